What follows belongs to an exercise in optimizing a design on an open flow for small area and few clock cycles; a production flow would make more cautious choices.
RTL that was checked went through simulation tests only; none was proved equivalent to the original.
The runs stand in the order in which they began. Some may have run side by side, so a run need not build on the results above it, and the first need not be the original design.
Some runs may be left out. An edit can pass the tests and still lose a function that they never use.
No functional check of the RTL was part of runs 2, 3 and 14.
The clock cells of runs 8 to 17 come from the design's own scripts or RTL, not from TritonCTS.
No driver is modelled on the clock port, so clock power and skew are understated where the tree is cut down; a real chip needs a root buffer or a tree.
No activity file was given, so power comes from the tool's default toggle rates.

$ cat flow/run.sh
#!/bin/bash
# synth_recipe.tcl (not shown) runs the flow's synth.tcl, then flattens the netlist and writes it again
# the make line also repeats each setting of config.mk as NAME=value (left out here)
make -C /OpenROAD-flow-scripts/flow DESIGN_CONFIG=/design/flow/config.mk WORK_HOME=/design/flow/orfs CLKGATE_MAP_FILE= SYNTH_SCRIPT=/design/flow/synth_recipe.tcl finish
$ cat flow/config.mk
export PLATFORM = sky130hd
export DESIGN_NAME = diff2d
export DESIGN_NICKNAME = diff2d
export VERILOG_FILES = /design/flow/design.v
export SDC_FILE = /design/flow/constraint.sdc
export NUM_CORES = 4
export LEC_CHECK = 0
export CAP_MARGIN = 20
export CORE_MARGIN = 2
export CORE_UTILIZATION = 40
export SLEW_MARGIN = 20
$ cat flow/constraint.sdc
create_clock -name core_clock -period 10.0 [get_ports {i_clk}]
set_input_delay 2.0000 -clock core_clock [delete_from_list [all_inputs] [get_ports {i_clk}]]
set_output_delay 2.0000 -clock core_clock [all_outputs]
set_load 0.01 [all_outputs]
$ cat flow/design.v
module diff2d(i_clk, i_reset, i_data, i_start, o_datax, o_datay, o_address, o_Dx_addr, o_DyValid, o_DxValid, o_bussy);
  parameter WIDTH = 32, ADD_W = 12;
  input  wire                      i_clk;
  input  wire                      i_reset;
  input  wire signed [(WIDTH-1):0] i_data;
  input  wire                      i_start;
  output wire signed [(WIDTH-1):0] o_datax;
  output wire signed [(WIDTH-1):0] o_datay;
  output wire        [(ADD_W-1):0] o_address;
  output wire        [(ADD_W-1):0] o_Dx_addr;
  output wire                      o_DyValid;
  output wire                      o_DxValid;
  output wire                      o_bussy;
  reg  [5:0]  r_x;
  reg  [5:0]  r_y;
  reg         r_phase;   
  reg         r_run;     
  reg         r_dv;      
  reg         r_ov;      
  reg  [(WIDTH-1):0] r_prev;
  reg  [(WIDTH-1):0] r_diff;
  wire        x_zero = (r_x == 6'd0);
  wire [5:0]  n_x = r_x + 6'd1;                        
  wire [5:0]  n_y = r_y + {5'd0, x_zero};
  wire [5:0]  a_y = r_y + {4'd0, x_zero & r_phase, x_zero ^ r_phase};
  wire        last = r_phase & r_dv & (&r_x) & (&r_y);
  always @(posedge i_clk) begin
    r_phase <= i_start | ~r_phase;
    if (i_start) begin
      r_x <= 6'd63;
      r_y <= 6'd63;
    end else if (r_phase) begin
      r_x <= n_x;
      r_y <= n_y;
    end
    if (r_phase | x_zero)
      r_prev <= i_data;
    r_diff <= i_data - r_prev;
  end
  always @(posedge i_clk) begin
    if (i_reset) begin
      r_run <= 1'b0;
      r_dv  <= 1'b0;
      r_ov  <= 1'b0;
    end else begin
      r_run <= i_start | (r_run & ~last);
      r_dv  <= r_run & (r_dv | ~r_phase);
      r_ov  <= r_dv;
    end
  end
  assign o_address = {a_y, n_x};
  assign o_Dx_addr = {r_y, r_x};
  assign o_datay   = r_diff;
  assign o_datax   = r_diff;
  assign o_DyValid = r_ov & ~r_phase;
  assign o_DxValid = r_ov & r_phase;
  assign o_bussy   = r_run | r_dv;
endmodule
==> results of run 1 <==
[cells in the mapped netlist, types with 8 or more instances]
master | instances | area share
nor2_1 | 9 | 0.0074
nand3_1 | 12 | 0.013
dfxtp_1 | 48 | 0.21
ha_1 | 39 | 0.11
inv_1 | 42 | 0.035
nor2b_1 | 8 | 0.011
o21ai_0 | 21 | 0.023
buf_4 | 33 | 0.054
a21oi_1 | 36 | 0.040
edfxtp_1 | 32 | 0.21
o21a_1 | 10 | 0.016
nand4_1 | 10 | 0.014
nand2_1 | 36 | 0.030
xnor2_1 | 22 | 0.042
xor2_1 | 22 | 0.042
[worst reg2reg max path, stage by stage (launching register included)]
cell and delay [ns]:
dfxtp_1 0.35, inv_1 0.10, ha_1 0.14, nand2b_1 0.05, nor4_1 0.37, inv_1 0.09
ha_1 0.22, inv_1 0.39, buf_4 0.39
[metrics by stage]
step                std cells    util
CTS                       696  0.5443
detailed placement        680  0.5150
global placement          680  0.5150
global route              696  0.5443
finish                    696  0.5443
floorplan                 463       -
[power groups by stage]
stage               clock [uW]  sequential, uW  combinational [uW]
finish                     353             419                 394
detailed placement           0             427                 395
global placement             0             424                 394
CTS                        363             421                 398
global route               377             427                 424
floorplan                    0             438                 217
[logic make-up (layout without fill, tap and decap cells)]
logic type	after synthesis	after routing	share of synthesized area
buf+inv	91	184	0.1077
flops	80	80	0.4219
mux	2	2	0.004395
simple gates	101	101	0.1123
xor+xnor	44	44	0.08459
fa+ha+maj	41	41	0.1159
compound gates	104	104	0.1533
[layout by cell type, fill, tap and decap left out, drive strengths merged, types with 3 or more instances in the layout]
cell	instances
nand2	36
nand3	12
nand4	10
a21o	4
a31oi	4
xnor2	22
o211a	3
and2	4
clkdlybuf4s50	125
clkbuf	9
nor2	10
a21oi	36
o21a	10
o211ai	4
nor2b	8
edfxtp	32
xor2	22
dfxtp	48
o21ai	24
and3	8
clkinv	5
ha	39
inv	42
[area by class of cell]
| type | count | share of cell area |
|---|---|---|
| Clock buffer | 9 | 0.03767 |
| Multi-Input combinational cell | 292 | 0.3585 |
| Clock inverter | 7 | 0.01612 |
| Timing Repair Buffer | 126 | 0.2105 |
| Sequential cell | 80 | 0.3215 |
| Tap cell | 140 | 0.02930 |
| Inverter | 42 | 0.02637 |
[metal layers]
layer / global-route usage / vias up
li1: - / 1753
met3: 0.04429 / 11
met4: 0.04500 / 0
met2: 0.2589 / 87
met5: 0 / -
met1: 0.2235 / 1646
[how the worst min path moves through the flow]
stage	slack (ns)	depth (start not counted)	to
final	0.50	1	r_dv
after global routing	0.51	1	r_dv
after CTS	0.49	1	r_dv
after detailed placement	0.47	1	r_dv
after global placement	0.47	1	r_dv
after floorplan	0.44	2	r_run
[registers in the layout, indices dropped and copies added, names as in the netlist]
signal / cells
r_ov: 1
r_phase: 1
r_prev: 32
r_run: 1
r_diff: 32
r_dv: 1
r_y: 6
r_x: 6
==> run_results.csv, run 1 <==
group,metric,value,unit
run_status,outcome,"timing/DRC/antenna clean",
pwr,p_sw,338.8,uW
clock_tree,htreeDepth,3,
setup_path,crit_slowest_cell,"clkdlybuf4s50_1",
yosys,yosysWarnings,1,
routing,top_layer_used,"met4",
setup_path,critPathLaunch,"r_x[0]",
routing,ant_nets,0,
yosys,postSynthNetCount,539,
clock_tree,cts_buffers,9,
layout,fillCellCount,1016,
setup_path,required,8.00,ns
routing,wl_met3,537,um
setup_path,start_kind,"register",
layout,regArea,1922,sq um
layout,area_growth,31.23,%
clock_tree,postCtsHoldBufs,0,
timing,max-slew-margin-rel,0.5366,
timing,fmax,194.0,MHz
routing,drc_errors,0,
timing,drv_slew,0,
clock_tree,clockRootBuffer,"clkbuf_16",
clock_tree,cts_resized,0,
timing,finalHoldViolations,0,
clock_tree,clk_path_buf_depth,2,
setup_path,crit_end,"o_address[10]",
setup_path,cp_common_cell,"ha_1",
global_routing,grt_pass1_wl,16.70,mm
timing,setup_slack,4.846,ns
die,coreArea,10980,sq um
timing,rsz0062_at_grt,"no",
timing,tns,0,ns
pwr,ir_worst_vdd,99.58,uV
clock_tree,cts_setup_buffers,0,
yosys,avgSynthCellArea,9.839,sq um
pwr,power_density,195.1,nW/um^2
die,ios,126,
yosys,synth_seq_cells,80,
yosys,synth_edf_count,32,
clock_tree,numClockSinks,80,
pwr,design_power_total,1166,uW
setup_path,crit_chain,"inv_1 > ha_1 > nand2b_1 > nor4_1 > inv_1 > ha_1 > ha_1 > fa_1 > nand3_1 > xnor2_1 > clkdlybuf4s50_1",
timing,hold_slack,0.5002,ns
setup_path,rr_endpoint,"r_prev[10]",
placement,place_ws,5.210,ns
timing,layout_min_cycle_time,5.154,ns
die,initial_core_util,0.4148,
timing,tightest_slew,0.6941,ns
routing,first_iter_violations,155,
clock_tree,cts_tree,"yes",
placement,port_buffers,125,
routing,firstDrtPassIters,4,
min_path,hold_path_class,"reg2reg",
layout,nNetsFinal,627,
setup_path,path_depth,11,
routing,wl_met1,4.857,mm
clock_tree,path_clk_slew,0.06,ns
yosys,ys.flop_type,"dfxtp_1",
setup_path,worst_r2r_startpoint,"r_x[0]",
layout,drive_gt1_frac,0.05576,
layout,diodes,0,
yosys,synth_cell_type_count,57,
routing,totalWireLength,10.22,mm
routing,dr_wl_met2,4.703,mm
layout,multi_input_area,2143,sq um
timing,setup_viol_count_final,0,
setup_path,slowest_delay,0.55,ns
min_path,hp-start,"r_run",
setup_path,rrSetupSlack,7.56,ns
yosys,synth_cells,463,
pwr,pwr-share-comb,0.338,
placement,place_hpwl,7.929,mm
routing,wl_per_cell,14.69,um
yosys,seq_area_frac_synth,0.4219,
routing,vias_per_cell,5.024,
pwr,p_leak,0.002517,uW
global_routing,antenna_found_initial,0,
placement,gp_congestion,0.8132,
setup_path,path_max_fanout,5,
setup_path,path_buf_inv,3,
layout,final_cell_area,5978,sq um
pwr,power.share.clock,0.303,
clock_tree,clkLatencyLatePin,0.33,ns
die,die_area,12260,sq um
setup_path,rr_worst_depth,8,
die,die_h,110.7,um
run,cap_violations,0,
setup_path,cp_data_arrival_time,3.15,ns
setup_path,critPathCaptureType,"primary output",
yosys,synthArstFlopShare,0,
pwr,sequentialPowerShare,0.359,
yosys,netlist_area,4556,sq um
global_routing,grt_overflow_total,0,
global_routing,track_usage,0.1644,
timing,period_share,0.5154,
timing,skew,0.01134,ns
setup_path,path_delay_family,"adder cells",
die,num_rows,38,
die,die_x,110.7,um
placement,dpl-instance-area,5657,sq um
routing,vias,3497,
setup_path,critPathKind,"reg2out",
global_routing,grt_pass1_vias,3346,
pwr,swShare,0.2905,
global_routing,grt_max_degree,21,
pwr,cellInternalPower,827.6,uW
Testbench counts, summed over its fixed seeds: cycles 196,680.
==> run 2: changes to the inputs <==
--- a/flow/design.v
+++ b/flow/design.v
@@ -2,2 +2,3 @@
   parameter WIDTH = 32, ADD_W = 12;
+  localparam H = WIDTH/2;
   input  wire                      i_clk;
@@ -19,4 +20,8 @@
   reg         r_ov;      
-  reg  [(WIDTH-1):0] r_prev;
-  reg  [(WIDTH-1):0] r_diff;
+  reg         r_ld;      
+  reg  [(H-1):0]     r_nprev_lo;   
+  reg  [(WIDTH-1):H] r_nprev_hi;   
+  reg  [(WIDTH-1):H] r_data_hi;
+  reg  [(H-1):0]     r_diff_lo;
+  reg                r_carry;
   wire        x_zero = (r_x == 6'd0);
@@ -26,2 +31,20 @@
   wire        last = r_phase & r_dv & (&r_x) & (&r_y);
+  wire        ld = r_phase | x_zero;
+  function [H:0] add_rc;
+    input [(H-1):0] a;
+    input [(H-1):0] b;
+    input           cin;
+    integer i;
+    reg c;
+    begin
+      c = cin;
+      for (i = 0; i < H; i = i + 1) begin
+        add_rc[i] = a[i] ^ b[i] ^ c;
+        c = (a[i] & b[i]) | (c & (a[i] ^ b[i]));
+      end
+      add_rc[H] = c;
+    end
+  endfunction
+  wire [H:0]         w_lo = add_rc(i_data[(H-1):0], r_nprev_lo, 1'b1);
+  wire [H:0]         w_hi = add_rc(r_data_hi, r_nprev_hi, r_carry);
   always @(posedge i_clk) begin
@@ -35,5 +58,10 @@
     end
-    if (r_phase | x_zero)
-      r_prev <= i_data;
-    r_diff <= i_data - r_prev;
+    r_ld <= ld;
+    if (ld)
+      r_nprev_lo <= ~i_data[(H-1):0];
+    if (r_ld)
+      r_nprev_hi <= ~r_data_hi;
+    r_data_hi <= i_data[(WIDTH-1):H];
+    r_diff_lo <= w_lo[(H-1):0];
+    r_carry   <= w_lo[H];
   end
@@ -50,6 +78,7 @@
   end
+  wire [(WIDTH-1):0] w_diff = {w_hi[(H-1):0], r_diff_lo};
   assign o_address = {a_y, n_x};
   assign o_Dx_addr = {r_y, r_x};
-  assign o_datay   = r_diff;
-  assign o_datax   = r_diff;
+  assign o_datay   = w_diff;
+  assign o_datax   = w_diff;
   assign o_DyValid = r_ov & ~r_phase;
==> flow/flow/run.sh (new file) <==
#!/bin/bash
# The standard layout, with the smallest buffer on each port and a clock tree
# without dummy balancing loads. make's full output goes to flow.log.
set -euo pipefail
export BUFFER_PORTS_ARGS="-buffer_cell sky130_fd_sc_hd__buf_1"
export CTS_ARGS="-sink_clustering_enable -repair_clock_nets -dont_use_dummy_load -buf_list sky130_fd_sc_hd__clkbuf_4 -sink_clustering_size 40 -sink_clustering_max_diameter 100"
bash standard.sh > flow.log 2>&1
==> flow/standard.sh (new file) <==
#!/bin/bash
# synth_recipe.tcl (not shown) runs the flow's synth.tcl, then flattens the netlist and writes it again
# the make line also repeats each setting of config.mk as NAME=value (left out here)
make -C /OpenROAD-flow-scripts/flow DESIGN_CONFIG=/design/flow/config.mk WORK_HOME=/design/flow/orfs CLKGATE_MAP_FILE= SYNTH_SCRIPT=/design/flow/synth_recipe.tcl "${@:-finish}"
--- a/flow/config.mk
+++ b/flow/config.mk
@@ -9,3 +9,6 @@
 export CORE_MARGIN = 2
-export CORE_UTILIZATION = 40
+export CORE_UTILIZATION = 70
+export CTS_BUF_LIST = sky130_fd_sc_hd__clkbuf_4
+export CTS_CLUSTER_DIAMETER = 100
+export CTS_CLUSTER_SIZE = 40
 export SLEW_MARGIN = 20
removed: flow/run.sh
==> run 2 against run 1 <==
Still clean. Global-route usage rose by 4.2 points. Die area fell by 53%. Non-clock buffer count is 1 lower. Largest cell class is now flip-flops and latches.
==> run_results.csv, run 2 <==
group,metric,value,unit
run_status,outcome,"timing/DRC/antenna clean",
yosys,seq_area_frac_synth,0.5385,
yosys,synth.most_common_cell,"inv_1",
timing,period_share,0.8993,
layout,final_cell_mix,"125 x buf_1, 58 x inv_1, 50 x dfxtp_1, 32 x edfxtp_1, 31 x fa_1",
pwr,power_density,181.4,nW/um^2
die,num_rows,26,
setup_path,path_buf_inv,3,
routing,firstDrtPassIters,4,
die,initial_core_util,0.7179,
yosys,synth_top_cells_by_count,"58 x inv_1, 50 x dfxtp_1, 33 x buf_4, 32 x edfxtp_1, 31 x fa_1",
yosys,synthArstFlopShare,0,
clock_tree,clockRootBuffer,"clkbuf_4",
layout,regArea,1962,sq um
yosys,yosysWarnings,1,
global_routing,grt_max_degree,21,
die,coreArea,5075,sq um
global_routing,antenna_found_initial,0,
pwr,p_leak,0.001708,uW
placement,port_buffers,125,
setup_path,critPathCaptureType,"primary output",
clock_tree,numClockSinks,82,
timing,layout_min_cycle_time,8.993,ns
clock_tree,postCtsHoldBufs,0,
yosys,postSynthNetCount,361,
timing,rsz0062_at_grt,"no",
setup_path,path_max_fanout,2,
timing,hold_slack,0.4740,ns
placement,gp_congestion,0.7127,
timing,max-slew-margin-rel,0.4581,
placement,place_hpwl,4.412,mm
yosys,netlist_area,3643,sq um
setup_path,start_kind,"register",
setup_path,cp_common_cell,"fa_1",
layout,fillCellCount,355,
setup_path,crit_slowest_cell,"fa_1",
min_path,hold_path_class,"reg2reg",
global_routing,grt_pass1_vias,2010,
routing,wl_met1,2.431,mm
setup_path,worst_r2r_startpoint,"r_nprev_lo[0]",
clock_tree,cts_resized,0,
die,die_area,5798,sq um
clock_tree,cts_tree,"yes",
yosys,synth_edf_count,32,
layout,nNetsFinal,458,
clock_tree,clk_path_buf_depth,2,
yosys,synth_seq_cells,82,
run,cap_violations,0,
global_routing,track_usage,0.2062,
die,ios,126,
yosys,synth_cell_type_count,31,
pwr,power.share.clock,0.185,
pwr,cellInternalPower,493.3,uW
timing,tightest_slew,0.8118,ns
timing,drv_slew,0,
die,die_x,76.15,um
yosys,ys.flop_type,"dfxtp_1",
pwr,pwr-share-comb,0.244,
clock_tree,htreeDepth,3,
yosys,synth_cells,286,
min_path,hp-start,"r_data_hi[27]",
pwr,sequentialPowerShare,0.571,
routing,wl_per_cell,12.57,um
layout,diodes,0,
routing,ant_nets,0,
routing,vias,2152,
timing,setup_viol_count_final,0,
timing,fmax,111.2,MHz
clock_tree,path_clk_slew,0.10,ns
global_routing,grt_overflow_total,0,
clock_tree,cts_setup_buffers,0,
yosys,synth_area_leader_cell,"dfxtp_1",
layout,multi_input_area,1175,sq um
routing,dr_wl_met2,2.823,mm
routing,wl_met3,346,um
routing,top_layer_used,"met4",
placement,dp.cells,442,
setup_path,critPathKind,"reg2out",
timing,finalHoldViolations,0,
die,die_h,76.15,um
global_routing,grt_pass1_wl,9.177,mm
layout,drive_gt1_frac,0.03412,
pwr,ir_worst_vdd,111.8,uV
routing,drc_errors,0,
routing,totalWireLength,5.669,mm
clock_tree,clkLatencyLatePin,0.40,ns
clock_tree,cts_buffers,9,
timing,skew,0.02820,ns
setup_path,slowest_delay,0.40,ns
setup_path,crit_chain,"inv_1 > fa_1 > inv_1 > fa_1 > fa_1 > fa_1 > fa_1 > fa_1 > fa_1 > fa_1 > fa_1 > fa_1 > fa_1 > fa_1 > fa_1 > fa_1 > fa_1 > xnor2_1 > xnor2_1 > buf_1",
yosys,ys_top_cells_by_area,"dfxtp_1 27%, edfxtp_1 26%, fa_1 17%",
yosys,yosysTopAreaCellShare,0.2747,
timing,tns,0,ns
setup_path,critPathLaunch,"r_nprev_hi[16]",
routing,first_iter_violations,52,
yosys,avgSynthCellArea,12.74,sq um
routing,vias_per_cell,4.772,
pwr,p_sw,228.6,uW
layout,area_growth,9.203,%
setup_path,cp_data_arrival_time,6.99,ns
layout,layout.cells.non_filler,451,
layout,final_common_cell,"buf_1",
pwr,swShare,0.3167,
setup_path,path_delay_family,"adder cells",
setup_path,required,8.00,ns
## run 2: changes by cell type in the layout (fill, tap and decap cells not counted), moves of 10 or more
cell,previous run,this run
o21a_1,10,0
fa_1,2,31
nand2_1,36,13
xor2_1,22,9
clkdlybuf4s50_1,125,0
xnor2_1,22,6
o21ai_0,21,4
inv_1,42,58
a21oi_1,36,3
buf_1,0,125
ha_1,39,9
## run 2: metrics by stage
step                utilization  power, uW  instance area, sq um  worst slack [ns]
CTS                      0.7840      730.8                  3979            0.9580
floorplan                     -      567.4                  3643             1.482
finish                   0.7840      722.0                  3979             1.007
detailed placement       0.7707      598.7                  3911             1.404
global placement         0.7707      591.4                  3911             1.472
global route             0.7840      764.2                  3979            0.6532
## run 2: path summary, 6_finish.rpt
kind / endpoint / slack (ns) / cells past startpoint
worst min-delay path: r_nprev_hi[27] / 0.47 / 1
worst max-delay path: o_datay[31] / 1.01 / 20
worst max register to register: r_diff_lo[15] / 3.42 / 22
worst min register to register: r_nprev_hi[27] / 0.47 / 1
## run 2: power by group through the flow
| stage | sequential (uW) | clock, uW | combinational, uW |
|---|---|---|---|
| 6_report | 412 | 134 | 176 |
| 5_1_grt | 418 | 149 | 198 |
| 4_1_cts | 412 | 139 | 180 |
| 3_5_place_dp | 420 | 0 | 178 |
| 3_3_place_gp | 419 | 0 | 173 |
| 2_1_floorplan | 421 | 0 | 146 |
## run 2: cell families after synthesis
| logic type | count (synthesis) | share of synthesized area |
|---|---|---|
| buf+inv | 97 | 0.1391 |
| fa+ha+maj | 40 | 0.2012 |
| simple gates | 41 | 0.06594 |
| compound gates | 10 | 0.01648 |
| flops | 82 | 0.5385 |
| xor+xnor | 15 | 0.03606 |
| mux | 1 | 0.002747 |
## run 2: area by class of cell
class	instances	area share
Clock buffer	9	0.01698
Inverter	58	0.05472
Multi-Input combinational cell	107	0.2953
Sequential cell	82	0.4931
Tap cell	70	0.02201
Timing Repair Buffer	125	0.1179
## run 2: layer usage
metal | track usage | vias up
met2 | 0.3384 | 79
met1 | 0.2615 | 1024
met3 | 0.04621 | 4
met4 | 0.1036 | 0
met5 | 0 | -
li1 | - | 1045
==> run 3: changes to the inputs <==
==> flow/run.sh (new file) <==
#!/bin/bash
# synth_recipe.tcl (not shown) runs the flow's synth.tcl, then flattens the netlist and writes it again
# the make line also repeats each setting of config.mk as NAME=value (left out here)
make -C /OpenROAD-flow-scripts/flow DESIGN_CONFIG=/design/flow/config.mk WORK_HOME=/design/flow/orfs CLKGATE_MAP_FILE= SYNTH_SCRIPT=/design/flow/synth_recipe.tcl finish
removed: flow/flow/run.sh
removed: flow/standard.sh
==> run 3 against run 2 <==
The flow now stops in global routing (5_1_grt). Synthesized cell count is the same. Area after synthesis is the same.
==> run_results.csv, run 3 <==
group,metric,value,unit
run_status,outcome,"aborted with a tool error",
run_status,stop_stage,"global routing (5_1_grt)",
run_status,error_line,"[ERROR GRT-0232] Routing congestion too high. Check the congestion heatmap in the GUI.",
yosys,yosysTopAreaCellShare,0.2747,
die,die_h,76.15,um
die,ios,126,
clock_tree,cts_buffers,9,
yosys,synth-adder-area-share,0.2012,
yosys,postSynthNetCount,361,
die,die_x,76.15,um
global_routing,grt_overflow_total,7,
yosys,netlist_area,3643,sq um
yosys,synthArstFlopShare,0,
yosys,ys.flop_type,"dfxtp_1",
placement,place_hpwl,7.342,mm
yosys,synth_top_family_by_area,"adder cells",
yosys,synth_seq_cells,82,
yosys,avgSynthCellArea,12.74,sq um
die,initial_core_util,0.7179,
clock_tree,numClockSinks,82,
global_routing,grt_max_degree,21,
global_routing,track_usage,0.6346,
clock_tree,clk_path_buf_depth,2,
yosys,yosysWarnings,1,
yosys,synth_cell_type_count,31,
yosys,seq_area_frac_synth,0.5385,
placement,dpl-instance-area,4693,sq um
yosys,synth_edf_count,32,
yosys,ys_top_cells_by_area,"dfxtp_1 27%, edfxtp_1 26%, fa_1 17%",
yosys,synth_cells,286,
yosys,synth_area_leader_cell,"dfxtp_1",
die,num_rows,26,
timing,worstEpCategory,"top-level output",
clock_tree,htreeDepth,3,
clock_tree,cts_setup_buffers,0,
placement,gp_congestion,0.7262,
yosys,synthXorXnorAreaFrac,0.03606,
yosys,synth-simple-area-share,0.06593,
timing,grt_repair_worst_endpoint,"o_datax[31]",
yosys,synth_top_cells_by_count,"58 x inv_1, 50 x dfxtp_1, 33 x buf_4, 32 x edfxtp_1, 31 x fa_1",
yosys,synthMuxAreaShare,0.002747,
yosys,synth.most_common_cell,"inv_1",
placement,port_buffers,125,
yosys,synth_compound_area_frac,0.01648,
clock_tree,clockRootBuffer,"clkbuf_4",
## run 3: layer usage
| layer | overflow | track usage |
|---|---|---|
| met5 | 0 | 0 |
| met4 | 3 | 0.6964 |
| met3 | 0 | 0.3910 |
| met2 | 4 | 0.8795 |
| met1 | 0 | 0.6069 |
## run 3: power groups by stage
stage | registers (uW) | clock network, uW | logic (uW)
CTS | 420 | 246 | 320
global placement | 419 | 0 | 277
floorplan | 421 | 0 | 146
detailed placement | 424 | 0 | 298
## run 3: worst min-delay path by stage
stage                        startpoint             end  slack, ns
after floorplan                   r_run            r_dv       0.44
after global placement    r_data_hi[31]  r_nprev_hi[31]       0.45
after detailed placement  r_data_hi[21]  r_nprev_hi[21]       0.47
after CTS                         r_run            r_dv       0.50
## run 3: logic make-up after synthesis
logic type,after synthesis
xor+xnor,15
fa+ha+maj,40
simple gates,41
flops,82
buf+inv,97
mux,1
compound gates,10
## run 3: timing repair
item / 4_1_cts
hold buffers: 0
setup endpoints to repair: 1
gates resized for setup: 1
## run 3: through the flow
stage	setup slack (ns)	std cells	total power (uW)
4_1_cts	0.02992	458	986.5
3_5_place_dp	0.6419	442	721.9
3_3_place_gp	1.078	442	695.4
2_1_floorplan	1.482	286	567.4
==> run 4: changes to the inputs <==
--- a/flow/design.v
+++ b/flow/design.v
@@ -20,3 +20,2 @@
   reg         r_ov;      
-  reg         r_ld;      
   reg  [(H-1):0]     r_nprev_lo;   
@@ -32,2 +31,3 @@
   wire        ld = r_phase | x_zero;
+  wire        ld_d = ~r_phase | x_zero;
   function [H:0] add_rc;
@@ -42,3 +42,3 @@
         add_rc[i] = a[i] ^ b[i] ^ c;
-        c = (a[i] & b[i]) | (c & (a[i] ^ b[i]));
+        c = (a[i] & b[i]) | (a[i] & c) | (b[i] & c);
       end
@@ -58,6 +58,5 @@
     end
-    r_ld <= ld;
     if (ld)
       r_nprev_lo <= ~i_data[(H-1):0];
-    if (r_ld)
+    if (ld_d)
       r_nprev_hi <= ~r_data_hi;
==> flow/flow/run.sh (new file) <==
#!/bin/bash
# The standard layout, with the smallest buffer on each port and a clock tree
# without dummy balancing loads. make's full output goes to flow.log.
set -euo pipefail
export BUFFER_PORTS_ARGS="-buffer_cell sky130_fd_sc_hd__buf_1"
export CTS_ARGS="-sink_clustering_enable -repair_clock_nets -dont_use_dummy_load -buf_list sky130_fd_sc_hd__clkbuf_8 -sink_clustering_size 100 -sink_clustering_max_diameter 500"
bash standard.sh > flow.log 2>&1
==> flow/standard.sh (new file) <==
#!/bin/bash
# synth_recipe.tcl (not shown) runs the flow's synth.tcl, then flattens the netlist and writes it again
# the make line also repeats each setting of config.mk as NAME=value (left out here)
make -C /OpenROAD-flow-scripts/flow DESIGN_CONFIG=/design/flow/config.mk WORK_HOME=/design/flow/orfs CLKGATE_MAP_FILE= SYNTH_SCRIPT=/design/flow/synth_recipe.tcl "${@:-finish}"
--- a/flow/config.mk
+++ b/flow/config.mk
@@ -10,5 +10,2 @@
 export CORE_UTILIZATION = 70
-export CTS_BUF_LIST = sky130_fd_sc_hd__clkbuf_4
-export CTS_CLUSTER_DIAMETER = 100
-export CTS_CLUSTER_SIZE = 40
 export SLEW_MARGIN = 20
removed: flow/run.sh
==> run 4 against run 3 <==
The run now finishes clean. Area after synthesis down 1.4%. Synthesized cell count is 1.4% lower.
==> run_results.csv, run 4 <==
group,metric,value,unit
run_status,outcome,"timing/DRC/antenna clean",
clock_tree,cts_setup_buffers,0,
timing,hold_slack,0.4719,ns
layout,regArea,1942,sq um
layout,nNetsFinal,456,
layout,final_common_cell,"buf_1",
placement,dpl-instance-area,3872,sq um
global_routing,antenna_found_initial,0,
setup_path,critPathCaptureType,"primary output",
setup_path,start_kind,"register",
yosys,synth.most_common_cell,"inv_1",
die,initial_core_util,0.7124,
timing,drv_slew,0,
setup_path,required,8.00,ns
clock_tree,postCtsHoldBufs,0,
timing,period_share,0.8988,
yosys,postSynthNetCount,358,
min_path,holdPathStages,1,
yosys,synth_top_cells_by_count,"55 x inv_1, 49 x dfxtp_1, 35 x buf_4, 32 x edfxtp_1, 31 x fa_1",
yosys,synth_cell_type_count,29,
yosys,ys.flop_type,"dfxtp_1",
clock_tree,numClockSinks,81,
global_routing,grt_pass1_wl,8.211,mm
layout,final_cell_area,3996,sq um
layout,multi_input_area,1167,sq um
placement,place_hpwl,4.231,mm
die,die_x,75.64,um
timing,fmax,111.3,MHz
yosys,synth_area_leader_cell,"dfxtp_1",
yosys,synth_edf_count,32,
die,coreArea,5042,sq um
clock_tree,cts_resized,0,
layout,final_cell_mix,"125 x buf_1, 55 x inv_1, 49 x dfxtp_1, 32 x edfxtp_1, 31 x fa_1",
timing,setup_viol_count_final,0,
pwr,power_density,186.3,nW/um^2
clock_tree,clockRootBuffer,"clkbuf_8",
run,cap_violations,0,
routing,vias_per_cell,4.757,
yosys,netlist_area,3592,sq um
setup_path,worst_r2r_startpoint,"r_nprev_lo[0]",
pwr,design_power_total,744.6,uW
layout,drive_gt1_frac,0.03175,
clock_tree,clk_path_buf_depth,2,
routing,first_iter_violations,58,
placement,port_buffers,125,
clock_tree,htreeDepth,3,
setup_path,critPathKind,"reg2out",
routing,ant_nets,0,
pwr,p_leak,0.001708,uW
routing,wl_per_cell,11.93,um
clock_tree,clkLatencyLatePin,0.35,ns
clock_tree,path_clk_slew,0.06,ns
die,ios,126,
global_routing,grt_max_degree,23,
layout,diodes,0,
yosys,seq_area_frac_synth,0.5406,
layout,area_growth,11.25,%
die,die_area,5721,sq um
setup_path,rr_endpoint,"r_diff_lo[15]",
yosys,ys_top_cells_by_area,"dfxtp_1 27%, edfxtp_1 27%, fa_1 17%",
routing,drc_errors,0,
setup_path,path_max_fanout,2,
setup_path,rr_worst_depth,20,
routing,firstDrtPassIters,4,
clock_tree,cts_tree,"yes",
yosys,synth_seq_cells,81,
pwr,ir_worst_vdd,147.3,uV
yosys,synth_cells,282,
setup_path,rrSetupSlack,3.37,ns
timing,tightest_slew,0.7185,ns
setup_path,cp_data_arrival_time,6.99,ns
min_path,hp-start,"r_data_hi[31]",
timing,rsz0062_at_grt,"no",
timing,max-slew-margin-rel,0.5204,
timing,skew,0.02181,ns
min_path,hold_path_class,"reg2reg",
routing,totalWireLength,5.343,mm
min_path,whs_endpoint,"r_nprev_hi[31]",
timing,layout_min_cycle_time,8.988,ns
yosys,synthArstFlopShare,0,
timing,tns,0,ns
yosys,yosysTopAreaCellShare,0.2731,
timing,finalHoldViolations,0,
global_routing,grt_overflow_total,0,
layout,fin_util,0.7926,
global_routing,track_usage,0.2000,
die,die_h,75.64,um
clock_tree,cts_buffers,9,
routing,vias,2131,
yosys,avgSynthCellArea,12.74,sq um
yosys,yosysWarnings,1,
global_routing,grt_pass1_vias,1957,
layout,fillCellCount,359,
die,num_rows,26,
placement,gp_congestion,0.7319,
-- run 4: power by group --
part | internal, uW | leakage (uW) | switching, uW
combinational | 64.4 | 0.000919 | 103
sequential | 378 | 0.000723 | 25.0
clock | 80.3 | 0.0000647 | 94.3
total | 523 | 0.00171 | 222
-- run 4: stage by stage --
stage,cells,setup WS [ns]
after floorplan,282,1.482
after global placement,439,1.452
after detailed placement,439,1.374
after CTS,448,0.9767
after global routing,448,0.6747
final,448,1.012
-- run 4: cells by family after synthesis --
family / synth area share
buf+inv: 0.1344
simple gates: 0.06131
xor+xnor: 0.03657
mux: 0.002787
compound gates: 0.01672
flops: 0.5406
fa+ha+maj: 0.2076
-- run 4: worst max path at each step --
stage	from	to	slack, ns	cells after the start
6_report	r_nprev_hi[16]	o_datay[31]	1.01	20
5_1_grt	r_nprev_hi[16]	o_datax[31]	0.67	20
4_1_cts	r_nprev_hi[16]	o_datay[31]	0.98	20
3_5_place_dp	r_nprev_hi[16]	o_datay[31]	1.37	20
3_3_place_gp	r_nprev_hi[16]	o_datay[31]	1.45	20
2_1_floorplan	r_nprev_hi[16]	o_datay[31]	1.48	20
-- run 4: worst max-delay path, cell delays in order, from the launching register on --
cell and delay, ns:
edfxtp_1 0.35, inv_1 0.09, fa_1 0.18, inv_1 0.06, fa_1 0.37, fa_1 0.40
fa_1 0.40, fa_1 0.39, fa_1 0.41, fa_1 0.39, fa_1 0.40, fa_1 0.39
fa_1 0.39, fa_1 0.38, fa_1 0.38, fa_1 0.38, fa_1 0.38, fa_1 0.39
xnor2_1 0.20, xnor2_1 0.15, buf_1 0.17
-- run 4: final cells by class --
type,instances,share of cell area
clock buffers,9,0.03100
inverters,55,0.05166
multi-input cells,108,0.2921
flip-flops and latches,81,0.4859
well taps,70,0.02192
repair buffers,125,0.1174
-- run 4: routing by layer --
layer	global-route usage	part of all wire	routed length [um]	vias up
li1	-	-	-	1033
met3	0.08069	0.065	347	7
met1	0.2319	0.40	2154	1020
met4	0.07018	0.012	64	0
met5	0	0	0	-
met2	0.3382	0.52	2776	71
Testbench counts for the RTL of run 4, summed over its fixed seeds: cycles 196,680.
==> run 5: changes to the inputs <==
==> flow/flow/run.sh (replaced) <==
#!/bin/bash
# The standard layout, with the smallest buffer on each port and a clock tree
# without dummy balancing loads. make's full output goes to flow.log.
set -euo pipefail
export BUFFER_PORTS_ARGS="-buffer_cell sky130_fd_sc_hd__buf_1"
export CTS_ARGS="-sink_clustering_enable -repair_clock_nets -dont_use_dummy_load -buf_list sky130_fd_sc_hd__clkbuf_16 -sink_clustering_size 100 -sink_clustering_max_diameter 500"
bash standard.sh > flow.log 2>&1
==> run 5 against run 4 <==
First-iteration DRC count grew 33%. Sequential cell count is the same. Final area is 2.5% higher. Count of clock-buffer cells in the layout unchanged. Sequential power hardly changed. Critical path depth unchanged. Worst hold slack got worse by 0.0065 ns. Largest power group unchanged. Area after synthesis unchanged.
==> run_results.csv, run 5 <==
group,metric,value,unit
run_status,outcome,"timing/DRC/antenna clean",
pwr,pwr-share-comb,0.202,
layout,area_growth,14.07,%
min_path,hold_path_class,"reg2reg",
pwr,power_density,203.9,nW/um^2
yosys,yosysTopAreaCellShare,0.2731,
pwr,sequentialPowerShare,0.484,
timing,layout_min_cycle_time,9.067,ns
setup_path,rr_worst_depth,20,
yosys,ys.flop_type,"dfxtp_1",
clock_tree,clkLatencyLatePin,0.33,ns
timing,skew,0.01517,ns
pwr,ir_worst_vdd,150.5,uV
timing,tightest_slew,0.7214,ns
yosys,synth_edf_count,32,
yosys,avgSynthCellArea,12.74,sq um
placement,place_hpwl,4.231,mm
setup_path,critPathCaptureType,"primary output",
yosys,synth.most_common_cell,"inv_1",
routing,vias_per_cell,4.817,
pwr,p_sw,234.3,uW
routing,vias,2158,
yosys,netlist_area,3592,sq um
die,die_x,75.64,um
timing,drv_slew,0,
global_routing,antenna_found_initial,0,
setup_path,cp_common_cell,"fa_1",
clock_tree,clockRootBuffer,"clkbuf_16",
routing,firstDrtPassIters,4,
yosys,synth_seq_cells,81,
clock_tree,postCtsHoldBufs,0,
global_routing,grt_overflow_total,0,
setup_path,path_depth,20,
routing,first_iter_violations,77,
setup_path,cp_data_arrival_time,7.07,ns
layout,final_cell_mix,"125 x buf_1, 55 x inv_1, 49 x dfxtp_1, 32 x edfxtp_1, 31 x fa_1",
clock_tree,cts_resized,0,
setup_path,path_buf_inv,3,
global_routing,grt_max_degree,23,
layout,diodes,0,
global_routing,grt_pass1_wl,8.811,mm
clock_tree,cts_setup_buffers,0,
yosys,synth_top_cells_by_count,"55 x inv_1, 49 x dfxtp_1, 35 x buf_4, 32 x edfxtp_1, 31 x fa_1",
setup_path,start_kind,"register",
clock_tree,cts_buffers,9,
routing,wl_per_cell,12.60,um
routing,drc_errors,0,
die,die_area,5721,sq um
routing,ant_nets,0,
die,num_rows,26,
timing,finalHoldViolations,0,
placement,gp_congestion,0.7319,
setup_path,crit_end,"o_datay[31]",
yosys,postSynthNetCount,358,
clock_tree,clk_path_buf_depth,2,
yosys,synth_cell_type_count,29,
setup_path,rrSetupSlack,3.30,ns
die,ios,126,
timing,fmax,110.3,MHz
global_routing,grt_pass1_vias,1967,
die,die_h,75.64,um
timing,tns,0,ns
layout,final_common_cell,"buf_1",
timing,setup_viol_count_final,0,
pwr,design_power_total,835.5,uW
clock_tree,htreeDepth,3,
run,cap_violations,0,
layout,nNetsFinal,456,
clock_tree,cts_tree,"yes",
setup_path,rr_endpoint,"r_diff_lo[15]",
pwr,swShare,0.2804,
pwr,power.share.clock,0.315,
setup_path,critPathKind,"reg2out",
setup_path,critPathLaunch,"r_nprev_hi[16]",
pwr,p_leak,0.001754,uW
setup_path,crit_chain,"inv_1 > fa_1 > inv_1 > fa_1 > fa_1 > fa_1 > fa_1 > fa_1 > fa_1 > fa_1 > fa_1 > fa_1 > fa_1 > fa_1 > fa_1 > fa_1 > fa_1 > xnor2_1 > xnor2_1 > buf_1",
die,initial_core_util,0.7124,
clock_tree,numClockSinks,81,
setup_path,crit_slowest_cell,"fa_1",
yosys,synth_area_leader_cell,"dfxtp_1",
global_routing,track_usage,0.2129,
timing,rsz0062_at_grt,"no",
setup_path,path_delay_family,"adder cells",
layout,drive_gt1_frac,0.03175,
yosys,yosysWarnings,1,
routing,totalWireLength,5.644,mm
setup_path,slowest_delay,0.42,ns
die,coreArea,5042,sq um
setup_path,worst_r2r_startpoint,"r_nprev_lo[0]",
timing,period_share,0.9067,
yosys,synth_cells,282,
clock_tree,path_clk_slew,0.05,ns
setup_path,required,8.00,ns
pwr,cellInternalPower,601.2,uW
timing,max-slew-margin-rel,0.5184,
yosys,synthArstFlopShare,0,
yosys,ys_top_cells_by_area,"dfxtp_1 27%, edfxtp_1 27%, fa_1 17%",
yosys,seq_area_frac_synth,0.5406,
setup_path,path_max_fanout,2,
placement,port_buffers,125,
-- run 5: power groups by stage --
stage | clock network [uW] | registers [uW] | logic, uW
floorplan | 0 | 414 | 137
global placement | 0 | 410 | 164
detailed placement | 0 | 411 | 169
CTS | 268 | 405 | 172
global route | 278 | 410 | 195
finish | 263 | 404 | 168
-- run 5: layer usage --
metal  share of wire  up-vias  wire, um  global-route usage
li1                -     1036         -                   -
met1            0.41     1040      2311              0.2667
met2            0.53       77      2977              0.3507
met3           0.057        5       321             0.08466
met4          0.0060        0        34             0.05263
met5               0        -         0                   0
-- run 5: worst min path at each step --
stage / start / endpoint / slack (ns) / cells after the start
after floorplan: r_data_hi[31] / r_nprev_hi[31] / 0.44 / 1
after CTS: r_data_hi[31] / r_nprev_hi[31] / 0.47 / 1
after detailed placement: r_data_hi[30] / r_nprev_hi[30] / 0.46 / 1
after global routing: r_data_hi[31] / r_nprev_hi[31] / 0.48 / 1
final: r_data_hi[31] / r_nprev_hi[31] / 0.47 / 1
after global placement: r_data_hi[31] / r_nprev_hi[31] / 0.46 / 1
-- run 5: kinds of logic after synthesis --
logic type / count (synthesis) / share of synthesized area
adders and majority gates: 41 / 0.2076
muxes: 1 / 0.002787
AOI/OAI and AO/OA: 10 / 0.01672
xor gates and xnor gates: 15 / 0.03657
and+or+nand+nor: 41 / 0.06131
buffers and inverters: 93 / 0.1344
DFF: 81 / 0.5406
-- run 5: cell type report --
| type | count | area [sq um] |
|---|---|---|
| Clock buffer | 9 | 225.2 |
| Sequential cell | 81 | 1942 |
| Inverter | 55 | 206.4 |
| Timing Repair Buffer | 125 | 469.2 |
| Fill cell | 322 | 944.7 |
| Multi-Input combinational cell | 108 | 1167 |
| Tap cell | 70 | 87.58 |
-- run 5: through the flow --
| stage | cell area (sq um) | utilization | std cells | hold WS (ns) | setup WS, ns |
|---|---|---|---|---|---|
| final | 4098 | 0.8127 | 448 | 0.4654 | 0.9329 |
| after global routing | 4098 | 0.8127 | 448 | 0.4844 | 0.6351 |
| after CTS | 4098 | 0.8127 | 448 | 0.4669 | 0.8839 |
| after detailed placement | 3872 | 0.7680 | 439 | 0.4624 | 1.374 |
| after global placement | 3872 | 0.7680 | 439 | 0.4561 | 1.452 |
| after floorplan | 3592 | - | 282 | 0.4403 | 1.482 |
==> run 6: changes to the inputs <==
==> flow/flow/run.sh (replaced) <==
#!/bin/bash
# The standard layout, with the smallest buffer on each port and a clock tree
# of one buffer (flow/pre_cts.tcl). make's full output goes to flow.log.
set -euo pipefail
export BUFFER_PORTS_ARGS="-buffer_cell sky130_fd_sc_hd__buf_1"
export PRE_CTS_TCL="$PWD/flow/pre_cts.tcl"
export CLOCK_ROOT_BUF=sky130_fd_sc_hd__clkbuf_16
bash standard.sh > flow.log 2>&1
==> flow/flow/pre_cts.tcl (new file) <==
# Clock tree: a single clock buffer, placed at the centre of the registers,
# drives every register's clock pin; the clock port drives only that buffer.
set xs 0
set ys 0
set n 0
foreach inst [[ord::get_db_block] getInsts] {
  if { [[$inst getMaster] isSequential] } {
    set bb [$inst getBBox]
    set xs [expr { $xs + ([$bb xMin] + [$bb xMax]) / 2.0 }]
    set ys [expr { $ys + ([$bb yMin] + [$bb yMax]) / 2.0 }]
    incr n
  }
}
set dbu [[ord::get_db_tech] getDbUnitsPerMicron]
set cx [expr { $xs / $n / $dbu }]
set cy [expr { $ys / $n / $dbu }]
puts "clock root buffer for $n registers at ($cx, $cy)"
insert_buffer -buffer_cell $::env(CLOCK_ROOT_BUF) -net i_clk \
  -location [list $cx $cy] -buffer_name clkbuf_root -net_name clknet_root
[[ord::get_db_block] findNet clknet_root] setSigType CLOCK
# the tree is built: clock_tree_synthesis has nothing left to do
proc clock_tree_synthesis { args } {
  puts "clock_tree_synthesis skipped: the clock tree is the single buffer clkbuf_root"
}
==> run 6 against run 5 <==
The run now fails in clock tree synthesis (4_1_cts). Area after synthesis is the same. Synthesized cell count is the same.
==> run_results.csv, run 6 <==
group,metric,value,unit
placement,gp_congestion,0.7319,
placement,place_hpwl,4.231,mm
run_status,stop_stage,"clock tree synthesis (4_1_cts)",
die,num_rows,26,
yosys,synth.most_common_cell,"inv_1",
yosys,ys_top_cells_by_area,"dfxtp_1 27%, edfxtp_1 27%, fa_1 17%",
placement,dpl-instance-area,3872,sq um
yosys,seq_area_frac_synth,0.5406,
yosys,ys.flop_type,"dfxtp_1",
die,die_h,75.64,um
yosys,synthArstFlopShare,0,
placement,port_buffers,125,
run_status,error_line,"Error: cts.tcl, 6 invalid command name \"NULL\"",
die,die_x,75.64,um
yosys,synth_cells,282,
yosys,synth_edf_count,32,
placement,dp.cells,439,
yosys,postSynthNetCount,358,
yosys,yosysWarnings,1,
yosys,synth_top_cells_by_count,"55 x inv_1, 49 x dfxtp_1, 35 x buf_4, 32 x edfxtp_1, 31 x fa_1",
run_status,outcome,"aborted with a tool error",
die,initial_core_util,0.7124,
yosys,avgSynthCellArea,12.74,sq um
yosys,synth_area_leader_cell,"dfxtp_1",
die,ios,126,
yosys,yosysTopAreaCellShare,0.2731,
yosys,synth_seq_cells,81,
yosys,netlist_area,3592,sq um
yosys,synth_cell_type_count,29,
-- run 6: worst min path at each step --
stage	from	endpoint	slack (ns)	cells after the start
after detailed placement	r_data_hi[30]	r_nprev_hi[30]	0.46	1
after floorplan	r_data_hi[31]	r_nprev_hi[31]	0.44	1
after global placement	r_data_hi[31]	r_nprev_hi[31]	0.46	1
-- run 6: power groups by stage --
stage | Combinational, uW | Clock (uW) | Sequential (uW)
2_1_floorplan | 137 | 0 | 414
3_5_place_dp | 169 | 0 | 411
3_3_place_gp | 164 | 0 | 410
-- run 6: logic make-up after synthesis --
kind of cell               Yosys count  synth area share
buffers and inverters               93            0.1344
muxes                                1          0.002787
adders and majority gates           41            0.2076
and+or+nand+nor                     41           0.06131
DFF                                 81            0.5406
AOI/OAI and AO/OA                   10           0.01672
xor gates and xnor gates            15           0.03657
-- run 6: through the flow --
step,utilization,worst slack [ns]
3_5_place_dp,0.7680,1.374
3_3_place_gp,0.7680,1.452
2_1_floorplan,-,1.482
==> run 7: changes to the inputs <==
--- a/flow/flow/run.sh
+++ b/flow/flow/run.sh
@@ -6,3 +6,3 @@
 export PRE_CTS_TCL="$PWD/flow/pre_cts.tcl"
-export CLOCK_ROOT_BUF=sky130_fd_sc_hd__clkbuf_16
+export CLOCK_ROOT_BUF=sky130_fd_sc_hd__clkbuf_8
 bash standard.sh > flow.log 2>&1
==> run 7 against run 6 <==
The flow again stops in clock tree synthesis (4_1_cts). Synthesized cell count did not move. Area after synthesis unchanged.
==> run_results.csv, run 7 <==
group,metric,value,unit
run_status,outcome,"aborted with a tool error",
run_status,stop_stage,"clock tree synthesis (4_1_cts)",
run_status,error_line,"Error: cts.tcl, 6 invalid command name \"NULL\"",
yosys,synth_cells,282,
die,die_h,75.64,um
yosys,synth_area_leader_cell,"dfxtp_1",
yosys,synth_cell_type_count,29,
placement,place_hpwl,4.231,mm
yosys,ys.flop_type,"dfxtp_1",
placement,port_buffers,125,
yosys,netlist_area,3592,sq um
die,ios,126,
die,initial_core_util,0.7124,
yosys,ys_top_cells_by_area,"dfxtp_1 27%, edfxtp_1 27%, fa_1 17%",
yosys,yosysWarnings,1,
yosys,synth.most_common_cell,"inv_1",
yosys,synth_edf_count,32,
die,die_x,75.64,um
die,num_rows,26,
yosys,postSynthNetCount,358,
yosys,seq_area_frac_synth,0.5406,
placement,gp_congestion,0.7319,
yosys,synth_top_cells_by_count,"55 x inv_1, 49 x dfxtp_1, 35 x buf_4, 32 x edfxtp_1, 31 x fa_1",
placement,place_ws,1.374,ns
yosys,synthArstFlopShare,0,
yosys,synth_seq_cells,81,
yosys,yosysTopAreaCellShare,0.2731,
yosys,avgSynthCellArea,12.74,sq um
## run 7: cell counts after synthesis
Identical to the previous run, type by type.
## run 7: logic make-up after synthesis
group | share of synthesized area
AOI/OAI and AO/OA | 0.01672
xor gates and xnor gates | 0.03657
adders and majority gates | 0.2076
buffers and inverters | 0.1344
DFF | 0.5406
muxes | 0.002787
and+or+nand+nor | 0.06131
## run 7: worst min-delay path by stage
stage | slack [ns] | end | startpoint | cells past startpoint
floorplan | 0.44 | r_nprev_hi[31] | r_data_hi[31] | 1
global placement | 0.46 | r_nprev_hi[31] | r_data_hi[31] | 1
detailed placement | 0.46 | r_nprev_hi[30] | r_data_hi[30] | 1
## run 7: power groups by stage
| stage | logic, uW | clock network (uW) | registers [uW] |
|---|---|---|---|
| 3_5_place_dp | 169 | 0 | 411 |
| 3_3_place_gp | 164 | 0 | 410 |
| 2_1_floorplan | 137 | 0 | 414 |
## run 7: per-stage QoR
step	cells	cell area (sq um)
floorplan	282	3592
detailed placement	439	3872
global placement	439	3872
==> run 8: changes to the inputs <==
==> flow/flow/run.sh (replaced) <==
#!/bin/bash
# The standard layout, with the smallest buffer on each port and a two-level
# clock tree built by flow/pre_cts.tcl. make's full output goes to flow.log.
set -euo pipefail
export BUFFER_PORTS_ARGS="-buffer_cell sky130_fd_sc_hd__buf_1"
export PRE_CTS_TCL="$PWD/flow/pre_cts.tcl"
export CLOCK_LEAVES=8
export CLOCK_LEAF_BUF=sky130_fd_sc_hd__clkbuf_4
export CLOCK_ROOT_BUF=sky130_fd_sc_hd__clkbuf_4
bash standard.sh > flow.log 2>&1
==> flow/flow/pre_cts.tcl (replaced) <==
# Clock tree built by hand: the registers are split into CLOCK_LEAVES groups by
# position (halving alternately along x and y); a leaf buffer at each group's
# centre drives that group's clock pins, and a root buffer at the centre of the
# leaves drives the leaves. The clock port drives only the root buffer.
set blk [ord::get_db_block]
set clk [$blk findNet i_clk]

proc centre { iterms } {
  set xs 0.0
  set ys 0.0
  foreach it $iterms {
    set bb [[$it getInst] getBBox]
    set xs [expr { $xs + ([$bb xMin] + [$bb xMax]) / 2.0 }]
    set ys [expr { $ys + ([$bb yMin] + [$bb yMax]) / 2.0 }]
  }
  set n [llength $iterms]
  return [list [expr { int($xs / $n) }] [expr { int($ys / $n) }]]
}

proc split_groups { iterms levels axis } {
  if { $levels == 0 } { return [list $iterms] }
  set keyed {}
  foreach it $iterms {
    set bb [[$it getInst] getBBox]
    if { $axis == 0 } { set k [expr { [$bb xMin] + [$bb xMax] }] } else { set k [expr { [$bb yMin] + [$bb yMax] }] }
    lappend keyed [list $k $it]
  }
  set sorted {}
  foreach p [lsort -integer -index 0 $keyed] { lappend sorted [lindex $p 1] }
  set h [expr { [llength $sorted] / 2 }]
  set a [lrange $sorted 0 [expr { $h - 1 }]]
  set b [lrange $sorted $h end]
  return [concat [split_groups $a [expr { $levels - 1 }] [expr { 1 - $axis }]] \
                 [split_groups $b [expr { $levels - 1 }] [expr { 1 - $axis }]]]
}

proc add_buffer { blk master name netname driver_net loads } {
  set inst [odb::dbInst_create $blk $master $name]
  set net [odb::dbNet_create $blk $netname]
  $net setSigType CLOCK
  foreach it $loads {
    $it disconnect
    $it connect $net
  }
  [$inst findITerm X] connect $net
  [$inst findITerm A] connect $driver_net
  set c [centre $loads]
  set w [[$inst getMaster] getWidth]
  $inst setLocation [expr { [lindex $c 0] - $w / 2 }] [lindex $c 1]
  $inst setPlacementStatus PLACED
  return $inst
}

set sinks {}
foreach it [$clk getITerms] { lappend sinks $it }
set levels [expr { int(log($::env(CLOCK_LEAVES)) / log(2) + 0.5) }]
set groups [split_groups $sinks $levels 0]
set leaf_master [[ord::get_db] findMaster $::env(CLOCK_LEAF_BUF)]
set root_master [[ord::get_db] findMaster $::env(CLOCK_ROOT_BUF)]
set leaves {}
set k 0
foreach g $groups {
  set inst [add_buffer $blk $leaf_master clkbuf_leaf_$k clknet_leaf_$k $clk $g]
  puts "clock leaf $k: [llength $g] registers"
  lappend leaves [$inst findITerm A]
  incr k
}
add_buffer $blk $root_master clkbuf_root clknet_root $clk $leaves
puts "clock root drives $k leaves"

# the tree is built: clock_tree_synthesis has nothing left to do
proc clock_tree_synthesis { args } {
  puts "clock_tree_synthesis skipped: the clock tree was built by pre_cts.tcl"
}
==> run 8 against run 7 <==
Now clean on timing, DRC and antenna. Area after synthesis unchanged. Synthesized cell count is the same.
==> run_results.csv, run 8 <==
group,metric,value,unit
clock_tree,cts_resized,0,
yosys,yosysWarnings,1,
yosys,ys_top_cells_by_area,"dfxtp_1 27%, edfxtp_1 27%, fa_1 17%",
routing,firstDrtPassIters,4,
clock_tree,path_clk_slew,0.10,ns
layout,area_growth,9.683,%
routing,totalWireLength,5.344,mm
setup_path,slowest_delay,0.41,ns
yosys,synth_seq_cells,81,
placement,place_ws,1.374,ns
routing,wl_per_cell,11.93,um
pwr,power_density,177.6,nW/um^2
die,coreArea,5042,sq um
yosys,synth_cells,282,
setup_path,crit_chain,"inv_1 > fa_1 > inv_1 > fa_1 > fa_1 > fa_1 > fa_1 > fa_1 > fa_1 > fa_1 > fa_1 > fa_1 > fa_1 > fa_1 > fa_1 > fa_1 > fa_1 > xnor2_1 > xnor2_1 > buf_1",
placement,place_hpwl,4.231,mm
pwr,ir_worst_vdd,131.3,uV
clock_tree,postCtsHoldBufs,0,
yosys,avgSynthCellArea,12.74,sq um
yosys,synth_top_cells_by_count,"55 x inv_1, 49 x dfxtp_1, 35 x buf_4, 32 x edfxtp_1, 31 x fa_1",
yosys,seq_area_frac_synth,0.5406,
die,die_area,5721,sq um
run_status,outcome,"timing/DRC/antenna clean",
routing,vias,2127,
yosys,ys.flop_type,"dfxtp_1",
yosys,netlist_area,3592,sq um
clock_tree,cts_setup_buffers,0,
timing,period_share,0.9062,
timing,max-slew-margin-rel,0.5007,
routing,drc_errors,0,
die,die_x,75.64,um
yosys,synth.most_common_cell,"inv_1",
layout,final_common_cell,"buf_1",
setup_path,critPathCaptureType,"primary output",
layout,drive_gt1_frac,0.03175,
timing,layout_min_cycle_time,9.062,ns
clock_tree,clkLatencyLatePin,0.40,ns
yosys,synthArstFlopShare,0,
timing,drv_slew,0,
setup_path,path_buf_inv,3,
placement,dpl-instance-area,3872,sq um
timing,tns,0,ns
placement,port_buffers,125,
global_routing,grt_pass1_wl,8.286,mm
setup_path,path_max_fanout,2,
timing,setup_slack,0.9384,ns
timing,skew,0.01364,ns
global_routing,antenna_found_initial,0,
global_routing,track_usage,0.1839,
setup_path,required,8.00,ns
global_routing,grt_pass1_vias,1978,
die,initial_core_util,0.7124,
setup_path,critPathKind,"reg2out",
setup_path,start_kind,"register",
layout,diodes,0,
pwr,design_power_total,699.7,uW
timing,fmax,110.4,MHz
global_routing,grt_max_degree,23,
timing,tightest_slew,0.7480,ns
routing,ant_nets,0,
layout,final_cell_mix,"125 x buf_1, 55 x inv_1, 49 x dfxtp_1, 32 x edfxtp_1, 31 x fa_1",
run,cap_violations,0,
pwr,p_leak,0.001684,uW
die,num_rows,26,
placement,gp_congestion,0.7319,
setup_path,crit_slowest_cell,"fa_1",
yosys,synth_edf_count,32,
layout,final_cell_area,3940,sq um
timing,finalHoldViolations,0,
global_routing,grt_overflow_total,0,
yosys,postSynthNetCount,358,
yosys,synth_cell_type_count,29,
yosys,synth_area_leader_cell,"dfxtp_1",
die,die_h,75.64,um
layout,nNetsFinal,456,
die,ios,126,
layout,fin_util,0.7814,
setup_path,cp_common_cell,"fa_1",
timing,setup_viol_count_final,0,
min_path,hold_path_class,"reg2reg",
setup_path,cp_data_arrival_time,7.06,ns
routing,vias_per_cell,4.748,
setup_path,path_delay_family,"adder cells",
timing,rsz0062_at_grt,"no",
routing,first_iter_violations,48,
yosys,yosysTopAreaCellShare,0.2731,
-- run 8: cell counts after synthesis --
No cell type changed its count.
-- run 8: worst register-to-register path, cell delays in order (launching register included) --
cell	delay, ns
edfxtp_1	0.36
inv_1	0.06
ha_1	0.13
inv_1	0.05
fa_1	0.39
fa_1	0.39
fa_1	0.38
fa_1	0.39
fa_1	0.39
fa_1	0.39
fa_1	0.38
fa_1	0.39
fa_1	0.39
fa_1	0.40
fa_1	0.39
fa_1	0.39
fa_1	0.40
fa_1	0.38
inv_1	0.08
fa_1	0.41
inv_1	0.07
-- run 8: metrics by stage --
step | hold WS [ns] | cells
3_5_place_dp | 0.4624 | 439
3_3_place_gp | 0.4561 | 439
4_1_cts | 0.4626 | 448
6_report | 0.4826 | 448
2_1_floorplan | 0.4403 | 282
5_1_grt | 0.5014 | 448
-- run 8: kinds of logic (layout without fill, tap and decap cells) --
logic type | after synthesis | count (layout) | synth area share
fa+ha+maj | 41 | 41 | 0.2076
xor+xnor | 15 | 15 | 0.03657
buf+inv | 93 | 189 | 0.1344
flops | 81 | 81 | 0.5406
simple gates | 41 | 41 | 0.06131
compound gates | 10 | 10 | 0.01672
mux | 1 | 1 | 0.002787
-- run 8: path summary, 6_finish.rpt --
kind	startpoint	end	slack (ns)	depth (start not counted)
max reg2reg	r_nprev_lo[0]	r_diff_lo[15]	3.36	20
max	r_nprev_hi[16]	o_datay[31]	0.94	20
min	r_data_hi[31]	r_nprev_hi[31]	0.48	1
min reg2reg	r_data_hi[31]	r_nprev_hi[31]	0.48	1
-- run 8: metal layers --
layer / vias to the layer above / global-route usage / share of wire / wire length, um
met5: - / 0 / 0 / 0
met4: 0 / 0.02534 / 0.013 / 69
met3: 6 / 0.03042 / 0.065 / 348
met2: 74 / 0.3401 / 0.52 / 2772
met1: 1015 / 0.2340 / 0.40 / 2154
li1: 1032 / - / - / -
-- run 8: cell type report --
type,instances,area [sq um]
Sequential cell,81,1942
Tap cell,70,87.58
Buffer,9,67.56
Multi-Input combinational cell,108,1167
Inverter,55,206.4
Timing Repair Buffer,125,469.2
Fill cell,373,1102
-- run 8: where the power goes --
group	switching, uW	total (uW)	internal [uW]
Sequential	25.2	403	378
Combinational	103	167	64.3
Clock	88.0	130	41.9
==> run 9: changes to the inputs <==
--- a/flow/design.v
+++ b/flow/design.v
@@ -20,3 +20,4 @@
   reg         r_ov;      
-  reg  [(H-1):0]     r_nprev_lo;   
+  reg  [(H-1):1]     r_nprev_lo;   
+  reg                r_prev_0;     
   reg  [(WIDTH-1):H] r_nprev_hi;   
@@ -32,6 +33,7 @@
   wire        ld_d = ~r_phase | x_zero;
-  function [H:0] add_rc;
-    input [(H-1):0] a;
-    input [(H-1):0] b;
-    input           cin;
+  function [WIDTH:0] add_rc;
+    input [(WIDTH-1):0] a;
+    input [(WIDTH-1):0] b;
+    input               cin;
+    input integer       n;
     integer i;
@@ -39,4 +41,5 @@
     begin
+      add_rc = {(WIDTH+1){1'b0}};
       c = cin;
-      for (i = 0; i < H; i = i + 1) begin
+      for (i = 0; i < n; i = i + 1) begin
         add_rc[i] = a[i] ^ b[i] ^ c;
@@ -44,7 +47,9 @@
       end
-      add_rc[H] = c;
+      add_rc[n] = c;
     end
   endfunction
-  wire [H:0]         w_lo = add_rc(i_data[(H-1):0], r_nprev_lo, 1'b1);
-  wire [H:0]         w_hi = add_rc(r_data_hi, r_nprev_hi, r_carry);
+  wire               w_c1 = i_data[0] | ~r_prev_0;
+  wire [WIDTH:0]     w_lo1 = add_rc({{(WIDTH-H+1){1'b0}}, i_data[(H-1):1]}, {{(WIDTH-H+1){1'b0}}, r_nprev_lo}, w_c1, H-1);
+  wire [H:0]         w_lo = {w_lo1[H-1:0], i_data[0] ^ r_prev_0};
+  wire [WIDTH:0]     w_hi = add_rc({{H{1'b0}}, r_data_hi}, {{H{1'b0}}, r_nprev_hi}, r_carry, WIDTH-H);
   always @(posedge i_clk) begin
@@ -58,4 +63,6 @@
     end
-    if (ld)
-      r_nprev_lo <= ~i_data[(H-1):0];
+    if (ld) begin
+      r_nprev_lo <= ~i_data[(H-1):1];
+      r_prev_0   <= i_data[0];
+    end
     if (ld_d)
@@ -77,3 +84,3 @@
   end
-  wire [(WIDTH-1):0] w_diff = {w_hi[(H-1):0], r_diff_lo};
+  wire [(WIDTH-1):0] w_diff = {w_hi[(WIDTH-H-1):0], r_diff_lo};
   assign o_address = {a_y, n_x};
--- a/flow/flow/run.sh
+++ b/flow/flow/run.sh
@@ -8,3 +8,3 @@
 export CLOCK_LEAF_BUF=sky130_fd_sc_hd__clkbuf_4
-export CLOCK_ROOT_BUF=sky130_fd_sc_hd__clkbuf_4
+export CLOCK_ROOT_BUF=sky130_fd_sc_hd__clkbuf_1
 bash standard.sh > flow.log 2>&1
==> run 9 against run 8 <==
Still clean. Core utilization is 0.15 points lower. Cell count decreased by 0.22%. Setup slack lost 0.27 ns. Combinational power barely moved. Sequential power about the same. Die area hardly changed. Critical path depth unchanged. Largest cell class unchanged. Largest power group unchanged. Highest routed layer unchanged.
==> run_results.csv, run 9 <==
group,metric,value,unit
run_status,outcome,"timing/DRC/antenna clean",
layout,reg.largest.list,"r_data_hi: 16 flops, r_diff_lo: 16 flops, r_nprev_hi: 16 flops",
timing,finalHoldViolations,0,
pwr,ir_worst_vdd,144.6,uV
setup_path,rr_worst_depth,19,
timing,rsz0062_at_grt,"no",
timing,max-slew-margin-rel,0.4809,
die,num_rows,26,
setup_path,path_max_fanout,2,
routing,first_iter_violations,64,
clock_tree,cts_setup_buffers,0,
run,cap_violations,0,
global_routing,grt_pass1_wl,8.383,mm
yosys,synth_top_cells_by_count,"54 x inv_1, 49 x dfxtp_1, 35 x buf_4, 32 x edfxtp_1, 31 x fa_1",
layout,diodes,0,
die,die_x,75.60,um
layout,final_cell_mix,"125 x buf_1, 54 x inv_1, 49 x dfxtp_1, 32 x edfxtp_1, 31 x fa_1",
layout,nNetsFinal,455,
timing,layout_min_cycle_time,9.331,ns
clock_tree,postCtsHoldBufs,0,
timing,drv_slew,0,
setup_path,critPathCaptureType,"primary output",
setup_path,critPathLaunch,"r_nprev_hi[16]",
yosys,ys_top_cells_by_area,"dfxtp_1 27%, edfxtp_1 27%, fa_1 17%",
routing,ant_nets,0,
yosys,seq_area_frac_synth,0.5411,
routing,vias_per_cell,4.716,
pwr,p_leak,0.001675,uW
placement,port_buffers,125,
global_routing,grt_pass1_vias,2014,
placement,gp_congestion,0.7183,
timing,skew,0.01060,ns
layout,final_common_cell,"buf_1",
setup_path,cp_data_arrival_time,7.33,ns
placement,place_hpwl,4.187,mm
die,die_area,5715,sq um
setup_path,rr_endpoint,"r_diff_lo[15]",
clock_tree,clkLatencyLatePin,0.68,ns
setup_path,start_kind,"register",
die,die_h,75.60,um
timing,setup_slack,0.6694,ns
yosys,netlist_area,3588,sq um
yosys,synthArstFlopShare,0,
timing,fmax,107.2,MHz
routing,vias,2108,
timing,period_share,0.9331,
die,initial_core_util,0.7117,
timing,tns,0,ns
clock_tree,cts_resized,0,
yosys,synth.most_common_cell,"inv_1",
yosys,yosysWarnings,1,
layout,drive_gt1_frac,0.02918,
placement,dp.cells,438,
clock_tree,path_clk_slew,0.11,ns
yosys,ys.flop_type,"dfxtp_1",
setup_path,required,8.00,ns
routing,wl_per_cell,11.87,um
yosys,synth_cell_type_count,28,
yosys,synth_area_leader_cell,"dfxtp_1",
layout,fillCellCount,352,
yosys,synth_seq_cells,81,
routing,totalWireLength,5.304,mm
yosys,synth_cells,281,
min_path,hold_path_class,"reg2reg",
timing,setup_viol_count_final,0,
yosys,yosysTopAreaCellShare,0.2734,
yosys,synth_edf_count,32,
global_routing,track_usage,0.1873,
global_routing,antenna_found_initial,0,
yosys,postSynthNetCount,357,
global_routing,grt_max_degree,23,
placement,place_ws,1.338,ns
min_path,hp-start,"r_run",
layout,area_growth,9.589,%
pwr,power_density,177.4,nW/um^2
global_routing,grt_overflow_total,0,
routing,drc_errors,0,
setup_path,crit_end,"o_datay[31]",
timing,tightest_slew,0.7776,ns
die,coreArea,5042,sq um
die,ios,126,
setup_path,worst_r2r_startpoint,"r_prev_0",
routing,firstDrtPassIters,4,
setup_path,critPathKind,"reg2out",
yosys,avgSynthCellArea,12.77,sq um
layout,layout.cells.non_filler,447,
setup_path,rrSetupSlack,3.34,ns
## run 9: cell count changes after synthesis, sizes merged
cell    before  now
clkbuf       2    1
inv         55   54
buf         36   37
## run 9: final cells by class
type	count	area [sq um]	share of cell area
Buffer	9	63.81	0.01623
Tap cell	70	87.58	0.02227
Timing Repair Buffer	125	469.2	0.1193
Multi-Input combinational cell	108	1167	0.2969
Sequential cell	81	1942	0.4938
Inverter	54	202.7	0.05154
## run 9: worst min-delay path by stage
| stage | end | slack, ns | cells after the start |
|---|---|---|---|
| 6_report | r_dv | 0.48 | 1 |
| 3_3_place_gp | r_nprev_hi[31] | 0.45 | 1 |
| 5_1_grt | r_nprev_hi[28] | 0.50 | 1 |
| 2_1_floorplan | r_nprev_hi[31] | 0.44 | 1 |
| 3_5_place_dp | r_nprev_hi[30] | 0.47 | 1 |
| 4_1_cts | r_nprev_hi[31] | 0.47 | 1 |
## run 9: critical path: stages (launching register included)
cell,delay [ns]
edfxtp_1,0.38
inv_1,0.08
fa_1,0.17
inv_1,0.05
fa_1,0.37
fa_1,0.39
fa_1,0.40
fa_1,0.39
fa_1,0.39
fa_1,0.39
fa_1,0.39
fa_1,0.38
fa_1,0.38
fa_1,0.38
fa_1,0.39
fa_1,0.39
fa_1,0.39
fa_1,0.38
xnor2_1,0.21
xnor2_1,0.17
buf_1,0.17
## run 9: logic make-up (layout without fill, tap and decap cells)
group           Yosys count  count (layout)  synth area share
buf+inv                  92             188            0.1335
flops                    81              81            0.5411
fa+ha+maj                41              41            0.2078
simple gates             41              41           0.06137
xor+xnor                 15              15           0.03661
compound gates           10              10           0.01673
mux                       1               1          0.002790
## run 9: report_power, final
group / total (uW) / internal, uW / switching (uW)
Combinational: 166 / 64.2 / 102
Sequential: 404 / 378 / 25.9
Clock: 128 / 38.0 / 89.5
Total: 698 / 480 / 218
## run 9: per-stage QoR
step / instance area, sq um / hold WS [ns] / power, uW / util
after floorplan: 3588 / 0.4403 / 550.3 / -
after global placement: 3869 / 0.4481 / 574.2 / 0.7672
after detailed placement: 3869 / 0.4665 / 581.3 / 0.7672
after CTS: 3933 / 0.4661 / 676.6 / 0.7799
after global routing: 3933 / 0.5033 / 750.5 / 0.7799
final: 3933 / 0.4807 / 697.5 / 0.7799
## run 9: routing by layer
layer,vias up,GRT usage,part of all wire
met3,5,0.02646,0.068
met4,0,0.01949,0.010
li1,1034,-,-
met5,-,0,0
met2,76,0.3556,0.52
met1,993,0.2361,0.41
Testbench counts for the RTL of run 9, summed over its fixed seeds: cycles 196,680.
==> run 10: changes to the inputs <==
--- a/flow/flow/run.sh
+++ b/flow/flow/run.sh
@@ -8,3 +8,3 @@
 export CLOCK_LEAF_BUF=sky130_fd_sc_hd__clkbuf_4
-export CLOCK_ROOT_BUF=sky130_fd_sc_hd__clkbuf_1
+export CLOCK_ROOT_BUF=sky130_fd_sc_hd__clkbuf_2
 bash standard.sh > flow.log 2>&1
==> run 10 against run 9 <==
Clock power about the same. Largest power group unchanged. Register-to-register slack about the same. Setup slack better by 0.22 ns. Final area about the same. Largest cell class unchanged.
==> run_results.csv, run 10 <==
group,metric,value,unit
setup_path,rr_worst_depth,19,
yosys,seq_area_frac_synth,0.5411,
timing,setup_viol_count_final,0,
die,num_rows,26,
global_routing,grt_overflow_total,0,
min_path,whs_endpoint,"r_dv",
layout,area_growth,9.623,%
pwr,p_leak,0.001678,uW
routing,totalWireLength,5.312,mm
min_path,hp-start,"r_run",
die,die_area,5715,sq um
clock_tree,path_clk_slew,0.10,ns
global_routing,grt_max_degree,23,
routing,ant_nets,0,
timing,max-slew-margin-rel,0.4798,
layout,nNetsFinal,455,
layout,final_cell_mix,"125 x buf_1, 54 x inv_1, 49 x dfxtp_1, 32 x edfxtp_1, 31 x fa_1",
layout,final_common_cell,"buf_1",
die,coreArea,5042,sq um
timing,fmax,109.7,MHz
run,cap_violations,0,
layout,reg.largest.list,"r_data_hi: 16 flops, r_diff_lo: 16 flops, r_nprev_hi: 16 flops",
routing,first_iter_violations,64,
timing,finalHoldViolations,0,
timing,rsz0062_at_grt,"no",
timing,skew,0.01011,ns
yosys,netlist_area,3588,sq um
yosys,synth_cell_type_count,28,
setup_path,rrSetupSlack,3.34,ns
placement,place_hpwl,4.187,mm
setup_path,critPathLaunch,"r_nprev_hi[16]",
setup_path,rr_endpoint,"r_diff_lo[15]",
yosys,synthArstFlopShare,0,
routing,vias_per_cell,4.720,
pwr,swShare,0.3115,
placement,gp_congestion,0.7183,
setup_path,required,8.00,ns
die,initial_core_util,0.7117,
yosys,synth_seq_cells,81,
yosys,avgSynthCellArea,12.77,sq um
pwr,p_sw,217.7,uW
pwr,sequentialPowerShare,0.577,
die,die_h,75.60,um
global_routing,grt_pass1_wl,8.397,mm
routing,drc_errors,0,
setup_path,worst_r2r_startpoint,"r_prev_0",
yosys,ys_top_cells_by_area,"dfxtp_1 27%, edfxtp_1 27%, fa_1 17%",
setup_path,start_kind,"register",
pwr,pwr-share-comb,0.238,
layout,fillCellCount,351,
timing,layout_min_cycle_time,9.114,ns
global_routing,track_usage,0.1876,
layout,diodes,0,
setup_path,path_max_fanout,2,
pwr,ir_worst_vdd,144.6,uV
yosys,synth.most_common_cell,"inv_1",
pwr,cellInternalPower,481.2,uW
yosys,postSynthNetCount,357,
yosys,synth_cells,281,
routing,wl_per_cell,11.88,um
timing,period_share,0.9114,
timing,hold_slack,0.4799,ns
routing,firstDrtPassIters,4,
yosys,synth_edf_count,32,
yosys,yosysTopAreaCellShare,0.2734,
die,die_x,75.60,um
placement,port_buffers,125,
yosys,yosysWarnings,1,
min_path,holdPathStages,1,
pwr,power_density,177.7,nW/um^2
setup_path,cp_data_arrival_time,7.11,ns
clock_tree,postCtsHoldBufs,0,
global_routing,antenna_found_initial,0,
yosys,synth_top_cells_by_count,"54 x inv_1, 49 x dfxtp_1, 35 x buf_4, 32 x edfxtp_1, 31 x fa_1",
clock_tree,cts_resized,0,
timing,drv_slew,0,
run_status,outcome,"timing/DRC/antenna clean",
clock_tree,cts_setup_buffers,0,
clock_tree,clkLatencyLatePin,0.47,ns
global_routing,grt_pass1_vias,2017,
routing,vias,2110,
layout,drive_gt1_frac,0.03183,
min_path,hold_path_class,"reg2reg",
setup_path,critPathKind,"reg2out",
pwr,power.share.clock,0.184,
die,ios,126,
yosys,ys.flop_type,"dfxtp_1",
yosys,synth_area_leader_cell,"dfxtp_1",
timing,tns,0,ns
timing,tightest_slew,0.7793,ns
setup_path,critPathCaptureType,"primary output",
run 10: cell counts after synthesis:
No cell type changed its count.
run 10: per-layer routing:
layer	vias up	part of all wire	wire length, um	track usage
li1	1032	-	-	-
met1	995	0.41	2163	0.2371
met2	78	0.51	2734	0.3556
met3	5	0.068	359	0.02646
met4	0	0.010	55	0.01949
met5	-	0	0	0
run 10: layout make-up:
type	instances	area, sq um	share of cell area
timing repair buffer	125	469.2	0.1193
sequential	81	1942	0.4936
tap	70	87.58	0.02226
buffer	9	65.06	0.01654
inverter	54	202.7	0.05153
multi-input combinational	108	1167	0.2968
run 10: kinds of logic (layout without fill, tap and decap cells):
logic type / count (synthesis) / after routing / share of synthesized area
adder cells (fa/ha/maj): 41 / 41 / 0.2078
buffers and inverters: 92 / 188 / 0.1335
AO/OA/AOI/OAI: 10 / 10 / 0.01673
flip-flops: 81 / 81 / 0.5411
multiplexers: 1 / 1 / 0.002790
XOR/XNOR: 15 / 15 / 0.03661
AND/OR/NAND/NOR: 41 / 41 / 0.06137
run 10: per-stage QoR:
step / worst slack, ns / std cells / power [uW] / instance area, sq um / utilization
after floorplan: 1.482 / 281 / 550.3 / 3588 / -
after global placement: 1.520 / 438 / 574.2 / 3869 / 0.7672
after detailed placement: 1.338 / 438 / 581.3 / 3869 / 0.7672
after CTS: 1.324 / 447 / 677.7 / 3934 / 0.7801
after global routing: 0.5300 / 447 / 751.7 / 3934 / 0.7801
final: 0.8857 / 447 / 698.9 / 3934 / 0.7801
run 10: power groups by stage:
stage               sequential [uW]  clock [uW]  combinational [uW]
detailed placement              412           0                 170
floorplan                       414           0                 137
finish                          404         129                 166
global placement                410           0                 164
CTS                             412        95.6                 170
global route                    411         146                 195
run 10: how the worst max path moves through the flow:
stage          slack [ns]          end  cells after the start
2_1_floorplan        1.48  o_datay[31]                     20
3_5_place_dp         1.34  o_datay[31]                     20
4_1_cts              1.32  o_datay[31]                     20
5_1_grt              0.53  o_datay[31]                     20
6_report             0.89  o_datay[31]                     20
3_3_place_gp         1.52  o_datax[31]                     20
run 10: worst max-delay path, stage by stage (launching register included):
cell and delay [ns]:
edfxtp_1 0.38, inv_1 0.08, fa_1 0.17, inv_1 0.05
fa_1 0.37, fa_1 0.39, fa_1 0.40, fa_1 0.39
fa_1 0.39, fa_1 0.39, fa_1 0.39, fa_1 0.38
fa_1 0.38, fa_1 0.38, fa_1 0.39, fa_1 0.39
fa_1 0.39, fa_1 0.38, xnor2_1 0.21, xnor2_1 0.17
buf_1 0.17
==> run 11: changes to the inputs <==
--- a/flow/design.v
+++ b/flow/design.v
@@ -25,8 +25,25 @@
   reg  [(H-1):0]     r_diff_lo;
-  reg                r_carry;
+  reg                r_borrow;    
   wire        x_zero = (r_x == 6'd0);
-  wire [5:0]  n_x = r_x + 6'd1;                        
-  wire [5:0]  n_y = r_y + {5'd0, x_zero};
-  wire [5:0]  a_y = r_y + {4'd0, x_zero & r_phase, x_zero ^ r_phase};
-  wire        last = r_phase & r_dv & (&r_x) & (&r_y);
+  function [6:0] inc6;
+    input [5:0] v;
+    input       ci;
+    integer i;
+    reg c;
+    begin
+      c = ci;
+      for (i = 0; i < 6; i = i + 1) begin
+        inc6[i] = v[i] ^ c;
+        c = v[i] & c;
+      end
+      inc6[6] = c;
+    end
+  endfunction
+  wire [6:0]  w_nx = inc6(r_x, 1'b1);
+  wire [6:0]  w_ny = inc6(r_y, x_zero);
+  wire [6:0]  w_ay = inc6(w_ny[5:0], r_phase);
+  wire [5:0]  n_x = w_nx[5:0];                         
+  wire [5:0]  n_y = w_ny[5:0];
+  wire [5:0]  a_y = w_ay[5:0];
+  wire        last = r_dv & w_nx[6] & w_ay[6];
   wire        ld = r_phase | x_zero;
@@ -53,3 +70,3 @@
   wire [H:0]         w_lo = {w_lo1[H-1:0], i_data[0] ^ r_prev_0};
-  wire [WIDTH:0]     w_hi = add_rc({{H{1'b0}}, r_data_hi}, {{H{1'b0}}, r_nprev_hi}, r_carry, WIDTH-H);
+  wire [WIDTH:0]     w_hi = add_rc({{H{1'b0}}, r_data_hi}, {{H{1'b0}}, r_nprev_hi}, ~r_borrow, WIDTH-H);
   always @(posedge i_clk) begin
@@ -71,3 +88,3 @@
     r_diff_lo <= w_lo[(H-1):0];
-    r_carry   <= w_lo[H];
+    r_borrow  <= ~w_lo[H];
   end
==> run 11 against run 10 <==
Still clean on timing, DRC and antenna. Worst hold slack lost 0.0019 ns. Critical path depth shrank 2. Global-route usage is essentially flat. Final area shrank 1.9%. Register-to-register slack gained 0.03 ns. Routed wire length shrank 2.4%. Die area shrank 2.9%. Via count shrank 6.7%.
==> run_results.csv, run 11 <==
group,metric,value,unit
run_status,outcome,"timing/DRC/antenna clean",
min_path,whs_endpoint,"r_nprev_hi[31]",
die,die_x,74.49,um
setup_path,critPathKind,"reg2out",
setup_path,rr_endpoint,"r_diff_lo[15]",
pwr,pwr-share-comb,0.240,
timing,tns,0,ns
timing,setup_viol_count_final,0,
setup_path,critPathCaptureType,"primary output",
setup_path,path_delay_family,"adder cells",
setup_path,worst_r2r_startpoint,"r_prev_0",
setup_path,crit_chain,"fa_1 > fa_1 > fa_1 > fa_1 > fa_1 > fa_1 > fa_1 > fa_1 > fa_1 > fa_1 > fa_1 > fa_1 > fa_1 > fa_1 > fa_1 > xnor2_1 > xnor2_1 > buf_1",
routing,vias,1969,
yosys,ys.flop_type,"dfxtp_1",
routing,ant_nets,0,
layout,diodes,0,
pwr,swShare,0.3084,
placement,dpl-instance-area,3792,sq um
timing,rsz0062_at_grt,"no",
timing,finalHoldViolations,0,
layout,regArea,1942,sq um
routing,drc_errors,0,
setup_path,rr_worst_depth,17,
yosys,avgSynthCellArea,14.20,sq um
global_routing,grt_overflow_total,0,
timing,period_share,0.9373,
pwr,sequentialPowerShare,0.576,
setup_path,rrSetupSlack,3.37,ns
timing,fmax,106.7,MHz
min_path,holdPathStages,1,
run,cap_violations,0,
yosys,yosysWarnings,1,
yosys,yosysTopAreaCellShare,0.2820,
timing,skew,0.007548,ns
layout,final_cell_mix,"125 x buf_1, 49 x dfxtp_1, 41 x inv_1, 32 x edfxtp_1, 30 x fa_1",
yosys,synth_cells,245,
layout,reg.largest.list,"r_data_hi: 16 flops, r_diff_lo: 16 flops, r_nprev_hi: 16 flops",
routing,wl_per_cell,12.53,um
setup_path,required,8.00,ns
yosys,synthArstFlopShare,0,
layout,drive_gt1_frac,0.05187,
placement,place_hpwl,4.223,mm
setup_path,path_buf_inv,1,
global_routing,grt_pass1_wl,8.135,mm
setup_path,start_kind,"register",
global_routing,grt_pass1_vias,1901,
setup_path,cp_data_arrival_time,7.37,ns
routing,first_iter_violations,28,
yosys,synth_area_leader_cell,"dfxtp_1",
die,die_h,74.49,um
routing,firstDrtPassIters,3,
clock_tree,cts_setup_buffers,0,
clock_tree,clkLatencyLatePin,0.47,ns
yosys,synth_edf_count,32,
placement,gp_congestion,0.7356,
setup_path,cp_common_cell,"fa_1",
global_routing,track_usage,0.1871,
layout,nNetsFinal,432,
routing,vias_per_cell,4.756,
pwr,p_sw,214.8,uW
die,initial_core_util,0.7316,
timing,tightest_slew,0.4127,ns
min_path,hp-start,"r_data_hi[31]",
yosys,synth_top_cells_by_count,"49 x dfxtp_1, 41 x inv_1, 32 x buf_4, 32 x edfxtp_1, 30 x fa_1",
layout,multi_input_area,1121,sq um
layout,final_common_cell,"buf_1",
die,coreArea,4755,sq um
pwr,cellInternalPower,481.7,uW
timing,drv_slew,0,
yosys,netlist_area,3478,sq um
yosys,postSynthNetCount,328,
timing,hold_slack,0.4781,ns
min_path,hold_path_class,"reg2reg",
clock_tree,postCtsHoldBufs,0,
layout,final_cell_area,3857,sq um
layout,layout.cells.non_filler,414,
yosys,synth_seq_cells,81,
die,ios,126,
global_routing,grt_max_degree,21,
routing,totalWireLength,5.186,mm
timing,layout_min_cycle_time,9.373,ns
placement,port_buffers,125,
yosys,ys_top_cells_by_area,"dfxtp_1 28%, edfxtp_1 28%, fa_1 17%",
pwr,p_leak,0.001635,uW
pwr,power.share.clock,0.183,
setup_path,crit_slowest_cell,"fa_1",
die,num_rows,25,
yosys,synth.most_common_cell,"dfxtp_1",
die,die_area,5549,sq um
setup_path,path_max_fanout,2,
placement,dp.cells,405,
yosys,seq_area_frac_synth,0.5583,
global_routing,antenna_found_initial,0,
setup_path,slowest_delay,0.45,ns
pwr,ir_worst_vdd,128.4,uV
timing,max-slew-margin-rel,0.7246,
clock_tree,path_clk_slew,0.10,ns
pwr,power_density,180.6,nW/um^2
clock_tree,cts_resized,0,
yosys,synth_cell_type_count,27,
layout,fillCellCount,306,
layout,area_growth,10.90,%
[run 11: cell count changes after synthesis, sizes merged, moves of 3 or more]
cell   previous run  this run
ha               10        18
nor2              3         0
xnor2             6         3
nand4             5         0
o21ai             4         1
inv              54        41
xor2              9         1
nand3             8         0
mux2i             1         9
[run 11: power groups by stage]
| stage | combinational (uW) | clock, uW | sequential, uW |
|---|---|---|---|
| 2_1_floorplan | 131 | 0 | 415 |
| 3_3_place_gp | 164 | 0 | 408 |
| 3_5_place_dp | 170 | 0 | 409 |
| 4_1_cts | 171 | 95.6 | 410 |
| 5_1_grt | 190 | 145 | 406 |
| 6_report | 167 | 128 | 401 |
[run 11: layout make-up]
class	instances	share of cell area
flip-flops and latches	81	0.5034
multi-input cells	88	0.2906
repair buffers	128	0.1275
inverters	41	0.03990
well taps	67	0.02173
plain buffers	9	0.01687
[run 11: logic make-up after synthesis]
group           share of synthesized area
simple gates                      0.02698
buf+inv                            0.1237
mux                               0.02590
fa+ha+maj                          0.2374
xor+xnor                          0.01007
compound gates                    0.01763
flops                              0.5583
[run 11: worst max path at each step]
stage | startpoint | endpoint | slack (ns) | cells after the start
after floorplan | r_nprev_hi[16] | o_datay[31] | 1.28 | 18
after global placement | r_nprev_hi[16] | o_datay[31] | 1.33 | 18
after detailed placement | r_nprev_hi[16] | o_datax[31] | 1.08 | 18
after CTS | r_nprev_hi[16] | o_datax[31] | 1.08 | 18
after global routing | r_nprev_hi[16] | o_datay[31] | 0.21 | 18
final | r_nprev_hi[16] | o_datax[31] | 0.63 | 18
[run 11: stage by stage]
stage                     total power [uW]  setup slack [ns]    util
after global placement               571.2             1.332  0.7976
final                                696.5            0.6265  0.8113
after CTS                            675.9             1.079  0.8113
after floorplan                      546.2             1.276       -
after detailed placement             579.2             1.083  0.7976
after global routing                 742.3            0.2075  0.8113
[run 11: per-layer routing]
metal  routed length [um]  track usage  vias to the layer above
li1                     -            -                      954
met4                   75      0.04563                        0
met2                 2740       0.3491                       82
met3                  372      0.03388                       11
met1                 1998       0.2245                      922
met5                    0            0                        -
Testbench counts for the RTL of run 11, summed over its fixed seeds: cycles 196,680.
==> run 12: changes to the inputs <==
--- a/flow/flow/run.sh
+++ b/flow/flow/run.sh
@@ -6,4 +6,4 @@
 export PRE_CTS_TCL="$PWD/flow/pre_cts.tcl"
-export CLOCK_LEAVES=8
-export CLOCK_LEAF_BUF=sky130_fd_sc_hd__clkbuf_4
+export CLOCK_LEAVES=4
+export CLOCK_LEAF_BUF=sky130_fd_sc_hd__clkbuf_8
 export CLOCK_ROOT_BUF=sky130_fd_sc_hd__clkbuf_2
==> run 12 against run 11 <==
Still clean on timing, DRC and antenna. Synthesized cell count is the same. Core utilization shrank 0.11 points. Sequential cell count is the same. Register-to-register slack is essentially flat. Area after synthesis is the same. Largest cell class unchanged. Highest routed layer unchanged.
==> run_results.csv, run 12 <==
group,metric,value,unit
min_path,hold_path_class,"reg2reg",
yosys,synth_area_leader_cell,"dfxtp_1",
setup_path,required,8.00,ns
setup_path,critPathKind,"reg2out",
yosys,synth_compound_area_frac,0.01763,
yosys,yosysTopAreaCellShare,0.2820,
setup_path,rr_endpoint,"r_diff_lo[15]",
timing,drv_slew,0,
yosys,synth_cell_type_count,27,
timing,max-slew-margin-rel,0.7225,
placement,place_hpwl,4.223,mm
yosys,synthArstFlopShare,0,
yosys,avgSynthCellArea,14.20,sq um
min_path,hp-start,"r_data_hi[31]",
global_routing,track_usage,0.1860,
layout,nNetsFinal,428,
pwr,power_density,180.3,nW/um^2
global_routing,grt_overflow_total,0,
yosys,synth_top_family_by_area,"adder cells",
global_routing,antenna_found_initial,0,
layout,diodes,0,
timing,layout_min_cycle_time,9.322,ns
yosys,ys_top_cells_by_area,"dfxtp_1 28%, edfxtp_1 28%, fa_1 17%",
timing,setup_viol_count_final,0,
yosys,netlist_area,3478,sq um
setup_path,rr_worst_depth,17,
routing,wl_per_cell,12.55,um
min_path,whs_endpoint,"r_nprev_hi[31]",
yosys,synth_cells,245,
die,die_x,74.49,um
yosys,ys.flop_type,"dfxtp_1",
routing,vias_per_cell,4.724,
clock_tree,cts_setup_buffers,0,
setup_path,rrSetupSlack,3.36,ns
global_routing,grt_pass1_wl,8.045,mm
timing,tightest_slew,0.4158,ns
layout,final_cell_mix,"125 x buf_1, 49 x dfxtp_1, 41 x inv_1, 32 x edfxtp_1, 30 x fa_1",
setup_path,worst_r2r_startpoint,"r_prev_0",
layout,layout.cells.non_filler,410,
yosys,synth.most_common_cell,"dfxtp_1",
placement,port_buffers,125,
yosys,synth_seq_cells,81,
die,coreArea,4755,sq um
die,num_rows,25,
run_status,outcome,"timing/DRC/antenna clean",
min_path,holdPathStages,1,
run,cap_violations,0,
die,ios,126,
clock_tree,clkLatencyLatePin,0.41,ns
routing,vias,1937,
timing,finalHoldViolations,0,
clock_tree,postCtsHoldBufs,0,
die,die_h,74.49,um
setup_path,path_max_fanout,2,
clock_tree,cts_resized,0,
timing,period_share,0.9322,
routing,drc_errors,0,
layout,reg.largest.list,"r_data_hi: 16 flops, r_diff_lo: 16 flops, r_nprev_hi: 16 flops",
pwr,ir_worst_vdd,130.9,uV
routing,first_iter_violations,98,
yosys,synth_edf_count,32,
routing,firstDrtPassIters,4,
placement,dp.cells,405,
yosys,synthMuxAreaShare,0.02590,
placement,gp_congestion,0.7356,
layout,final_common_cell,"buf_1",
die,initial_core_util,0.7316,
routing,ant_nets,0,
yosys,seq_area_frac_synth,0.5583,
pwr,p_leak,0.001627,uW
setup_path,cp_data_arrival_time,7.32,ns
yosys,yosysWarnings,1,
yosys,synth-adder-area-share,0.2374,
timing,fmax,107.3,MHz
global_routing,grt_pass1_vias,1855,
routing,totalWireLength,5.144,mm
layout,area_growth,10.76,%
yosys,synthXorXnorAreaFrac,0.01007,
setup_path,critPathLaunch,"r_nprev_hi[16]",
timing,rsz0062_at_grt,"no",
yosys,synth_top_cells_by_count,"49 x dfxtp_1, 41 x inv_1, 32 x buf_4, 32 x edfxtp_1, 30 x fa_1",
setup_path,critPathCaptureType,"primary output",
setup_path,start_kind,"register",
layout,drive_gt1_frac,0.04082,
timing,skew,0.007489,ns
timing,tns,0,ns
die,die_area,5549,sq um
yosys,synth-simple-area-share,0.02698,
clock_tree,path_clk_slew,0.12,ns
global_routing,grt_max_degree,22,
yosys,postSynthNetCount,328,
-- run 12: cell families after synthesis --
group                      count (synthesis)
AOI/OAI and AO/OA                          8
buffers and inverters                     76
muxes                                      9
and+or+nand+nor                           19
xor gates and xnor gates                   4
DFF                                       81
adders and majority gates                 48
-- run 12: through the flow --
| stage | hold WS, ns | utilization | worst slack [ns] | cell area (sq um) | power [uW] |
|---|---|---|---|---|---|
| 2_1_floorplan | 0.4384 | - | 1.276 | 3478 | 546.2 |
| 3_5_place_dp | 0.4617 | 0.7976 | 1.083 | 3792 | 579.2 |
| 3_3_place_gp | 0.4464 | 0.7976 | 1.332 | 3792 | 571.2 |
| 6_report | 0.4827 | 0.8103 | 0.6778 | 3852 | 694.7 |
| 4_1_cts | 0.4574 | 0.8103 | 1.079 | 3852 | 674.2 |
| 5_1_grt | 0.4885 | 0.8103 | 0.2836 | 3852 | 737.2 |
-- run 12: cell type report --
type | count | area, sq um
inverter | 41 | 153.9
fill | 303 | 902.1
multi-input combinational | 88 | 1121
sequential | 81 | 1942
timing repair buffer | 128 | 491.7
buffer | 5 | 60.06
tap | 67 | 83.83
-- run 12: layer usage --
| layer | routed length, um | part of all wire | global-route usage |
|---|---|---|---|
| met5 | 0 | 0 | 0 |
| met3 | 339 | 0.066 | 0.02439 |
| met1 | 2042 | 0.40 | 0.2367 |
| met4 | 106 | 0.021 | 0.04167 |
| met2 | 2656 | 0.52 | 0.3412 |
-- run 12: worst max-delay path by stage --
stage | end | cells past startpoint | slack [ns]
3_3_place_gp | o_datay[31] | 18 | 1.33
6_report | o_datax[31] | 18 | 0.68
3_5_place_dp | o_datax[31] | 18 | 1.08
2_1_floorplan | o_datay[31] | 18 | 1.28
5_1_grt | o_datay[31] | 18 | 0.28
4_1_cts | o_datax[31] | 18 | 1.08
-- run 12: where the power goes --
| group | switching, uW | internal [uW] |
|---|---|---|
| Combinational | 104 | 64.5 |
| Sequential | 23.2 | 378 |
| Clock | 86.6 | 38.9 |
| Total | 213 | 481 |
-- run 12: critical path: stages (launching register included) --
cell and delay, ns:
edfxtp_1 0.42, fa_1 0.45, fa_1 0.40, fa_1 0.39
fa_1 0.39, fa_1 0.39, fa_1 0.39, fa_1 0.39
fa_1 0.40, fa_1 0.39, fa_1 0.39, fa_1 0.39
fa_1 0.39, fa_1 0.38, fa_1 0.39, fa_1 0.41
xnor2_1 0.21, xnor2_1 0.17, buf_1 0.17
==> run 13: changes to the inputs <==
--- a/flow/flow/run.sh
+++ b/flow/flow/run.sh
@@ -6,4 +6,4 @@
 export PRE_CTS_TCL="$PWD/flow/pre_cts.tcl"
-export CLOCK_LEAVES=4
-export CLOCK_LEAF_BUF=sky130_fd_sc_hd__clkbuf_8
+export CLOCK_LEAVES=8
+export CLOCK_LEAF_BUF=sky130_fd_sc_hd__clkbuf_4
 export CLOCK_ROOT_BUF=sky130_fd_sc_hd__clkbuf_2
--- a/flow/config.mk
+++ b/flow/config.mk
@@ -7,5 +7,5 @@
 export LEC_CHECK = 0
-export CAP_MARGIN = 20
+export CAP_MARGIN = 0
 export CORE_MARGIN = 2
 export CORE_UTILIZATION = 70
-export SLEW_MARGIN = 20
+export SLEW_MARGIN = 0
==> run 13 against run 12 <==
Still clean on timing, DRC and antenna. Cell count increased by 0.98%. Combinational power about the same. Clock skew about the same. Setup slack got worse by 0.051 ns. Die area unchanged. Sequential share of layout area decreased by 0.065 points. Total power increased by 0.27%. Via count increased by 1.7%. Area after synthesis unchanged. Register-to-register slack about the same. Sequential power about the same. Critical path type unchanged.
==> run_results.csv, run 13 <==
group,metric,value,unit
timing,skew,0.007548,ns
setup_path,critPathCaptureType,"primary output",
yosys,synth.most_common_cell,"dfxtp_1",
global_routing,track_usage,0.1871,
routing,vias,1969,
pwr,p_leak,0.001635,uW
yosys,ys.flop_type,"dfxtp_1",
routing,wl_per_cell,12.53,um
setup_path,path_max_fanout,2,
placement,port_buffers,125,
clock_tree,cts_resized,0,
clock_tree,clkLatencyLatePin,0.47,ns
routing,drc_errors,0,
timing,setup_viol_count_final,0,
clock_tree,path_clk_slew,0.10,ns
min_path,hold_path_class,"reg2reg",
placement,place_hpwl,4.223,mm
yosys,avgSynthCellArea,14.20,sq um
clock_tree,cts_setup_buffers,0,
die,num_rows,25,
routing,first_iter_violations,28,
yosys,yosysWarnings,1,
placement,place_ws,1.083,ns
layout,regArea,1942,sq um
routing,totalWireLength,5.186,mm
layout,multi_input_area,1121,sq um
layout,nNetsFinal,432,
yosys,ys_top_cells_by_area,"dfxtp_1 28%, edfxtp_1 28%, fa_1 17%",
layout,drive_gt1_frac,0.05187,
yosys,seq_area_frac_synth,0.5583,
placement,gp_congestion,0.7356,
global_routing,grt_pass1_wl,8.135,mm
setup_path,worst_r2r_startpoint,"r_prev_0",
timing,tns,0,ns
timing,setup_slack,0.6265,ns
die,die_x,74.49,um
die,ios,126,
routing,vias_per_cell,4.756,
layout,area_growth,10.90,%
yosys,synth_cells,245,
layout,fillCellCount,306,
yosys,synthArstFlopShare,0,
timing,layout_min_cycle_time,9.373,ns
min_path,hp-start,"r_data_hi[31]",
yosys,yosysTopAreaCellShare,0.2820,
min_path,holdPathStages,1,
run_status,outcome,"timing/DRC/antenna clean",
yosys,synth_cell_type_count,27,
timing,drv_slew,0,
run,cap_violations,0,
routing,firstDrtPassIters,3,
routing,ant_nets,0,
yosys,synth_edf_count,32,
timing,tightest_slew,0.4127,ns
yosys,synth_area_leader_cell,"dfxtp_1",
yosys,synth_seq_cells,81,
global_routing,grt_overflow_total,0,
setup_path,critPathKind,"reg2out",
yosys,postSynthNetCount,328,
yosys,synth_top_cells_by_count,"49 x dfxtp_1, 41 x inv_1, 32 x buf_4, 32 x edfxtp_1, 30 x fa_1",
timing,finalHoldViolations,0,
timing,period_share,0.9373,
timing,rsz0062_at_grt,"no",
setup_path,cp_data_arrival_time,7.37,ns
timing,fmax,106.7,MHz
global_routing,antenna_found_initial,0,
yosys,netlist_area,3478,sq um
layout,reg.largest.list,"r_data_hi: 16 flops, r_diff_lo: 16 flops, r_nprev_hi: 16 flops",
setup_path,rr_worst_depth,17,
global_routing,grt_max_degree,21,
timing,max-slew-margin-rel,0.7246,
global_routing,grt_pass1_vias,1901,
die,die_area,5549,sq um
die,initial_core_util,0.7316,
layout,diodes,0,
clock_tree,postCtsHoldBufs,0,
pwr,power_density,180.6,nW/um^2
setup_path,critPathLaunch,"r_nprev_hi[16]",
die,die_h,74.49,um
pwr,ir_worst_vdd,128.4,uV
setup_path,required,8.00,ns
layout,final_common_cell,"buf_1",
setup_path,start_kind,"register",
layout,final_cell_mix,"125 x buf_1, 49 x dfxtp_1, 41 x inv_1, 32 x edfxtp_1, 30 x fa_1",
die,coreArea,4755,sq um
==> run 13: layer usage <==
metal | vias up | global-route usage | part of all wire
met5 | - | 0 | 0
met4 | 0 | 0.04563 | 0.014
met3 | 11 | 0.03388 | 0.072
met2 | 82 | 0.3491 | 0.53
met1 | 922 | 0.2245 | 0.39
li1 | 954 | - | -
==> run 13: cells by family (layout without fill, tap and decap cells) <==
kind of cell,Yosys count,count (layout),share of synthesized area
buf+inv,76,178,0.1237
simple gates,19,19,0.02698
mux,9,9,0.02590
flops,81,81,0.5583
compound gates,8,8,0.01763
xor+xnor,4,4,0.01007
fa+ha+maj,48,48,0.2374
==> run 13: power by group <==
part	internal [uW]	switching (uW)
Clock	39.3	88.5
Sequential	378	23.3
Combinational	64.4	103
Total	482	215
==> run 13: final timing paths <==
check,to,slack [ns]
worst max register to register,r_diff_lo[15],3.37
worst max-delay path,o_datax[31],0.63
worst min register to register,r_nprev_hi[31],0.48
worst min-delay path,r_nprev_hi[31],0.48
==> run 13: critical path, stage by stage (launching register included) <==
cell      delay [ns]
edfxtp_1        0.41
fa_1            0.45
fa_1            0.40
fa_1            0.39
fa_1            0.39
fa_1            0.39
fa_1            0.39
fa_1            0.38
fa_1            0.40
fa_1            0.39
fa_1            0.39
fa_1            0.38
fa_1            0.39
fa_1            0.38
fa_1            0.39
fa_1            0.41
xnor2_1         0.21
xnor2_1         0.17
buf_1           0.17
==> run 13: area by class of cell <==
cell class / instances / area share
Multi-Input combinational cell: 88 / 0.2906
Tap cell: 67 / 0.02173
Sequential cell: 81 / 0.5034
Inverter: 41 / 0.03990
Timing Repair Buffer: 128 / 0.1275
Buffer: 9 / 0.01687
==> run 13: stage by stage <==
step	utilization	instance area, sq um	hold WS [ns]	cells	total power, uW
2_1_floorplan	-	3478	0.4384	245	546.2
6_report	0.8113	3857	0.4781	414	696.5
3_5_place_dp	0.7976	3792	0.4617	405	579.2
4_1_cts	0.8113	3857	0.4574	414	675.9
5_1_grt	0.8113	3857	0.4905	414	742.3
3_3_place_gp	0.7976	3792	0.4464	405	571.2
==> run 14: changes to the inputs <==
--- a/flow/design.v
+++ b/flow/design.v
@@ -48,4 +48,6 @@
   wire        last = r_dv & w_nx[6] & w_ay[6];
-  wire        ld = r_phase | x_zero;
-  wire        ld_d = ~r_phase | x_zero;
+  reg         r_ld;
+  reg         r_ld_d;    
+  wire        ld = r_ld;
+  wire        ld_d = r_ld_d;
   function [WIDTH:0] add_rc;
@@ -80,2 +82,4 @@
     end
+    r_ld   <= i_start | ~r_phase | w_nx[6];
+    r_ld_d <= r_ld;
     if (ld) begin
--- a/flow/config.mk
+++ b/flow/config.mk
@@ -7,5 +7,5 @@
 export LEC_CHECK = 0
-export CAP_MARGIN = 0
+export CAP_MARGIN = 20
 export CORE_MARGIN = 2
 export CORE_UTILIZATION = 70
-export SLEW_MARGIN = 0
+export SLEW_MARGIN = 20
==> run 14 against run 13 <==
Final area is essentially flat. Cell count shrank 0.48%. Synthesized cell count is the same. Die area grew 0.85%. Sequential cell count grew 2. Clock power grew 5%. Total power grew 16%. Sequential share of layout area grew 1.0 points. Global-route usage grew 0.36 points. Critical path depth shrank 1. Clock skew grew 0.0068 ns. Combinational power grew 35%. Critical endpoint is now o_datay[31].
==> run_results.csv, run 14 <==
group,metric,value,unit
run_status,outcome,"timing/DRC/antenna clean",
layout,final_cell_mix,"125 x buf_1, 51 x dfxtp_1, 39 x inv_1, 32 x edfxtp_1, 30 x fa_1",
setup_path,crit_chain,"fa_1 > fa_1 > fa_1 > fa_1 > fa_1 > fa_1 > fa_1 > fa_1 > fa_1 > fa_1 > fa_1 > fa_1 > fa_1 > fa_1 > fa_1 > xnor2_1 > buf_1",
routing,vias,1951,
die,die_area,5596,sq um
layout,layout.cells.non_filler,412,
setup_path,critPathKind,"reg2out",
die,coreArea,4786,sq um
yosys,netlist_area,3510,sq um
setup_path,worst_r2r_startpoint,"r_prev_0",
yosys,synth_cells,245,
clock_tree,cts_setup_buffers,0,
yosys,synth_area_leader_cell,"dfxtp_1",
layout,fillCellCount,306,
placement,dp.cells,403,
setup_path,critPathCaptureType,"primary output",
timing,period_share,0.9225,
timing,layout_min_cycle_time,9.225,ns
global_routing,grt_pass1_vias,1908,
layout,multi_input_area,1105,sq um
placement,dpl-instance-area,3794,sq um
layout,final_cell_area,3859,sq um
layout,nNetsFinal,430,
layout,final_common_cell,"buf_1",
yosys,yosysTopAreaCellShare,0.2909,
routing,drc_errors,0,
yosys,ys_top_cells_by_area,"dfxtp_1 29%, edfxtp_1 27%, fa_1 17%",
pwr,ir_worst_vdd,134.2,uV
yosys,synth_top_cells_by_count,"51 x dfxtp_1, 39 x inv_1, 32 x buf_4, 32 x edfxtp_1, 30 x fa_1",
placement,port_buffers,125,
clock_tree,path_clk_slew,0.12,ns
global_routing,antenna_found_initial,0,
setup_path,cp_common_cell,"fa_1",
die,initial_core_util,0.7333,
yosys,seq_area_frac_synth,0.5647,
setup_path,path_max_fanout,2,
routing,wl_per_cell,12.93,um
timing,finalHoldViolations,0,
yosys,yosysWarnings,1,
placement,place_hpwl,4.290,mm
die,die_h,74.81,um
yosys,synth_cell_type_count,26,
die,num_rows,25,
setup_path,slowest_delay,0.45,ns
run,cap_violations,0,
layout,regArea,1982,sq um
clock_tree,cts_resized,0,
die,die_x,74.81,um
min_path,hold_path_class,"reg2reg",
setup_path,start_kind,"register",
yosys,postSynthNetCount,328,
setup_path,critPathLaunch,"r_nprev_hi[16]",
routing,first_iter_violations,45,
yosys,synthArstFlopShare,0,
timing,tns,0,ns
timing,drv_slew,0,
routing,firstDrtPassIters,4,
global_routing,track_usage,0.1907,
setup_path,required,8.00,ns
timing,hold_slack,0.4732,ns
layout,area_growth,9.947,%
global_routing,grt_pass1_wl,8.266,mm
layout,diodes,0,
routing,ant_nets,0,
min_path,hp-start,"r_data_hi[18]",
clock_tree,postCtsHoldBufs,0,
layout,drive_gt1_frac,0.03768,
yosys,synth_seq_cells,83,
global_routing,grt_overflow_total,0,
routing,vias_per_cell,4.735,
timing,tightest_slew,0.7506,ns
pwr,design_power_total,807.1,uW
setup_path,crit_slowest_cell,"fa_1",
placement,gp_congestion,0.7713,
yosys,avgSynthCellArea,14.32,sq um
timing,fmax,108.4,MHz
yosys,ys.flop_type,"dfxtp_1",
setup_path,path_buf_inv,1,
setup_path,cp_data_arrival_time,7.23,ns
pwr,p_leak,0.001633,uW
yosys,synth.most_common_cell,"dfxtp_1",
timing,rsz0062_at_grt,"no",
timing,max-slew-margin-rel,0.4989,
timing,skew,0.01435,ns
pwr,power_density,209.2,nW/um^2
layout,reg.largest.list,"r_data_hi: 16 flops, r_diff_lo: 16 flops, r_nprev_hi: 16 flops",
timing,setup_viol_count_final,0,
die,ios,126,
global_routing,grt_max_degree,20,
yosys,synth_edf_count,32,
routing,totalWireLength,5.328,mm
setup_path,path_delay_family,"adder cells",
clock_tree,clkLatencyLatePin,0.49,ns
-- run 14: layer usage --
metal  track usage  routed length (um)  up-vias
met5             0                   0        -
met4       0.02778                  61        0
met3       0.03347                 431        7
met2        0.3540                2680       85
met1        0.2412                2153      921
li1              -                   -      938
-- run 14: through the flow --
step	setup slack (ns)	utilization
floorplan	1.392	-
global placement	1.377	0.7927
detailed placement	1.286	0.7927
CTS	1.273	0.8063
global route	0.4510	0.8063
finish	0.7746	0.8063
-- run 14: cell families after synthesis --
family / Yosys count / synth area share
buf+inv: 74 / 0.1205
simple gates: 22 / 0.03423
compound gates: 5 / 0.009625
xor+xnor: 4 / 0.009984
fa+ha+maj: 48 / 0.2353
mux: 9 / 0.02567
flops: 83 / 0.5647
-- run 14: cell type report --
class | instances | area share
Tap cell | 67 | 0.02173
Buffer | 9 | 0.01686
Inverter | 39 | 0.03794
Timing Repair Buffer | 126 | 0.1235
Multi-Input combinational cell | 88 | 0.2863
Sequential cell | 83 | 0.5136
-- run 14: path summary, 6_finish.rpt --
kind / slack (ns) / to / cells past startpoint
setup / recovery: 0.77 / o_datay[31] / 17
hold / removal: 0.47 / r_nprev_hi[18] / 1
setup reg to reg: 3.37 / r_diff_lo[15] / 17
hold reg to reg: 0.47 / r_nprev_hi[18] / 1
-- run 14: where the power goes --
| group | internal [uW] | leakage, uW | switching (uW) |
|---|---|---|---|
| Combinational | 87.0 | 0.000840 | 139 |
| Clock | 39.3 | 0.0000410 | 95.2 |
| Sequential | 408 | 0.000753 | 38.3 |
==> run 15: changes to the inputs <==
--- a/flow/design.v
+++ b/flow/design.v
@@ -48,6 +48,4 @@
   wire        last = r_dv & w_nx[6] & w_ay[6];
-  reg         r_ld;
-  reg         r_ld_d;    
-  wire        ld = r_ld;
-  wire        ld_d = r_ld_d;
+  wire        ld = r_phase | x_zero;
+  wire        ld_d = ~r_phase | x_zero;
   function [WIDTH:0] add_rc;
@@ -82,4 +80,2 @@
     end
-    r_ld   <= i_start | ~r_phase | w_nx[6];
-    r_ld_d <= r_ld;
     if (ld) begin
--- a/flow/flow/run.sh
+++ b/flow/flow/run.sh
@@ -6,3 +6,3 @@
 export PRE_CTS_TCL="$PWD/flow/pre_cts.tcl"
-export CLOCK_LEAVES=8
+export CLOCK_LEAVES=7
 export CLOCK_LEAF_BUF=sky130_fd_sc_hd__clkbuf_4
--- a/flow/flow/pre_cts.tcl
+++ b/flow/flow/pre_cts.tcl
@@ -1,3 +1,3 @@
 # Clock tree built by hand: the registers are split into CLOCK_LEAVES groups by
-# position (halving alternately along x and y); a leaf buffer at each group's
+# position (cutting alternately along x and y); a leaf buffer at each group's
 # centre drives that group's clock pins, and a root buffer at the centre of the
@@ -19,4 +19,4 @@
 
-proc split_groups { iterms levels axis } {
-  if { $levels == 0 } { return [list $iterms] }
+proc split_groups { iterms k axis } {
+  if { $k <= 1 } { return [list $iterms] }
   set keyed {}
@@ -24,4 +24,4 @@
     set bb [[$it getInst] getBBox]
-    if { $axis == 0 } { set k [expr { [$bb xMin] + [$bb xMax] }] } else { set k [expr { [$bb yMin] + [$bb yMax] }] }
-    lappend keyed [list $k $it]
+    if { $axis == 0 } { set key [expr { [$bb xMin] + [$bb xMax] }] } else { set key [expr { [$bb yMin] + [$bb yMax] }] }
+    lappend keyed [list $key $it]
   }
@@ -29,7 +29,8 @@
   foreach p [lsort -integer -index 0 $keyed] { lappend sorted [lindex $p 1] }
-  set h [expr { [llength $sorted] / 2 }]
+  set k1 [expr { $k / 2 }]
+  set h [expr { ([llength $sorted] * $k1 + $k / 2) / $k }]
   set a [lrange $sorted 0 [expr { $h - 1 }]]
   set b [lrange $sorted $h end]
-  return [concat [split_groups $a [expr { $levels - 1 }] [expr { 1 - $axis }]] \
-                 [split_groups $b [expr { $levels - 1 }] [expr { 1 - $axis }]]]
+  return [concat [split_groups $a $k1 [expr { 1 - $axis }]] \
+                 [split_groups $b [expr { $k - $k1 }] [expr { 1 - $axis }]]]
 }
@@ -55,4 +56,3 @@
 foreach it [$clk getITerms] { lappend sinks $it }
-set levels [expr { int(log($::env(CLOCK_LEAVES)) / log(2) + 0.5) }]
-set groups [split_groups $sinks $levels 0]
+set groups [split_groups $sinks $::env(CLOCK_LEAVES) 0]
 set leaf_master [[ord::get_db] findMaster $::env(CLOCK_LEAF_BUF)]
==> run 15 against run 14 <==
Sequential cell count decreased by 2. Global-route usage decreased by 0.24 points. Total power decreased by 14%. Clock power decreased by 8%. Synthesized cell count unchanged. Area after synthesis decreased by 0.89%. Critical path type unchanged. Die area decreased by 0.84%. Critical path depth increased by 1. Register-to-register slack about the same.
==> run_results.csv, run 15 <==
group,metric,value,unit
die,initial_core_util,0.7316,
layout,diodes,0,
yosys,synth_compound_area_frac,0.01763,
timing,fmax,107.0,MHz
clock_tree,postCtsHoldBufs,0,
timing,setup_viol_count_final,0,
yosys,yosysTopAreaCellShare,0.2820,
clock_tree,path_clk_slew,0.11,ns
placement,place_hpwl,4.223,mm
timing,period_share,0.9341,
timing,layout_min_cycle_time,9.341,ns
yosys,seq_area_frac_synth,0.5583,
yosys,synth_cell_type_count,27,
yosys,netlist_area,3478,sq um
clock_tree,clkLatencyLatePin,0.45,ns
yosys,synth_edf_count,32,
yosys,ys.flop_type,"dfxtp_1",
pwr,power_density,179.9,nW/um^2
yosys,avgSynthCellArea,14.20,sq um
yosys,synth_cells,245,
yosys,synth_top_cells_by_count,"49 x dfxtp_1, 41 x inv_1, 32 x buf_4, 32 x edfxtp_1, 30 x fa_1",
routing,firstDrtPassIters,3,
global_routing,track_usage,0.1883,
setup_path,cp_data_arrival_time,7.34,ns
global_routing,grt_pass1_wl,8.148,mm
global_routing,grt_max_degree,21,
min_path,hold_path_class,"reg2reg",
pwr,power.share.clock,0.178,
setup_path,path_max_fanout,2,
routing,vias_per_cell,4.705,
yosys,synth-simple-area-share,0.02698,
pwr,p_leak,0.001630,uW
die,die_x,74.49,um
routing,drc_errors,0,
yosys,synth_area_leader_cell,"dfxtp_1",
global_routing,grt_pass1_vias,1896,
timing,drv_slew,0,
placement,gp_congestion,0.7356,
die,die_h,74.49,um
layout,final_cell_mix,"125 x buf_1, 49 x dfxtp_1, 41 x inv_1, 32 x edfxtp_1, 30 x fa_1",
routing,ant_nets,0,
global_routing,antenna_found_initial,0,
timing,skew,0.01285,ns
pwr,cellInternalPower,477.5,uW
layout,drive_gt1_frac,0.04913,
pwr,design_power_total,692.5,uW
layout,multi_input_area,1121,sq um
timing,finalHoldViolations,0,
setup_path,required,8.00,ns
yosys,synthXorXnorAreaFrac,0.01007,
pwr,swShare,0.3105,
routing,totalWireLength,5.251,mm
placement,port_buffers,125,
yosys,synth_seq_cells,81,
yosys,ys_top_cells_by_area,"dfxtp_1 28%, edfxtp_1 28%, fa_1 17%",
layout,area_growth,10.68,%
yosys,synthMuxAreaShare,0.02590,
layout,nNetsFinal,431,
pwr,pwr-share-comb,0.242,
layout,reg.largest.list,"r_data_hi: 16 flops, r_diff_lo: 16 flops, r_nprev_hi: 16 flops",
setup_path,critPathCaptureType,"primary output",
setup_path,critPathKind,"reg2out",
routing,first_iter_violations,47,
timing,rsz0062_at_grt,"no",
layout,fin_util,0.8097,
clock_tree,cts_resized,0,
clock_tree,cts_setup_buffers,0,
run,cap_violations,0,
layout,fillCellCount,306,
routing,vias,1943,
timing,tns,0,ns
pwr,sequentialPowerShare,0.580,
routing,wl_per_cell,12.71,um
layout,final_common_cell,"buf_1",
yosys,synth.most_common_cell,"dfxtp_1",
pwr,p_sw,215.0,uW
pwr,ir_worst_vdd,128.8,uV
timing,tightest_slew,0.4107,ns
yosys,postSynthNetCount,328,
die,ios,126,
die,coreArea,4755,sq um
global_routing,grt_overflow_total,0,
yosys,synthArstFlopShare,0,
setup_path,start_kind,"register",
die,num_rows,25,
run_status,outcome,"timing/DRC/antenna clean",
yosys,yosysWarnings,1,
timing,max-slew-margin-rel,0.7259,
layout,regArea,1942,sq um
yosys,synth_top_family_by_area,"adder cells",
yosys,synth-adder-area-share,0.2374,
die,die_area,5549,sq um
run 15: path summary, 6_finish.rpt:
| check | from | endpoint | slack [ns] | depth (start not counted) |
|---|---|---|---|---|
| setup / recovery | r_nprev_hi[16] | o_datax[31] | 0.66 | 18 |
| hold / removal | r_data_hi[31] | r_nprev_hi[31] | 0.48 | 1 |
| setup reg to reg | r_prev_0 | r_diff_lo[15] | 3.36 | 17 |
| hold reg to reg | r_data_hi[31] | r_nprev_hi[31] | 0.48 | 1 |
run 15: cell families (layout without fill, tap and decap cells):
kind of cell    count (synthesis)  in the layout
compound gates                  8              8
xor+xnor                        4              4
fa+ha+maj                      48             48
buf+inv                        76            177
flops                          81             81
mux                             9              9
simple gates                   19             19
run 15: routing by layer:
metal,wire (um),track usage,share of wire,up-vias
li1,-,-,-,947
met2,2769,0.3520,0.53,81
met1,2059,0.2283,0.39,907
met4,72,0.04563,0.014,0
met3,350,0.02981,0.067,8
met5,0,0,0,-
run 15: cell type report:
cell class,count,area share
Tap cell,67,0.02177
Multi-Input combinational cell,88,0.2912
Timing Repair Buffer,128,0.1277
Buffer,8,0.01495
Sequential cell,81,0.5044
Inverter,41,0.03997
run 15: power by group through the flow:
stage          registers, uW  clock network (uW)  logic [uW]
3_5_place_dp             409                   0         170
5_1_grt                  407                 139         191
3_3_place_gp             408                   0         164
2_1_floorplan            415                   0         131
4_1_cts                  410                90.2         171
6_report                 401                 123         168
run 15: stage by stage:
stage               instance area [sq um]  hold slack [ns]  cells  setup WS [ns]
global placement                     3792           0.4464    405          1.332
detailed placement                   3792           0.4617    405          1.083
CTS                                  3850           0.4574    413          1.079
global route                         3850           0.4877    413         0.2541
finish                               3850           0.4811    413         0.6585
floorplan                            3478           0.4384    245          1.276
run 15: critical path, cell delays in order, from the launching register on:
cell and delay (ns):
edfxtp_1 0.41, fa_1 0.45, fa_1 0.40, fa_1 0.39
fa_1 0.39, fa_1 0.39, fa_1 0.39, fa_1 0.38
fa_1 0.40, fa_1 0.39, fa_1 0.39, fa_1 0.39
fa_1 0.39, fa_1 0.38, fa_1 0.39, fa_1 0.41
xnor2_1 0.21, xnor2_1 0.17, buf_1 0.18
Testbench counts for the RTL of run 15, summed over its fixed seeds: cycles 196,680.
==> run 16: changes to the inputs <==
--- a/flow/flow/run.sh
+++ b/flow/flow/run.sh
@@ -6,3 +6,3 @@
 export PRE_CTS_TCL="$PWD/flow/pre_cts.tcl"
-export CLOCK_LEAVES=7
+export CLOCK_LEAVES=8
 export CLOCK_LEAF_BUF=sky130_fd_sc_hd__clkbuf_4
--- a/flow/flow/pre_cts.tcl
+++ b/flow/flow/pre_cts.tcl
@@ -1,3 +1,3 @@
 # Clock tree built by hand: the registers are split into CLOCK_LEAVES groups by
-# position (cutting alternately along x and y); a leaf buffer at each group's
+# position (halving alternately along x and y); a leaf buffer at each group's
 # centre drives that group's clock pins, and a root buffer at the centre of the
@@ -19,4 +19,4 @@
 
-proc split_groups { iterms k axis } {
-  if { $k <= 1 } { return [list $iterms] }
+proc split_groups { iterms levels axis } {
+  if { $levels == 0 } { return [list $iterms] }
   set keyed {}
@@ -24,4 +24,4 @@
     set bb [[$it getInst] getBBox]
-    if { $axis == 0 } { set key [expr { [$bb xMin] + [$bb xMax] }] } else { set key [expr { [$bb yMin] + [$bb yMax] }] }
-    lappend keyed [list $key $it]
+    if { $axis == 0 } { set k [expr { [$bb xMin] + [$bb xMax] }] } else { set k [expr { [$bb yMin] + [$bb yMax] }] }
+    lappend keyed [list $k $it]
   }
@@ -29,8 +29,7 @@
   foreach p [lsort -integer -index 0 $keyed] { lappend sorted [lindex $p 1] }
-  set k1 [expr { $k / 2 }]
-  set h [expr { ([llength $sorted] * $k1 + $k / 2) / $k }]
+  set h [expr { [llength $sorted] / 2 }]
   set a [lrange $sorted 0 [expr { $h - 1 }]]
   set b [lrange $sorted $h end]
-  return [concat [split_groups $a $k1 [expr { 1 - $axis }]] \
-                 [split_groups $b [expr { $k - $k1 }] [expr { 1 - $axis }]]]
+  return [concat [split_groups $a [expr { $levels - 1 }] [expr { 1 - $axis }]] \
+                 [split_groups $b [expr { $levels - 1 }] [expr { 1 - $axis }]]]
 }
@@ -56,3 +55,4 @@
 foreach it [$clk getITerms] { lappend sinks $it }
-set groups [split_groups $sinks $::env(CLOCK_LEAVES) 0]
+set levels [expr { int(log($::env(CLOCK_LEAVES)) / log(2) + 0.5) }]
+set groups [split_groups $sinks $levels 0]
 set leaf_master [[ord::get_db] findMaster $::env(CLOCK_LEAF_BUF)]
--- a/flow/config.mk
+++ b/flow/config.mk
@@ -9,3 +9,3 @@
 export CORE_MARGIN = 2
-export CORE_UTILIZATION = 70
+export CORE_UTILIZATION = 85
 export SLEW_MARGIN = 20
==> run 16 against run 15 <==
Still clean on timing, DRC and antenna. Sequential cell count stayed put. Combinational power grew 18%. Clock power increased by 13%. Routed wire length up 97%. First-iteration DRC count rose to 5.5 times the previous value.
==> run_results.csv, run 16 <==
group,metric,value,unit
run_status,outcome,"timing/DRC/antenna clean",
timing,max-slew-margin-rel,0.3550,
layout,area_growth,10.07,%
timing,tns,0,ns
placement,place_hpwl,6.268,mm
routing,wl_per_cell,26.18,um
timing,drv_slew,0,
die,die_h,67.97,um
routing,drc_errors,0,
timing,finalHoldViolations,0,
layout,nNetsFinal,431,
placement,gp_congestion,0.7445,
global_routing,grt_overflow_total,0,
clock_tree,postCtsHoldBufs,0,
routing,ant_nets,0,
setup_path,path_max_fanout,2,
yosys,synth_top_cells_by_count,"49 x dfxtp_1, 41 x inv_1, 32 x buf_4, 32 x edfxtp_1, 30 x fa_1",
yosys,synth_edf_count,32,
placement,dp.cells,387,
pwr,power_density,195.5,nW/um^2
timing,setup_viol_count_final,0,
pwr,swShare,0.3501,
timing,skew,0.01520,ns
yosys,avgSynthCellArea,14.20,sq um
die,die_area,4620,sq um
global_routing,antenna_found_initial,0,
yosys,netlist_area,3478,sq um
placement,port_buffers,125,
die,ios,126,
die,coreArea,3971,sq um
yosys,synth_seq_cells,81,
setup_path,cp_data_arrival_time,7.82,ns
die,num_rows,23,
setup_path,start_kind,"register",
pwr,p_sw,262.1,uW
pwr,pwr-share-comb,0.265,
yosys,ys.flop_type,"dfxtp_1",
yosys,synth_cells,245,
yosys,synth_area_leader_cell,"dfxtp_1",
clock_tree,cts_resized,0,
clock_tree,path_clk_slew,0.11,ns
routing,vias,2480,
pwr,power.share.clock,0.185,
yosys,ys_top_cells_by_area,"dfxtp_1 28%, edfxtp_1 28%, fa_1 17%",
global_routing,grt_pass1_vias,2747,
yosys,synthArstFlopShare,0,
yosys,seq_area_frac_synth,0.5583,
timing,fmax,101.8,MHz
timing,period_share,0.9823,
timing,tightest_slew,0.9662,ns
setup_path,critPathCaptureType,"primary output",
yosys,yosysWarnings,1,
layout,layout.cells.non_filler,396,
layout,final_cell_mix,"125 x buf_1, 49 x dfxtp_1, 41 x inv_1, 32 x edfxtp_1, 30 x fa_1",
setup_path,required,8.00,ns
pwr,p_leak,0.001630,uW
layout,final_common_cell,"buf_1",
layout,reg.largest.list,"r_data_hi: 16 flops, r_diff_lo: 16 flops, r_nprev_hi: 16 flops",
run,cap_violations,0,
yosys,synth.most_common_cell,"dfxtp_1",
die,initial_core_util,0.8759,
layout,fillCellCount,83,
die,die_x,67.97,um
routing,firstDrtPassIters,4,
clock_tree,clkLatencyLatePin,0.50,ns
setup_path,critPathKind,"reg2out",
yosys,postSynthNetCount,328,
min_path,hold_path_class,"reg2reg",
yosys,yosysTopAreaCellShare,0.2820,
clock_tree,cts_setup_buffers,0,
layout,diodes,0,
timing,layout_min_cycle_time,9.823,ns
routing,vias_per_cell,6.263,
routing,totalWireLength,10.37,mm
yosys,synth_cell_type_count,27,
timing,rsz0062_at_grt,"no",
global_routing,grt_max_degree,21,
pwr,sequentialPowerShare,0.550,
pwr,design_power_total,748.6,uW
layout,drive_gt1_frac,0.04913,
global_routing,grt_pass1_wl,15.52,mm
global_routing,track_usage,0.4883,
pwr,ir_worst_vdd,146.9,uV
pwr,cellInternalPower,486.6,uW
routing,first_iter_violations,260,
## run 16: cell counts after synthesis
Identical to the previous run, type by type.
## run 16: worst max-delay path, cell delays in order (launching register included)
cell and delay (ns):
edfxtp_1 0.42, fa_1 0.45, fa_1 0.42, fa_1 0.42, fa_1 0.42, fa_1 0.40, fa_1 0.44, fa_1 0.42
fa_1 0.43, fa_1 0.40, fa_1 0.41, fa_1 0.43, fa_1 0.40, fa_1 0.42, fa_1 0.40, fa_1 0.42
xnor2_1 0.24, xnor2_1 0.18, buf_1 0.19
## run 16: cells by family (layout without fill, tap and decap cells)
kind of cell,after synthesis,count (layout),share of synthesized area
buffers and inverters,76,177,0.1237
muxes,9,9,0.02590
AOI/OAI and AO/OA,8,8,0.01763
DFF,81,81,0.5583
xor gates and xnor gates,4,4,0.01007
adders and majority gates,48,48,0.2374
and+or+nand+nor,19,19,0.02698
## run 16: stage by stage
stage | cell area, sq um | util | worst slack (ns) | hold WS (ns)
after floorplan | 3478 | - | 1.276 | 0.4384
after global placement | 3764 | 0.9477 | 1.339 | 0.4494
after detailed placement | 3764 | 0.9477 | 0.9399 | 0.4687
after CTS | 3829 | 0.9641 | 0.7677 | 0.4728
after global routing | 3829 | 0.9641 | 0.02711 | 0.5116
final | 3829 | 0.9641 | 0.1771 | 0.4927
## run 16: metal layers
| metal | routed length, um | global-route usage | up-vias |
|---|---|---|---|
| met2 | 5367 | 0.8592 | 269 |
| met5 | 28 | 0.05000 | - |
| met4 | 977 | 0.3825 | 2 |
| met3 | 1045 | 0.1530 | 92 |
| li1 | - | - | 947 |
| met1 | 2947 | 0.4597 | 1170 |
## run 16: area by class of cell
cell class | instances | area, sq um | share of cell area
plain buffers | 9 | 65.06 | 0.01699
multi-input cells | 88 | 1121 | 0.2928
flip-flops and latches | 81 | 1942 | 0.5072
well taps | 50 | 62.56 | 0.01634
inverters | 41 | 153.9 | 0.04020
repair buffers | 127 | 484.2 | 0.1265
## run 16: path summary, 6_finish.rpt
kind             startpoint        endpoint  slack [ns]  cells after the start
max          r_nprev_hi[16]     o_datax[31]        0.18                     18
min           r_data_hi[17]  r_nprev_hi[17]        0.49                      1
min reg2reg   r_data_hi[17]  r_nprev_hi[17]        0.49                      1
max reg2reg        r_prev_0        r_borrow        3.10                     18
## run 16: power groups by stage
stage	Sequential (uW)	Combinational (uW)	Clock, uW
2_1_floorplan	415	131	0
3_3_place_gp	409	160	0
3_5_place_dp	415	181	0
4_1_cts	417	195	95.6
5_1_grt	415	213	148
6_report	411	199	139
==> run 17: changes to the inputs <==
--- a/flow/config.mk
+++ b/flow/config.mk
@@ -9,3 +9,3 @@
 export CORE_MARGIN = 2
-export CORE_UTILIZATION = 85
+export CORE_UTILIZATION = 55
 export SLEW_MARGIN = 20
==> run 17 against run 16 <==
Clock skew is 0.00061 ns lower. Sequential power is 3% lower. Critical path depth stayed put. Fmax is 5.3% higher. Area after synthesis stayed put. Largest cell class unchanged.
==> run_results.csv, run 17 <==
group,metric,value,unit
layout,reg.largest.list,"r_data_hi: 16 flops, r_diff_lo: 16 flops, r_nprev_hi: 16 flops",
yosys,ys.flop_type,"dfxtp_1",
setup_path,critPathCaptureType,"primary output",
global_routing,grt_overflow_total,0,
placement,dpl-instance-area,3802,sq um
routing,wl_per_cell,12.15,um
global_routing,antenna_found_initial,0,
timing,hold_slack,0.4696,ns
yosys,synth_area_leader_cell,"dfxtp_1",
placement,place_hpwl,4.000,mm
layout,fillCellCount,505,
die,die_h,83.53,um
timing,finalHoldViolations,0,
yosys,avgSynthCellArea,14.20,sq um
layout,drive_gt1_frac,0.05187,
die,num_rows,28,
clock_tree,cts_resized,0,
pwr,power_density,181.0,nW/um^2
placement,dp.cells,413,
yosys,synth_edf_count,32,
routing,ant_nets,0,
pwr,p_leak,0.001635,uW
yosys,postSynthNetCount,328,
min_path,hold_path_class,"reg2reg",
timing,tightest_slew,0.4065,ns
die,coreArea,6026,sq um
yosys,synthArstFlopShare,0,
routing,first_iter_violations,48,
die,die_area,6976,sq um
setup_path,cp_data_arrival_time,7.33,ns
timing,rsz0062_at_grt,"no",
setup_path,rr_worst_depth,17,
timing,fmax,107.2,MHz
setup_path,path_max_fanout,2,
clock_tree,clkLatencyLatePin,0.47,ns
timing,setup_viol_count_final,0,
yosys,synth_top_cells_by_count,"49 x dfxtp_1, 41 x inv_1, 32 x buf_4, 32 x edfxtp_1, 30 x fa_1",
layout,layout.cells.non_filler,422,
die,ios,126,
timing,tns,0,ns
clock_tree,path_clk_slew,0.11,ns
run,cap_violations,0,
routing,totalWireLength,5.129,mm
yosys,synth_cell_type_count,27,
timing,skew,0.01458,ns
placement,port_buffers,125,
die,initial_core_util,0.5772,
global_routing,grt_pass1_wl,8.631,mm
setup_path,required,8.00,ns
min_path,holdPathStages,1,
layout,nNetsFinal,432,
yosys,yosysWarnings,1,
clock_tree,postCtsHoldBufs,0,
run_status,outcome,"timing/DRC/antenna clean",
yosys,synth_cells,245,
layout,final_common_cell,"buf_1",
global_routing,grt_pass1_vias,1841,
clock_tree,cts_setup_buffers,0,
global_routing,grt_max_degree,21,
layout,diodes,0,
routing,vias,1929,
timing,drv_slew,0,
timing,period_share,0.9331,
timing,max-slew-margin-rel,0.7287,
yosys,synth.most_common_cell,"dfxtp_1",
routing,firstDrtPassIters,4,
yosys,ys_top_cells_by_area,"dfxtp_1 28%, edfxtp_1 28%, fa_1 17%",
die,die_x,83.53,um
layout,multi_input_area,1121,sq um
routing,vias_per_cell,4.571,
layout,final_cell_area,3867,sq um
pwr,ir_worst_vdd,102.2,uV
routing,drc_errors,0,
layout,final_cell_mix,"125 x buf_1, 49 x dfxtp_1, 41 x inv_1, 32 x edfxtp_1, 30 x fa_1",
placement,gp_congestion,0.7311,
setup_path,critPathKind,"reg2out",
yosys,netlist_area,3478,sq um
yosys,yosysTopAreaCellShare,0.2820,
yosys,seq_area_frac_synth,0.5583,
setup_path,rrSetupSlack,3.45,ns
global_routing,track_usage,0.1500,
layout,regArea,1942,sq um
setup_path,start_kind,"register",
yosys,synth_seq_cells,81,
timing,layout_min_cycle_time,9.331,ns
layout,area_growth,11.19,%
-- run 17: cell counts after synthesis --
Identical to the previous run, type by type.
-- run 17: path summary, 6_finish.rpt --
kind	startpoint	endpoint
setup / recovery	r_nprev_hi[16]	o_datay[31]
hold / removal	r_run	r_dv
setup reg to reg	r_prev_0	r_diff_lo[15]
hold reg to reg	r_run	r_dv
-- run 17: report_power, final --
group / internal (uW) / total, uW / leakage (uW) / switching [uW]
Combinational: 64.2 / 166 / 0.000870 / 102
Clock: 39.4 / 133 / 0.0000410 / 94.0
Sequential: 378 / 400 / 0.000723 / 22.5
-- run 17: area by class of cell --
| class | count | share of cell area |
|---|---|---|
| Tap cell | 75 | 0.02426 |
| Timing Repair Buffer | 128 | 0.1271 |
| Multi-Input combinational cell | 88 | 0.2899 |
| Sequential cell | 81 | 0.5021 |
| Buffer | 9 | 0.01682 |
| Inverter | 41 | 0.03979 |
-- run 17: kinds of logic (layout without fill, tap and decap cells) --
kind of cell	after synthesis	after routing	synth area share
AO/OA/AOI/OAI	8	8	0.01763
XOR/XNOR	4	4	0.01007
adder cells (fa/ha/maj)	48	48	0.2374
buffers and inverters	76	178	0.1237
flip-flops	81	81	0.5583
multiplexers	9	9	0.02590
AND/OR/NAND/NOR	19	19	0.02698
-- run 17: layer usage --
layer	GRT usage	vias up	share of wire
met2	0.2617	77	0.49
met5	0	-	0
li1	-	945	-
met3	0.02671	4	0.077
met4	0.01466	0	0.0068
met1	0.2072	903	0.42
-- run 17: through the flow --
| stage | total power (uW) | setup slack (ns) | util |
|---|---|---|---|
| after floorplan | 546.2 | 1.276 | - |
| after global placement | 573.9 | 1.311 | 0.6310 |
| after detailed placement | 578.6 | 1.086 | 0.6310 |
| after CTS | 675.3 | 1.087 | 0.6418 |
| after global routing | 748.6 | 0.3192 | 0.6418 |
| final | 700.0 | 0.6686 | 0.6418 |
-- run 17: critical path: stages, from the launching register on --
cell and delay, ns:
edfxtp_1 0.41, fa_1 0.46, fa_1 0.39, fa_1 0.40, fa_1 0.40, fa_1 0.40, fa_1 0.40, fa_1 0.39
fa_1 0.39, fa_1 0.38, fa_1 0.40, fa_1 0.40, fa_1 0.39, fa_1 0.39, fa_1 0.38, fa_1 0.38
xnor2_1 0.17, xnor2_1 0.15, buf_1 0.18

## re-timing with driven ports
How much do the figures lean on ideal ports? The routed layouts below were timed once more, with nothing changed but the port constraints. Step 1 (the two cells are an assumption about what drives the block):
set clk [get_ports {i_clk}]
set_driving_cell -lib_cell sky130_fd_sc_hd__clkbuf_16 $clk
set_driving_cell -lib_cell sky130_fd_sc_hd__buf_2 [delete_from_list [all_inputs] $clk]
Step 2 times the ports against the registers' clock, not the clock port: input delays grow and output delays shrink by t, the midpoint of the rising clock arrivals with the driver on. Three values: no drivers, after step 1, after step 2; two values: the first two.
run | shift t [ns] | setup slack, ns | worst setup path at the end
run 1 | 0.366 | 4.846 / 4.809 / 5.175 | register to output
run 2 | 0.416 | 1.007 / 0.979 / 1.395 | register to output
run 4 | 0.364 | 1.012 / 0.983 / 1.347 | register to output
run 5 | 0.351 | 0.933 / 0.902 / 1.253 | register to output
run 8 | 0.423 | 0.938 / 0.913 / 1.336 | register to output
run 9 | 0.704 | 0.669 / 0.643 / 1.347 | register to output
run 10 | 0.488 | 0.886 / 0.861 / 1.349 | register to output
run 11 | 0.488 | 0.627 / 0.603 / 1.092 | register to output
run 12 | 0.433 | 0.678 / 0.655 / 1.088 | register to output
run 13 | 0.488 | 0.627 / 0.603 / 1.092 | register to output
run 14 | 0.508 | 0.775 / 0.750 / 1.257 | register to output
run 15 | 0.468 | 0.659 / 0.636 / 1.103 | register to output
run 16 | 0.520 | 0.177 / 0.152 / 0.672 | register to output
run 17 | 0.482 | 0.669 / 0.645 / 1.127 | register to output
After both steps setup and hold are still met in every run listed.
